This design comes from an exercise in tuning for small area on the open sky130 flow, not from production work.
Where RTL was checked, it was by simulation tests only, not by an equivalence proof against the original.
Order is by start time. A run may have started before the one above it ended, and the first run may already hold edits.
Some runs may be left out. An edit can pass the tests and still lose a function that they never use.
Function not checked in runs 6 and 7: the RTL went through the layout flow alone.
The clock port is modelled as an ideal driver; clocking choices that lean on that would not hold on a real chip.

--- design.v ---
`timescale 1ns / 1ns
module Top(Clk, Rst, DivRst, Start, LED, LCD_Data, LCD_E, LCD_RS, LCD_RW);
   input Clk, Rst, DivRst;
   input Start;
   output [7:0] LED;
   output [11:8] LCD_Data;
   output LCD_E, LCD_RS, LCD_RW;
   reg [3:0] c12;
   reg [3:0] c10;
   always @(posedge Clk) begin
      if (DivRst) begin
         c12 <= 0;
         c10 <= 0;
      end
      else begin
         c12 <= (c12 == 11) ? 4'd0 : c12 + 4'd1;
         c10 <= (c10 == 9) ? 4'd0 : c10 + 4'd1;
      end
   end
   wire TickMS  = !DivRst && c12 == 5;
   wire TickLCD = !DivRst && c10 == 4;
   localparam G_BEGIN = 3'd0, G_WAIT = 3'd1, G_COUNTER = 3'd2, G_CHEAT = 3'd3,
              G_LOSE = 3'd4, G_WIN = 3'd5, G_WAITR = 3'd6;
   reg [2:0] gs;
   reg [12:0] X;       
   reg [12:0] Deb;     
   reg [10:0] T;       
   reg [10:0] R;       
   reg RecAck, Cheat, Slow, Wait, LCDUpdate, LEDr;
   wire LCDAck;
   wire inW = (gs == G_WAIT) || (gs == G_CHEAT);
   wire [8:0] RT = inW ? 9'd0 : X[8:0];
   always @(posedge Clk) if (TickMS) begin
      if (Rst) R <= 0;
      else R <= (R == 2001) ? 11'd0 : R + 11'd1;
   end
   always @(posedge Clk) if (TickMS) begin
      if (Rst) begin
         gs <= G_BEGIN;
         RecAck <= 0;
         if (inW) X <= 0;
      end
      else begin
         case (gs)
           G_BEGIN: begin
              LEDr <= 0; Cheat <= 0; Slow <= 0; Wait <= 0;
              if (!RecAck) LCDUpdate <= 1;
              if (LCDAck) begin RecAck <= 1; LCDUpdate <= 0; end
              Deb <= 0;
              X <= 13'd0;
              if (Start) begin
                 gs <= G_WAITR;
                 T <= R;
                 RecAck <= 0;
              end
           end
           G_WAIT, G_WAITR: begin
              Deb <= Deb + 13'd1;
              X <= (gs == G_WAITR) ? 13'd7193 : X + 13'd1;
              if (!Wait) begin Wait <= 1; LCDUpdate <= 1; end
              Slow <= 0; Cheat <= 0; LEDr <= 0;
              if (LCDAck) LCDUpdate <= 0;
              gs <= G_WAIT;
              if (gs == G_WAIT && X == {2'b00, T}) begin
                 gs <= G_COUNTER;
                 Wait <= 0;
                 Deb <= 0;
                 X <= 0;
              end
              else if (Deb > 500 && Start) begin
                 gs <= G_CHEAT;
                 Wait <= 0;
                 Deb <= 0;
              end
           end
           G_COUNTER: begin
              Wait <= 0;
              Deb <= 0;
              LEDr <= 1;
              X <= X + 13'd1;
              if (X >= 500) gs <= G_LOSE;
              else if (Start) gs <= G_WIN;
           end
           G_CHEAT: begin
              if (!Cheat) begin Cheat <= 1; LCDUpdate <= 1; end
              Wait <= 0;
              Deb <= Deb + 13'd1;
              if (LCDAck) LCDUpdate <= 0;
              if (Start && Deb > 500) begin
                 gs <= G_WAIT;
                 T <= R;
                 Cheat <= 0;
                 Deb <= 0;
              end
           end
           G_LOSE: begin
              if (!Slow) begin Slow <= 1; LCDUpdate <= 1; end
              if (LCDAck) LCDUpdate <= 0;
              if (Start) begin
                 gs <= G_WAITR;
                 T <= R;
              end
           end
           G_WIN: begin
              if (!RecAck) LCDUpdate <= 1;
              Deb <= Deb + 13'd1;
              if (LCDAck) LCDUpdate <= 0;
              RecAck <= 1;
              if (Start && Deb > 100) begin
                 gs <= G_WAITR;
                 T <= R;
                 Deb <= 0;
              end
           end
           default: ;
         endcase
      end
   end
   assign LED = {8{LEDr}};
   localparam D_INIT = 3'd0, D_WAIT = 3'd1, D_ACK = 3'd2,
              D_XC = 3'd4, D_XS = 3'd5, D_XW = 3'd6, D_XR = 3'd7;
   localparam M_CHEAT = 2'd0, M_SLOW = 2'd1, M_WAIT = 2'd2, M_REACT = 2'd3;
   reg [2:0] ds;
   reg AckR;
   reg [1:0] dtype;    
   reg [8:0] drt;
   reg [1:0] stype;    
   reg [8:0] srt;
   assign LCDAck = AckR;
   wire GO = (ds == D_ACK) || (ds == D_WAIT && AckR);
   always @(posedge Clk) if (TickLCD) begin
      if (Rst) begin
         ds <= D_INIT;
         AckR <= 0;
      end
      else begin
         AckR <= 0;
         case (ds)
           D_INIT: ds <= D_WAIT;
           D_WAIT: begin
              if (LCDUpdate) begin
                 if (Cheat) ds <= D_XC;
                 else if (Slow) ds <= D_XS;
                 else if (Wait) ds <= D_XW;
                 else ds <= D_XR;
              end
           end
           D_ACK: begin
              AckR <= 1;
              if (!LCDUpdate) ds <= D_WAIT;
           end
           default: begin    
              dtype <= ds[1:0];
              drt <= RT;
              ds <= D_ACK;
           end
         endcase
      end
   end
   reg [4:0] slot;
   reg [3:0] r;
   wire idle = (slot == 22) && (r == 11);
   wire preload = (slot == 5) && (r == 11);
   always @(posedge Clk) if (TickLCD) begin
      if (Rst) begin
         slot <= 0;
         r <= 0;
      end
      else if (idle) begin
         if (GO) begin
            slot <= 5;
            r <= 11;
         end
      end
      else if (r == 11) begin
         slot <= slot + 5'd1;
         r <= 0;
      end
      else r <= r + 4'd1;
      if (!Rst && preload) begin
         stype <= dtype;
         srt <= drt;
      end
   end
   reg [3:0] d2, d1, d0;
   reg [19:0] tmp;
   integer i;
   always @* begin
      tmp = {11'd0, srt};
      for (i = 0; i < 9; i = i + 1) begin
         if (tmp[12:9] > 4) tmp[12:9] = tmp[12:9] + 4'd3;
         if (tmp[16:13] > 4) tmp[16:13] = tmp[16:13] + 4'd3;
         tmp = tmp << 1;
      end
      d2 = tmp[20-1:17] & 4'hf;
      d1 = tmp[16:13];
      d0 = tmp[12:9];
   end
   wire [3:0] c = slot - 5'd7;
   reg [7:0] ch;
   always @* begin
      case (stype)
        M_CHEAT: case (c)
           0: ch = "N"; 1: ch = "o"; 2: ch = " "; 3: ch = "C"; 4: ch = "h"; 5: ch = "e";
           6: ch = "a"; 7: ch = "t"; 8: ch = "i"; 9: ch = "n"; 10: ch = "g"; 11: ch = "!";
           default: ch = " ";
        endcase
        M_SLOW: case (c)
           0: ch = "T"; 1: ch = "o"; 2: ch = "o"; 3: ch = " "; 4: ch = "S"; 5: ch = "l";
           6: ch = "o"; 7: ch = "w"; 8: ch = "!";
           default: ch = " ";
        endcase
        M_WAIT: case (c)
           0: ch = "W"; 1: ch = "a"; 2: ch = "i"; 3: ch = "t"; 4: ch = " "; 5: ch = "f";
           6: ch = "o"; 7: ch = "r"; 8: ch = " "; 9: ch = "L"; 10: ch = "E"; 11: ch = "D";
           12: ch = "s"; 13: ch = "."; 14: ch = "."; default: ch = ".";
        endcase
        default: case (c)
           0: ch = "0"; 1: ch = "."; 2: ch = {4'h3, d2}; 3: ch = {4'h3, d1}; 4: ch = {4'h3, d0};
           5: ch = " "; 6: ch = "s";
           default: ch = " ";
        endcase
      endcase
   end
   wire [7:0] byte_ = (slot == 6) ? 8'h80 : ch;
   reg [3:0] pd;
   reg pe;
   wire [6:0] m = {slot[2:0], 4'd0} - {slot[2:0], 2'd0} + {3'd0, r};
   always @* begin
      pd = 4'd0; pe = 1'b0;
      case (m)
        2, 4, 6, 8: pd = 4'h3;
        3, 5, 7: begin pd = 4'h3; pe = 1; end
        9, 11: pd = 4'h2;
        10, 12: begin pd = 4'h2; pe = 1; end
        14: begin pd = 4'h8; pe = 1; end
        16, 20, 24: pe = 1;
        18: begin pd = 4'h6; pe = 1; end
        22: begin pd = 4'hc; pe = 1; end
        26: begin pd = 4'h1; pe = 1; end
        default: ;
      endcase
   end
   wire init = slot < 6;
   wire sendw = (r >= 2) && (r <= 5);
   assign LCD_E  = init ? pe : (r == 2 || r == 4);
   assign LCD_RS = !init && sendw && (slot != 6);
   assign LCD_Data = init ? pd :
                     (r == 2) ? byte_[7:4] :
                     (r == 4) ? byte_[3:0] : 4'd0;
   assign LCD_RW = 1'b0;
endmodule
--- constraint.sdc ---
create_clock -name core_clock -period 10.0 [get_ports {Clk}]
set_input_delay 2.0000 -clock core_clock [delete_from_list [all_inputs] [get_ports {Clk}]]
set_output_delay 2.0000 -clock core_clock [all_outputs]
set_load 0.01 [all_outputs]
--- run.sh ---
#!/bin/bash
# synth_recipe.tcl (not shown) runs the flow's synth.tcl, then flattens the netlist and writes it again
# the make line also repeats each setting of config.mk as NAME=value (left out here)
make -C /OpenROAD-flow-scripts/flow DESIGN_CONFIG=/design/flow/config.mk WORK_HOME=/design/flow/orfs CLKGATE_MAP_FILE= SYNTH_SCRIPT=/design/flow/synth_recipe.tcl finish
--- config.mk ---
export PLATFORM = sky130hd
export DESIGN_NAME = Top
export DESIGN_NICKNAME = Top
export VERILOG_FILES = /design/flow/design.v
export SDC_FILE = /design/flow/constraint.sdc
export NUM_CORES = 4
export LEC_CHECK = 0
export CAP_MARGIN = 20
export CORE_MARGIN = 2
export CORE_UTILIZATION = 40
export SLEW_MARGIN = 20
==> results of run 1 <==
[worst max-delay path, stage by stage (launching register included)]
cell and delay (ps):
edfxtp_1 440, inv_1 100, ha_1 190, inv_1 50
ha_1 240, xor2_1 320, xnor2_1 240, nand2_2 230
nor2_1 230, xnor2_1 180, and2_1 230, inv_1 80
ha_1 220, o211a_1 160, nor3_2 240, o21a_1 320
mux2i_1 110, a21oi_1 230, ha_1 330, nor2_1 80
a32o_1 230, a211oi_4 210, xnor2_1 100, o221a_1 290
o211ai_2 150, clkdlybuf4s50_1 550
[registers in the layout (all words and copies together) (netlist names), 5 cells and up]
register / cells
Deb: 13
R: 11
T: 11
X: 13
drt: 9
slot: 5
srt: 9
[cell usage in the layout (no fill, tap or decap), drive strengths merged, types with 25 or more instances in the layout]
master,count
ha,42
a21oi,57
nand2,63
nand3,32
edfxtp,92
nor3,25
nor2,93
inv,44
xnor2,36
o21ai,26
[per-stage QoR]
step	cells	cell area, um^2	setup WS (ps)	hold WS [ps]
2_1_floorplan	833	7680	3380	400
3_3_place_gp	1042	7980	2410	401
3_5_place_dp	1042	7980	2260	405
4_1_cts	1058	8280	1870	416
5_1_grt	1058	8280	1330	429
6_report	1058	8280	1890	415
[layout make-up]
| class | count | area (um^2) | area share, % |
|---|---|---|---|
| clock buffers | 9 | 225 | 2.72 |
| clock inverters | 7 | 83.8 | 1.01 |
| inverters | 43 | 161 | 1.95 |
| multi-input cells | 642 | 4380 | 52.9 |
| flip-flops and latches | 100 | 2920 | 35.3 |
| well taps | 234 | 293 | 3.53 |
| repair buffers | 23 | 215 | 2.60 |
[path summary, 6_finish.rpt]
kind / from / end / depth (start not counted)
min: drt[6] / srt[6] / 0
min reg2reg: drt[6] / srt[6] / 0
max: srt[6] / LCD_Data[9] / 25
max reg2reg: gs[2] / Deb[5] / 7
[per-layer routing]
layer,vias to the layer above,part of all wire (%)
li1,3018,-
met1,2804,48
met2,80,48
met3,17,2.5
met4,0,1.6
met5,-,0
[logic make-up after synthesis]
| kind of cell | Yosys count | share of synthesized area, % |
|---|---|---|
| and+or+nand+nor | 326 | 21.6 |
| AOI/OAI and AO/OA | 199 | 19.3 |
| DFF | 100 | 38.1 |
| buffers and inverters | 91 | 5.13 |
| xor gates and xnor gates | 60 | 7.04 |
| adders and majority gates | 42 | 6.84 |
| muxes | 14 | 1.96 |
| other | 1 | 0.0488 |
[synthesized netlist by cell type, types with 5 or more instances]
master    instances  area, um^2
ha_1             42         526
dfxtp_1           8         160
nand3_1          32         160
a21oi_1          55         275
nor3b_1           9        67.6
o211ai_1          5        37.5
nor4_1            5        31.3
xnor2_1          36         315
inv_1            42         158
mux2i_1          12         120
o21a_1           10        75.1
buf_4             9        67.6
clkbuf_1         29         109
nor3_1           23         115
nand4_1          18         113
nor2_1           92         345
nand2b_1         12        75.1
a311oi_1          5        43.8
a211oi_1          9        67.6
nor2b_1          20         125
o21ai_0          23         115
xor2_1           23         201
a31oi_1          19         119
and2_1           15        93.8
buf_1             5        18.8
edfxtp_1         92        2760
and3_1           13        81.3
nand2_1          62         233
o22ai_1           7        43.8
==> flow_metrics.env, run 1 <==
export IMPL_grt_pass1_wl_mm=26.7
export IMPL_cts_repair_resize_count=0
export IMPL_required_ps=8000
export IMPL_wl_per_cell_um=14.8
export IMPL_totalWireLength_mm=15.7
export IMPL_antenna_left=0
export IMPL_cts_setup_buffers=0
export IMPL_critPathMaxFanout=10
export IMPL_synth_edff_count=92
export IMPL_syn_num_nets=879
export IMPL_fin_skew_ps=8.41
export IMPL_cts_hold_buf=0
export IMPL_num_rows=50
export IMPL_cts_root_buf="clkbuf_16"
export IMPL_finalWeightedCongestion=0.843
export IMPL_clkSinkCount=100
export IMPL_antenna_found_initial=0
export IMPL_syn_area_um2=7680
export IMPL_cts_buffers=9
export IMPL_status="no timing/DRC/antenna violations"
export IMPL_die_area_um2=20300
export IMPL_grt_usage_pct=15.9
export IMPL_cp_arrival_ps=6110
export IMPL_final_core_util_pct=44.1
export IMPL_yosys_warnings=1
export IMPL_critPathCaptureType="primary output"
export IMPL_clockBufferDepth=2
export IMPL_seq_area_frac_synth_pct=38.1
export IMPL_first_pass_iters=5
export IMPL_clkTransAtPathRegs_ps=70
export IMPL_r2r_setup_slack_ps=6600
export IMPL_core_um2=18800
export IMPL_slew_viol_final=0
export IMPL_grt_overflow_total=0
export IMPL_synthDistinctLibCells=94
export IMPL_start_util_pct=40.9
export IMPL_clk_latency_ps=350
export IMPL_syn_to_final_growth_pct=7.89
export IMPL_postSynthCellCount=833
export IMPL_grt_pass1_vias=5557
export IMPL_use_met1_pct=21.5
export IMPL_vias=5919
export IMPL_drtIter0Drc=294
export IMPL_hp_class="flip-flop to flip-flop"
export IMPL_critPathKind="flip-flop to primary output"
export IMPL_nNetsFinal=865
export IMPL_hold_viol_final=0
export IMPL_worstSetupStartpointType="flip-flop"
export IMPL_dp_hpwl_mm=11.4
export IMPL_finalCriticalPeriod_ps=8110
export IMPL_busiest_layer="met2"
export IMPL_synth_ff_type="edfxtp_1"
export IMPL_max_slew_margin_pct=35.3
export IMPL_die_w_um=143
export IMPL_drc=0
export IMPL_tightest_slew_ps=971
export IMPL_drive_gt1_share_pct=7.16
export IMPL_synthArstFlopShare_pct=0
export IMPL_n_fill_cell=1829
export IMPL_fmax_ghz=0.123
export IMPL_met2_usage_pct=26.6
export IMPL_ctsHtreeMaxLevel=3
export IMPL_ios=19
export IMPL_syn_avg_cell_area_um2=9.22
export IMPL_fin_crit_sh_pct=81.1
export IMPL_ys_ff_latch=100
export IMPL_use_met3_pct=1.62
export IMPL_maxCapViolations=0
export IMPL_grt_setup_unrepaired="no"
export IMPL_viasPerCell=5.59
export IMPL_grt_max_degree=29
export IMPL_die_y_um=143
export IMPL_port_buffers=17
export IMPL_antennaDiodeCount=0
export IMPL_finalSetupViolCount=0
export IMPL_cts_tree="done"
export IMPL_fin_setup_tns_ps=0
Power of run 1 is not shown: the default activity estimate is doubtful for this run.
==> run 2, diff against run 1 <==
--- a/design.v
+++ b/design.v
@@ -5,20 +5,23 @@
    output [7:0] LED;
    output [11:8] LCD_Data;
    output LCD_E, LCD_RS, LCD_RW;
-   reg [3:0] c12;
-   reg [3:0] c10;
+   reg [1:0] k4;    
+   reg [1:0] k3;    
+   reg [2:0] k5;    
    always @(posedge Clk) begin
       if (DivRst) begin
-         c12 <= 0;
-         c10 <= 0;
+         k4 <= 0;
+         k3 <= 0;
+         k5 <= 0;
       end
       else begin
-         c12 <= (c12 == 11) ? 4'd0 : c12 + 4'd1;
-         c10 <= (c10 == 9) ? 4'd0 : c10 + 4'd1;
-      end
-   end
-   wire TickMS  = !DivRst && c12 == 5;
-   wire TickLCD = !DivRst && c10 == 4;
+         k4 <= {k4[0], !k4[1]};
+         k3 <= {k3[0], !(k3[1] | k3[0])};
+         k5 <= {k5[1], k5[0], !(k5[2] | k5[1])};
+      end
+   end
+   wire TickMS  = !DivRst && k4[0] && !k4[1] && k3[1];
+   wire TickLCD = !DivRst && (k4[0] == k4[1]) && k5[2] && !k5[1];
    localparam G_BEGIN = 3'd0, G_WAIT = 3'd1, G_COUNTER = 3'd2, G_CHEAT = 3'd3,
               G_LOSE = 3'd4, G_WIN = 3'd5, G_WAITR = 3'd6;
    reg [2:0] gs;
@@ -28,8 +31,17 @@
    reg [10:0] R;       
    reg RecAck, Cheat, Slow, Wait, LCDUpdate, LEDr;
    wire LCDAck;
-   wire inW = (gs == G_WAIT) || (gs == G_CHEAT);
-   wire [8:0] RT = inW ? 9'd0 : X[8:0];
+   wire inW = !gs[2] && gs[0];    
+   wire [10:0] RT = inW ? 11'd0 : X[10:0];
+   wire bcd = (gs == G_COUNTER);
+   wire [4:0] n0 = {1'b0, X[3:0]} + 5'd1;
+   wire w0 = bcd && X[3:0] == 4'd9;
+   wire c0 = n0[4] | w0;
+   wire [4:0] n1 = {1'b0, X[7:4]} + {4'd0, c0};
+   wire w1 = bcd && c0 && X[7:4] == 4'd9;
+   wire c1 = n1[4] | w1;
+   wire [4:0] n2 = X[12:8] + {4'd0, c1};
+   wire [12:0] Xinc = {n2, w1 ? 4'd0 : n1[3:0], w0 ? 4'd0 : n0[3:0]};
    always @(posedge Clk) if (TickMS) begin
       if (Rst) R <= 0;
       else R <= (R == 2001) ? 11'd0 : R + 11'd1;
@@ -56,7 +68,7 @@
            end
            G_WAIT, G_WAITR: begin
               Deb <= Deb + 13'd1;
-              X <= (gs == G_WAITR) ? 13'd7193 : X + 13'd1;
+              X <= (gs == G_WAITR) ? 13'd7193 : Xinc;
               if (!Wait) begin Wait <= 1; LCDUpdate <= 1; end
               Slow <= 0; Cheat <= 0; LEDr <= 0;
               if (LCDAck) LCDUpdate <= 0;
@@ -77,8 +89,8 @@
               Wait <= 0;
               Deb <= 0;
               LEDr <= 1;
-              X <= X + 13'd1;
-              if (X >= 500) gs <= G_LOSE;
+              X <= Xinc;
+              if (X[10] && X[8]) gs <= G_LOSE;    
               else if (Start) gs <= G_WIN;
            end
            G_CHEAT: begin
@@ -123,9 +135,9 @@
    reg [2:0] ds;
    reg AckR;
    reg [1:0] dtype;    
-   reg [8:0] drt;
+   reg [10:0] drt;
    reg [1:0] stype;    
-   reg [8:0] srt;
+   reg [10:0] srt;
    assign LCDAck = AckR;
    wire GO = (ds == D_ACK) || (ds == D_WAIT && AckR);
    always @(posedge Clk) if (TickLCD) begin
@@ -159,16 +171,16 @@
    end
    reg [4:0] slot;
    reg [3:0] r;
-   wire idle = (slot == 22) && (r == 11);
-   wire preload = (slot == 5) && (r == 11);
+   wire idle = (slot == 31) && (r == 11);
+   wire preload = (slot == 14) && (r == 11);
    always @(posedge Clk) if (TickLCD) begin
       if (Rst) begin
-         slot <= 0;
+         slot <= 9;
          r <= 0;
       end
       else if (idle) begin
          if (GO) begin
-            slot <= 5;
+            slot <= 14;
             r <= 11;
          end
       end
@@ -182,69 +194,107 @@
          srt <= drt;
       end
    end
-   reg [3:0] d2, d1, d0;
-   reg [19:0] tmp;
-   integer i;
-   always @* begin
-      tmp = {11'd0, srt};
-      for (i = 0; i < 9; i = i + 1) begin
-         if (tmp[12:9] > 4) tmp[12:9] = tmp[12:9] + 4'd3;
-         if (tmp[16:13] > 4) tmp[16:13] = tmp[16:13] + 4'd3;
-         tmp = tmp << 1;
-      end
-      d2 = tmp[20-1:17] & 4'hf;
-      d1 = tmp[16:13];
-      d0 = tmp[12:9];
-   end
-   wire [3:0] c = slot - 5'd7;
-   reg [7:0] ch;
-   always @* begin
-      case (stype)
-        M_CHEAT: case (c)
-           0: ch = "N"; 1: ch = "o"; 2: ch = " "; 3: ch = "C"; 4: ch = "h"; 5: ch = "e";
-           6: ch = "a"; 7: ch = "t"; 8: ch = "i"; 9: ch = "n"; 10: ch = "g"; 11: ch = "!";
-           default: ch = " ";
-        endcase
-        M_SLOW: case (c)
-           0: ch = "T"; 1: ch = "o"; 2: ch = "o"; 3: ch = " "; 4: ch = "S"; 5: ch = "l";
-           6: ch = "o"; 7: ch = "w"; 8: ch = "!";
-           default: ch = " ";
-        endcase
-        M_WAIT: case (c)
-           0: ch = "W"; 1: ch = "a"; 2: ch = "i"; 3: ch = "t"; 4: ch = " "; 5: ch = "f";
-           6: ch = "o"; 7: ch = "r"; 8: ch = " "; 9: ch = "L"; 10: ch = "E"; 11: ch = "D";
-           12: ch = "s"; 13: ch = "."; 14: ch = "."; default: ch = ".";
-        endcase
-        default: case (c)
-           0: ch = "0"; 1: ch = "."; 2: ch = {4'h3, d2}; 3: ch = {4'h3, d1}; 4: ch = {4'h3, d0};
-           5: ch = " "; 6: ch = "s";
-           default: ch = " ";
-        endcase
-      endcase
-   end
-   wire [7:0] byte_ = (slot == 6) ? 8'h80 : ch;
-   reg [3:0] pd;
-   reg pe;
-   wire [6:0] m = {slot[2:0], 4'd0} - {slot[2:0], 2'd0} + {3'd0, r};
-   always @* begin
-      pd = 4'd0; pe = 1'b0;
-      case (m)
-        2, 4, 6, 8: pd = 4'h3;
-        3, 5, 7: begin pd = 4'h3; pe = 1; end
-        9, 11: pd = 4'h2;
-        10, 12: begin pd = 4'h2; pe = 1; end
-        14: begin pd = 4'h8; pe = 1; end
-        16, 20, 24: pe = 1;
-        18: begin pd = 4'h6; pe = 1; end
-        22: begin pd = 4'hc; pe = 1; end
-        26: begin pd = 4'h1; pe = 1; end
-        default: ;
-      endcase
-   end
-   wire init = slot < 6;
+   wire [3:0] d2 = {1'b0, srt[10:8]};
+   wire [3:0] d1 = srt[7:4];
+   wire [3:0] d0 = srt[3:0];
+   wire [3:0] c = slot[3:0];
+   wire [5:0] ci = {stype, c};
+   wire [7:0] chc =
+      (ci == 6'd0) ? 8'h4e :
+      (ci == 6'd1) ? 8'h6f :
+      (ci == 6'd2) ? 8'h20 :
+      (ci == 6'd3) ? 8'h43 :
+      (ci == 6'd4) ? 8'h68 :
+      (ci == 6'd5) ? 8'h65 :
+      (ci == 6'd6) ? 8'h61 :
+      (ci == 6'd7) ? 8'h74 :
+      (ci == 6'd8) ? 8'h69 :
+      (ci == 6'd9) ? 8'h6e :
+      (ci == 6'd10) ? 8'h67 :
+      (ci == 6'd11) ? 8'h21 :
+      (ci == 6'd12) ? 8'h20 :
+      (ci == 6'd13) ? 8'h20 :
+      (ci == 6'd14) ? 8'h20 :
+      (ci == 6'd15) ? 8'h20 :
+      (ci == 6'd16) ? 8'h54 :
+      (ci == 6'd17) ? 8'h6f :
+      (ci == 6'd18) ? 8'h6f :
+      (ci == 6'd19) ? 8'h20 :
+      (ci == 6'd20) ? 8'h53 :
+      (ci == 6'd21) ? 8'h6c :
+      (ci == 6'd22) ? 8'h6f :
+      (ci == 6'd23) ? 8'h77 :
+      (ci == 6'd24) ? 8'h21 :
+      (ci == 6'd25) ? 8'h20 :
+      (ci == 6'd26) ? 8'h20 :
+      (ci == 6'd27) ? 8'h20 :
+      (ci == 6'd28) ? 8'h20 :
+      (ci == 6'd29) ? 8'h20 :
+      (ci == 6'd30) ? 8'h20 :
+      (ci == 6'd31) ? 8'h20 :
+      (ci == 6'd32) ? 8'h57 :
+      (ci == 6'd33) ? 8'h61 :
+      (ci == 6'd34) ? 8'h69 :
+      (ci == 6'd35) ? 8'h74 :
+      (ci == 6'd36) ? 8'h20 :
+      (ci == 6'd37) ? 8'h66 :
+      (ci == 6'd38) ? 8'h6f :
+      (ci == 6'd39) ? 8'h72 :
+      (ci == 6'd40) ? 8'h20 :
+      (ci == 6'd41) ? 8'h4c :
+      (ci == 6'd42) ? 8'h45 :
+      (ci == 6'd43) ? 8'h44 :
+      (ci == 6'd44) ? 8'h73 :
+      (ci == 6'd45) ? 8'h2e :
+      (ci == 6'd46) ? 8'h2e :
+      (ci == 6'd47) ? 8'h2e :
+      (ci == 6'd48) ? 8'h30 :
+      (ci == 6'd49) ? 8'h2e :
+      (ci == 6'd50) ? 8'h30 :
+      (ci == 6'd51) ? 8'h30 :
+      (ci == 6'd52) ? 8'h30 :
+      (ci == 6'd53) ? 8'h20 :
+      (ci == 6'd54) ? 8'h73 :
+      (ci == 6'd55) ? 8'h20 :
+      (ci == 6'd56) ? 8'h20 :
+      (ci == 6'd57) ? 8'h20 :
+      (ci == 6'd58) ? 8'h20 :
+      (ci == 6'd59) ? 8'h20 :
+      (ci == 6'd60) ? 8'h20 :
+      (ci == 6'd61) ? 8'h20 :
+      (ci == 6'd62) ? 8'h20 :
+      8'h20;
+   wire [7:0] ch = (stype == M_REACT && c == 2) ? {4'h3, d2} :
+                   (stype == M_REACT && c == 3) ? {4'h3, d1} :
+                   (stype == M_REACT && c == 4) ? {4'h3, d0} : chc;
+   wire [7:0] byte_ = slot[4] ? ch : 8'h80;
+   wire [8:0] sr = {slot, r};
+   wire [4:0] pw =
+      (sr == {5'd9, 4'd2}) ? 5'b00011 :
+      (sr == {5'd9, 4'd3}) ? 5'b10011 :
+      (sr == {5'd9, 4'd4}) ? 5'b00011 :
+      (sr == {5'd9, 4'd5}) ? 5'b10011 :
+      (sr == {5'd9, 4'd6}) ? 5'b00011 :
+      (sr == {5'd9, 4'd7}) ? 5'b10011 :
+      (sr == {5'd9, 4'd8}) ? 5'b00011 :
+      (sr == {5'd9, 4'd9}) ? 5'b00010 :
+      (sr == {5'd9, 4'd10}) ? 5'b10010 :
+      (sr == {5'd9, 4'd11}) ? 5'b00010 :
+      (sr == {5'd10, 4'd0}) ? 5'b10010 :
+      (sr == {5'd10, 4'd2}) ? 5'b11000 :
+      (sr == {5'd10, 4'd4}) ? 5'b10000 :
+      (sr == {5'd10, 4'd6}) ? 5'b10110 :
+      (sr == {5'd10, 4'd8}) ? 5'b10000 :
+      (sr == {5'd10, 4'd10}) ? 5'b11100 :
+      (sr == {5'd11, 4'd0}) ? 5'b10000 :
+      (sr == {5'd11, 4'd2}) ? 5'b10001 :
+      5'b00000;
+   wire [3:0] pd = pw[3:0];
+   wire pe = pw[4];
+   wire init = !slot[4] && slot[3:0] != 4'd15;
    wire sendw = (r >= 2) && (r <= 5);
    assign LCD_E  = init ? pe : (r == 2 || r == 4);
-   assign LCD_RS = !init && sendw && (slot != 6);
+   assign LCD_RS = slot[4] && sendw;
    assign LCD_Data = init ? pd :
                      (r == 2) ? byte_[7:4] :
                      (r == 4) ? byte_[3:0] : 4'd0;
--- a/config.mk
+++ b/config.mk
@@ -5,6 +5,7 @@
 export SDC_FILE = /design/flow/constraint.sdc
 export NUM_CORES = 4
 export LEC_CHECK = 0
+export ABC_AREA = 1
 export CAP_MARGIN = 20
 export CORE_MARGIN = 2
 export CORE_UTILIZATION = 40
==> run 2 against run 1 <==
Highest routed layer unchanged. Routed wire length is 11% lower. Still clean on timing, DRC and antenna. Sequential share of layout area increased by 6.4 points. First-iteration DRC count up 27%. Non-clock buffer count grew 1. Critical path type unchanged. Worst hold slack lost 3.6 ps. Final cell count up 0.95%. Utilization grew 1.2 points. Critical endpoint is now LCD_Data[8]. Synthesized cell count grew 0.12%.
==> flow_metrics.env, run 2 <==
export IMPL_antenna_found_initial=0
export IMPL_drc=0
export IMPL_yosys_top_cells_count="160 x nand2_1, 146 x nor2_1, 128 x inv_1"
export IMPL_grt_max_degree=19
export IMPL_crit_family="simple AND/OR/NAND/NOR gates"
export IMPL_status="no timing/DRC/antenna violations"
export IMPL_grt_usage_pct=16.2
export IMPL_antennaDiodeCount=0
export IMPL_yosysMostFrequentCell="nand2_1"
export IMPL_dp_hpwl_mm=10.8
export IMPL_syn_avg_cell_area_um2=7.90
export IMPL_clockBufferDepth=2
export IMPL_grt_pass1_vias=5041
export IMPL_postSynthCellCount=834
export IMPL_synth_top_cell_area_share_pct=43.8
export IMPL_nNetsFinal=871
export IMPL_totalWireLength_mm=14.0
export IMPL_cts_setup_buffers=0
export IMPL_finalSetupViolCount=0
export IMPL_core_um2=16000
export IMPL_start_util_pct=41.2
export IMPL_cts_tree="done"
export IMPL_synth_edff_count=96
export IMPL_min_from="k5[0]"
export IMPL_synth_ff_type="edfxtp_1"
export IMPL_clk_latency_ps=340
export IMPL_r2r_cells=14
export IMPL_finalWeightedCongestion=0.946
export IMPL_worstSetupStartpointType="flip-flop"
export IMPL_final_cell_mix="160 x nand2_1, 146 x nor2_1, 128 x inv_1, 96 x edfxtp_1, 52 x nand3_1"
export IMPL_first_pass_iters=6
export IMPL_clkTransAtPathRegs_ps=70
export IMPL_antenna_left=0
export IMPL_timing_rr_start="gs[0]"
export IMPL_critPathMaxFanout=5
export IMPL_grt_pass1_wl_mm=23.5
export IMPL_yosysTopAreaCell="edfxtp_1"
export IMPL_biggestRegsByFlops="Deb x13, X x13"
export IMPL_max_stage_delay_ps=520
export IMPL_die_y_um=132
export IMPL_hp_class="flip-flop to flip-flop"
export IMPL_port_buffers=17
export IMPL_syn_to_final_growth_pct=10.2
export IMPL_grt_overflow_total=0
export IMPL_synthDistinctLibCells=49
export IMPL_fin_skew_ps=8.36
export IMPL_worst_path_most_repeated_cell="nand2_1"
export IMPL_cp_arrival_ps=3330
export IMPL_slew_viol_final=0
export IMPL_r2r_end="X[12]"
export IMPL_die_w_um=132
export IMPL_grt_setup_unrepaired="no"
export IMPL_fin_setup_tns_ps=0
export IMPL_synthArstFlopShare_pct=0
export IMPL_worstSetupPathDepth=27
export IMPL_drive_gt1_share_pct=7.04
export IMPL_cts_repair_resize_count=0
export IMPL_tightest_slew_ps=844
export IMPL_syn_num_nets=858
export IMPL_r2r_setup_slack_ps=6830
export IMPL_die_area_um2=17500
export IMPL_cts_root_buf="clkbuf_16"
export IMPL_drtIter0Drc=372
export IMPL_vias=5328
export IMPL_layout_commonest_cell="nand2_1"
export IMPL_hold_viol_final=0
export IMPL_critPathCaptureType="primary output"
export IMPL_clkSinkCount=103
export IMPL_finalCriticalPeriod_ps=5330
export IMPL_yosys_warnings=1
export IMPL_viasPerCell=4.99
export IMPL_cts_hold_buf=0
export IMPL_cts_buffers=9
export IMPL_max_slew_margin_pct=43.5
export IMPL_critPathKind="flip-flop to primary output"
export IMPL_required_ps=8000
export IMPL_ys_ff_latch=103
export IMPL_ctsHtreeMaxLevel=3
export IMPL_wl_per_cell_um=13.1
export IMPL_seq_area_frac_synth_pct=45.9
export IMPL_fin_crit_sh_pct=53.3
export IMPL_crit_path_end="LCD_Data[8]"
export IMPL_syn_area_um2=6590
export IMPL_ios=19
export IMPL_maxCapViolations=0
export IMPL_num_rows=46
export IMPL_crit_buf_inv=2
export IMPL_synth_area_leaders="edfxtp_1 44%, nand2_1 9.1%, nor2_1 8.3%"
export IMPL_crit_slowest_cell="clkdlybuf4s50_1"
export IMPL_crit_path_start="slot[0]"
export IMPL_fmax_ghz=0.188
## run 2: how the worst min path moves through the flow
stage | to | cells past startpoint | slack [ps]
floorplan | k5[1] | 2 | 390
global placement | srt[3] | 0 | 400
detailed placement | srt[5] | 0 | 400
CTS | k5[1] | 2 | 420
global route | srt[8] | 0 | 430
finish | k5[1] | 2 | 410
## run 2: final cells by class
type	count	area, um^2
Inverter	138	524
Sequential cell	103	3020
Fill cell	1619	8740
Clock buffer	9	225
Clock inverter	7	80.1
Timing Repair Buffer	24	223
Tap cell	216	270
Multi-Input combinational cell	571	2910
## run 2: stage by stage
stage | util [%] | std cells | instance area [um^2] | worst slack [ps] | hold WS, ps
global placement | 43.4 | 1052 | 6950 | 5030 | 400
finish | 45.3 | 1068 | 7260 | 4670 | 412
detailed placement | 43.4 | 1052 | 6950 | 5070 | 405
global route | 45.3 | 1068 | 7260 | 4320 | 425
CTS | 45.3 | 1068 | 7260 | 4690 | 420
floorplan | - | 834 | 6590 | 5070 | 388
## run 2: worst min-delay path, stage by stage, from the launching register on
cell and delay [ps]:
dfxtp_1 300, inv_1 40, nor2_1 30
## run 2: kinds of logic after synthesis
group                    synth area share (%)
adder cells (fa/ha/maj)                  3.80
XOR/XNOR                                 3.33
AO/OA/AOI/OAI                            7.79
flip-flops                               45.9
AND/OR/NAND/NOR                          29.0
buffers and inverters                    10.1
other                                  0.0569
## run 2: routing by layer
| metal | wire (um) | GRT usage [%] |
|---|---|---|
| met1 | 6610 | 21.0 |
| met2 | 6460 | 27.1 |
| met3 | 576 | 2.42 |
| met4 | 360 | 6.63 |
| met5 | 0 | 0 |
Power of run 2 is not shown: the default activity estimate is doubtful for this run.
==> run 3, diff against run 2 <==
--- a/design.v
+++ b/design.v
@@ -29,7 +29,7 @@
    reg [12:0] Deb;     
    reg [10:0] T;       
    reg [10:0] R;       
-   reg RecAck, Cheat, Slow, Wait, LCDUpdate, LEDr;
+   reg RecAck, Cheat, Slow, Wait, LCDUpdate;
    wire LCDAck;
    wire inW = !gs[2] && gs[0];    
    wire [10:0] RT = inW ? 11'd0 : X[10:0];
@@ -55,7 +55,7 @@
       else begin
          case (gs)
            G_BEGIN: begin
-              LEDr <= 0; Cheat <= 0; Slow <= 0; Wait <= 0;
+              Cheat <= 0; Slow <= 0; Wait <= 0;
               if (!RecAck) LCDUpdate <= 1;
               if (LCDAck) begin RecAck <= 1; LCDUpdate <= 0; end
               Deb <= 0;
@@ -70,7 +70,7 @@
               Deb <= Deb + 13'd1;
               X <= (gs == G_WAITR) ? 13'd7193 : Xinc;
               if (!Wait) begin Wait <= 1; LCDUpdate <= 1; end
-              Slow <= 0; Cheat <= 0; LEDr <= 0;
+              Slow <= 0; Cheat <= 0; 
               if (LCDAck) LCDUpdate <= 0;
               gs <= G_WAIT;
               if (gs == G_WAIT && X == {2'b00, T}) begin
@@ -88,7 +88,6 @@
            G_COUNTER: begin
               Wait <= 0;
               Deb <= 0;
-              LEDr <= 1;
               X <= Xinc;
               if (X[10] && X[8]) gs <= G_LOSE;    
               else if (Start) gs <= G_WIN;
@@ -128,6 +127,7 @@
          endcase
       end
    end
+   wire LEDr = (gs[2] && !gs[1]) || (gs[1] && !gs[0] && X[10:0] != 11'd0);
    assign LED = {8{LEDr}};
    localparam D_INIT = 3'd0, D_WAIT = 3'd1, D_ACK = 3'd2,
               D_XC = 3'd4, D_XS = 3'd5, D_XW = 3'd6, D_XR = 3'd7;
--- a/config.mk
+++ b/config.mk
@@ -8,5 +8,7 @@
 export ABC_AREA = 1
 export CAP_MARGIN = 20
 export CORE_MARGIN = 2
-export CORE_UTILIZATION = 40
+export CORE_UTILIZATION = 70
+export CTS_BUF_LIST = sky130_fd_sc_hd__clkbuf_8
+export PLACE_DENSITY = 0.8
 export SLEW_MARGIN = 20
==> run 3 against run 2 <==
Still clean on timing, DRC and antenna. Clock skew increased by 3.7 ps. Die area decreased by 43%. Worst setup slack got worse by 200 ps. Utilization increased by 31 points. Synthesized cell count decreased by 1.7%. Critical path depth decreased by 1. Largest cell class unchanged.
==> flow_metrics.env, run 3 <==
export IMPL_grt_usage_pct=31.6
export IMPL_cts_setup_buffers=0
export IMPL_port_buffers=17
export IMPL_clk_latency_ps=380
export IMPL_die_area_um2=9990
export IMPL_dp_hpwl_mm=11.3
export IMPL_nNetsFinal=861
export IMPL_finalCriticalPeriod_ps=5530
export IMPL_max_slew_margin_pct=44.0
export IMPL_cts_root_buf="clkbuf_8"
export IMPL_drc=0
export IMPL_stdcell_count=952
export IMPL_grt_pass1_vias=5459
export IMPL_ys_ff_latch=102
export IMPL_die_y_um=99.9
export IMPL_cp_arrival_ps=3530
export IMPL_fmax_ghz=0.181
export IMPL_synth_top_cell_area_share_pct=44.3
export IMPL_clkTransAtPathRegs_ps=100
export IMPL_syn_area_um2=6440
export IMPL_fin_crit_sh_pct=55.3
export IMPL_synth_area_leaders="edfxtp_1 44%, nand2_1 9.4%, nor2_1 8.6%"
export IMPL_seq_area_um2=2990
export IMPL_synthArstFlopShare_pct=0
export IMPL_cts_repair_resize_count=0
export IMPL_yosys_top_cells_count="162 x nand2_1, 148 x nor2_1, 128 x inv_1"
export IMPL_syn_num_nets=845
export IMPL_finalWeightedCongestion=0.980
export IMPL_hold_viol_final=0
export IMPL_biggestRegsByFlops="Deb x13, X x13"
export IMPL_ctsHtreeMaxLevel=3
export IMPL_hp_class="flip-flop to flip-flop"
export IMPL_synth_ff_type="edfxtp_1"
export IMPL_worstSetupStartpointType="flip-flop"
export IMPL_start_util_pct=71.1
export IMPL_die_w_um=99.9
export IMPL_drtIter0Drc=508
export IMPL_core_um2=9060
export IMPL_dp_slack_ps=4930
export IMPL_yosysMostFrequentCell="nand2_1"
export IMPL_yosys_warnings=1
export IMPL_tightest_slew_ps=837
export IMPL_grt_pass1_wl_mm=25.1
export IMPL_cts_buffers=9
export IMPL_critPathCaptureType="primary output"
export IMPL_grt_max_degree=19
export IMPL_required_ps=8000
export IMPL_drive_gt1_share_pct=4.64
export IMPL_final_cell_mix="162 x nand2_1, 148 x nor2_1, 128 x inv_1, 95 x edfxtp_1, 53 x nand3_1"
export IMPL_cts_tree="done"
export IMPL_multi_input_comb_area_um2=2860
export IMPL_vias=5715
export IMPL_maxCapViolations=0
export IMPL_clockBufferDepth=2
export IMPL_n_fill_cell=628
export IMPL_first_pass_iters=10
export IMPL_grt_overflow_total=0
export IMPL_syn_avg_cell_area_um2=7.86
export IMPL_status="no timing/DRC/antenna violations"
export IMPL_antennaDiodeCount=0
export IMPL_seq_area_frac_synth_pct=46.4
export IMPL_ios=19
export IMPL_fin_skew_ps=12.1
export IMPL_num_rows=35
export IMPL_layout_commonest_cell="nand2_1"
export IMPL_synth_edff_count=95
export IMPL_slew_viol_final=0
export IMPL_critPathKind="flip-flop to primary output"
export IMPL_viasPerCell=6.00
export IMPL_setup_slack_ps=4470
export IMPL_critPathMaxFanout=6
export IMPL_grt_setup_unrepaired="no"
export IMPL_wl_per_cell_um=15.9
export IMPL_dp_cells=936
export IMPL_antenna_left=0
export IMPL_yosysTopAreaCell="edfxtp_1"
export IMPL_fin_setup_tns_ps=0
export IMPL_antenna_found_initial=0
export IMPL_syn_to_final_growth_pct=7.09
export IMPL_clkSinkCount=102
export IMPL_finalSetupViolCount=0
export IMPL_synthDistinctLibCells=43
export IMPL_totalWireLength_mm=15.1
export IMPL_postSynthCellCount=820
export IMPL_cts_hold_buf=0
## run 3: cell types whose count changed in the layout (fill, tap and decap cells not counted), sizes merged, moves of 3 or more
cell / before / now
clkinv: 4 / 1
nor2: 154 / 151
nor3b: 3 / 8
xor2: 16 / 11
inv: 139 / 135
a211oi: 0 / 4
nand4: 10 / 18
a21oi: 27 / 33
o211ai: 5 / 2
nand2: 168 / 164
nor4: 10 / 4
## run 3: cell type report
class / count / area share, %
inverters: 132 / 7.18
clock inverters: 7 / 1.18
flip-flops and latches: 102 / 43.4
multi-input cells: 569 / 41.5
well taps: 111 / 2.01
clock buffers: 9 / 1.80
repair buffers: 22 / 3.01
## run 3: final timing paths
check                           depth (start not counted)     from           to  slack, ps
worst max-delay path                                   26  slot[0]  LCD_Data[8]       4470
worst min-delay path                                    2    k5[0]        k5[1]        410
worst max register to register                         14    gs[2]        X[12]       6580
worst min register to register                          2    k5[0]        k5[1]        410
## run 3: cells by family after synthesis
logic type,Yosys count,share of synthesized area (%)
XOR/XNOR,18,2.45
adder cells (fa/ha/maj),21,4.08
buffers and inverters,149,9.22
AO/OA/AOI/OAI,91,8.27
flip-flops,102,46.4
other,1,0.0582
AND/OR/NAND/NOR,438,29.5
## run 3: metrics by stage
stage / area, um^2 / util [%] / hold slack, ps
after floorplan: 6440 / - / 388
after global placement: 6690 / 73.8 / 393
after detailed placement: 6700 / 73.9 / 399
after CTS: 6900 / 76.1 / 413
after global routing: 6900 / 76.1 / 437
final: 6900 / 76.1 / 411
## run 3: metal layers
metal  vias to the layer above  track usage (%)  wire length (um)
li1                       2733                -                 -
met1                      2572             37.8              5660
met2                       332             56.0              7600
met3                        78             4.46              1140
met4                         0             15.4               750
met5                         -                0                 0
## run 3: critical path, cell delays in order, from the launching register on
cell	delay [ps]
edfxtp_1	460
inv_1	120
ha_1	310
inv_1	120
nor2_1	220
nand2_1	180
nand2_1	100
nor2_1	50
nand2_1	80
nand3_1	80
nand2_1	70
nand3_1	60
nand2_1	60
nand2_1	50
nand2_1	50
nand3_1	60
nand2_1	60
nand2_1	50
nand2_1	50
nand2_1	40
nand2_1	50
nand3_1	120
nand2_1	90
nand2_1	50
nand2_1	60
nand2_1	50
clkdlybuf4s50_1	470
Power of run 3 is not shown: the default activity estimate is doubtful for this run.
==> run 4, diff against run 3 <==
==> flow/run.sh (new file) <==
#!/bin/bash
# Standard synthesis, then the combinational logic re-mapped for area (the
# flip-flops stay as the standard synthesis made them, by name and cell), a
# SAT proof that the re-mapped logic equals the standard one, then the
# standard layout steps with small port buffers and a clock tree without
# dummy loads.
set -euo pipefail
R=orfs/results/$FLOW_PLATFORM/Top/base
LIB=$FLOW_HOME/platforms/$FLOW_PLATFORM/lib/sky130_fd_sc_hd__tt_025C_1v80.lib
bash standard.sh synth > 1_standard_synth.log 2>&1
cp $R/1_2_yosys.v standard_synth_netlist.v.txt
yosys -c flow/reopt.tcl > 2_reopt_yosys.log 2>&1
python3 flow/cutff.py standard_synth_netlist.v.txt comb_std.v gold
python3 flow/cutff.py $R/1_2_yosys.v comb_new.v gate
sed "s#@LIB@#$LIB#" flow/combeq.ys.in > combeq.ys
yosys -s combeq.ys > 3_combeq_yosys.log 2>&1
grep -q "SAT proof finished - no model found: SUCCESS" 3_combeq_yosys.log
rm -f $R/1_synth.odb $R/1_synth.sdc
bash standard.sh \
  BUFFER_PORTS_ARGS="-buffer_cell sky130_fd_sc_hd__buf_1" \
  CTS_ARGS="-sink_clustering_enable -repair_clock_nets -dont_use_dummy_load -buf_list sky130_fd_sc_hd__clkbuf_8 -sink_clustering_size 30 -sink_clustering_max_diameter 200" \
  finish > 4_standard_layout.log 2>&1
==> flow/combeq.ys.in (new file) <==
read_liberty -ignore_miss_func @LIB@
read_verilog comb_std.v comb_new.v
hierarchy -check
flatten gold gate
opt_clean
miter -equiv -flatten -make_assert gold gate miter
hierarchy -top miter
sat -verify -prove-asserts miter
==> flow/cutff.py (new file) <==
# cutff.py in.v out.v modname : replace flop instances by ports (comb-only module)
import re,sys
s=open(sys.argv[1]).read()
inst=re.compile(r'\n\s*(sky130_fd_sc_hd__e?dfxtp_1)\s+(\S+)\s*\((.*?)\);',re.S)
ports=[];decl=[];assigns=[]
def fix(n): return re.sub(r'[^A-Za-z0-9_]','_',n)
def repl(m):
    t,name,body=m.groups()
    pins=dict((k,v.strip()) for k,v in re.findall(r'\.(\w+)\(([^)]*)\)',body))
    b=fix(name)
    ports.append('q_'+b); decl.append(f'  input q_{b};'); assigns.append(f'  assign {pins["Q"]} = q_{b};')
    ports.append('d_'+b); decl.append(f'  output d_{b};'); assigns.append(f'  assign d_{b} = {pins["D"]} ;')
    if 'DE' in pins:
        ports.append('e_'+b); decl.append(f'  output e_{b};'); assigns.append(f'  assign e_{b} = {pins["DE"]} ;')
    return '\n'
s=inst.sub(repl,s)
s=re.sub(r'module Top\((.*?)\);',lambda m:'module '+sys.argv[3]+'('+m.group(1)+', '+', '.join(ports)+');\n'+'\n'.join(decl),s,count=1,flags=re.S)
s=s.replace('endmodule','\n'.join(assigns)+'\nendmodule')
open(sys.argv[2],'w').write(s)
==> flow/dontuse.txt (new file) <==
sky130_fd_sc_hd__probe_p_8 sky130_fd_sc_hd__probec_p_8 sky130_fd_sc_hd__lpflow_bleeder_1 sky130_fd_sc_hd__lpflow_clkbufkapwr_1 sky130_fd_sc_hd__lpflow_clkbufkapwr_16 sky130_fd_sc_hd__lpflow_clkbufkapwr_2 sky130_fd_sc_hd__lpflow_clkbufkapwr_4 sky130_fd_sc_hd__lpflow_clkbufkapwr_8 sky130_fd_sc_hd__lpflow_clkinvkapwr_1 sky130_fd_sc_hd__lpflow_clkinvkapwr_16 sky130_fd_sc_hd__lpflow_clkinvkapwr_2 sky130_fd_sc_hd__lpflow_clkinvkapwr_4 sky130_fd_sc_hd__lpflow_clkinvkapwr_8 sky130_fd_sc_hd__lpflow_decapkapwr_12 sky130_fd_sc_hd__lpflow_decapkapwr_3 sky130_fd_sc_hd__lpflow_decapkapwr_4 sky130_fd_sc_hd__lpflow_decapkapwr_6 sky130_fd_sc_hd__lpflow_decapkapwr_8 sky130_fd_sc_hd__lpflow_inputiso0n_1 sky130_fd_sc_hd__lpflow_inputiso0p_1 sky130_fd_sc_hd__lpflow_inputiso1n_1 sky130_fd_sc_hd__lpflow_inputiso1p_1 sky130_fd_sc_hd__lpflow_inputisolatch_1 sky130_fd_sc_hd__lpflow_isobufsrc_1 sky130_fd_sc_hd__lpflow_isobufsrc_16 sky130_fd_sc_hd__lpflow_isobufsrc_2 sky130_fd_sc_hd__lpflow_isobufsrc_4 sky130_fd_sc_hd__lpflow_isobufsrc_8 sky130_fd_sc_hd__lpflow_isobufsrckapwr_16 sky130_fd_sc_hd__lpflow_lsbuf_lh_hl_isowell_tap_1 sky130_fd_sc_hd__lpflow_lsbuf_lh_hl_isowell_tap_2 sky130_fd_sc_hd__lpflow_lsbuf_lh_hl_isowell_tap_4 sky130_fd_sc_hd__lpflow_lsbuf_lh_isowell_4 sky130_fd_sc_hd__lpflow_lsbuf_lh_isowell_tap_1 sky130_fd_sc_hd__lpflow_lsbuf_lh_isowell_tap_2 sky130_fd_sc_hd__lpflow_lsbuf_lh_isowell_tap_4
==> flow/flop_stubs.v (new file) <==
(* blackbox *) module sky130_fd_sc_hd__edfxtp_1(input CLK, input D, input DE, output Q); endmodule
(* blackbox *) module sky130_fd_sc_hd__dfxtp_1(input CLK, input D, output Q); endmodule
==> flow/reopt.abc (new file) <==
strash; &get -n; &deepsyn -T 60; &put; &get -n; &dch -f; &nf -R 1000; &put; dnsize
==> flow/reopt.tcl (new file) <==
# Re-map the combinational logic of the standard synthesis netlist for area.
# The flip-flops are kept as they are (black boxes), with their names and cells.
set lib $::env(FLOW_HOME)/platforms/$::env(FLOW_PLATFORM)/lib/sky130_fd_sc_hd__tt_025C_1v80.lib
set res orfs/results/$::env(FLOW_PLATFORM)/Top/base
set f [open flow/dontuse.txt]; set du [read $f]; close $f
set duargs {}
foreach c $du { lappend duargs -dont_use $c }
yosys read_verilog -lib flow/flop_stubs.v
yosys read_liberty -ignore_miss_func -nooverwrite $lib
yosys read_verilog $res/1_2_yosys.v
yosys hierarchy -top $::env(FLOW_TOP)
yosys stat -liberty $lib
yosys flatten
yosys opt -purge
yosys abc -liberty $lib {*}$duargs -script flow/reopt.abc
yosys opt_clean -purge
yosys hilomap -singleton -hicell sky130_fd_sc_hd__conb_1 HI -locell sky130_fd_sc_hd__conb_1 LO
yosys insbuf -buf sky130_fd_sc_hd__buf_1 A X
yosys splitnets
yosys opt_clean -purge
yosys read_liberty -lib -ignore_miss_func -nooverwrite $lib
yosys stat -liberty $lib
yosys check -assert
yosys write_verilog -noattr -nohex -nodec $res/1_2_yosys.v
==> standard.sh (new file) <==
#!/bin/bash
# synth_recipe.tcl (not shown) runs the flow's synth.tcl, then flattens the netlist and writes it again
# the make line also repeats each setting of config.mk as NAME=value (left out here)
make -C /OpenROAD-flow-scripts/flow DESIGN_CONFIG=/design/flow/config.mk WORK_HOME=/design/flow/orfs CLKGATE_MAP_FILE= SYNTH_SCRIPT=/design/flow/synth_recipe.tcl "${@:-finish}"
--- a/config.mk
+++ b/config.mk
@@ -8,7 +8,6 @@
 export ABC_AREA = 1
 export CAP_MARGIN = 20
 export CORE_MARGIN = 2
-export CORE_UTILIZATION = 70
-export CTS_BUF_LIST = sky130_fd_sc_hd__clkbuf_8
-export PLACE_DENSITY = 0.8
+export CORE_UTILIZATION = 85
+export PLACE_DENSITY = 0.9
 export SLEW_MARGIN = 20
removed: run.sh
==> run 4 against run 3 <==
Still clean on timing, DRC and antenna. Global-route usage up 12 points. Die area down 33%. Routed wire length down 9.5%. Worst hold slack better by 14 ps. Cell area down 21%. Register-to-register slack worse by 140 ps. Via count down 20%. Fmax down 0.59%. Flip-flop and latch count unchanged. Critical path type unchanged.
==> flow_metrics.env, run 4 <==
export IMPL_layout_commonest_cell="edfxtp_1"
export IMPL_maxCapViolations=0
export IMPL_clkTransAtPathRegs_ps=80
export IMPL_max_slew_margin_pct=30.8
export IMPL_critPathCaptureType="primary output"
export IMPL_grt_pass1_wl_mm=21.4
export IMPL_drc=0
export IMPL_finalSetupViolCount=0
export IMPL_finalCriticalPeriod_ps=5560
export IMPL_cts_hold_buf=0
export IMPL_worstSetupStartpointType="flip-flop"
export IMPL_antennaDiodeCount=0
export IMPL_hp_class="flip-flop to flip-flop"
export IMPL_cts_buffers=9
export IMPL_busiest_layer="met2"
export IMPL_crit_buf_inv=1
export IMPL_cts_repair_resize_count=0
export IMPL_required_ps=8000
export IMPL_slew_viol_final=0
export IMPL_grt_pass1_vias=4180
export IMPL_worst_path_most_repeated_cell="a311oi_1"
export IMPL_grt_overflow_total=0
export IMPL_first_pass_iters=9
export IMPL_n_fill_cell=205
export IMPL_syn_num_nets=501
export IMPL_r2r_setup_slack_ps=6440
export IMPL_final_area_um2=5470
export IMPL_drtIter0Drc=837
export IMPL_hold_viol_final=0
export IMPL_cts_tree="done"
export IMPL_viasPerCell=7.64
export IMPL_setup_slack_ps=4440
export IMPL_fin_crit_sh_pct=55.6
export IMPL_clk_latency_ps=360
export IMPL_crit_family="simple AND/OR/NAND/NOR gates"
export IMPL_postSynthCellCount=497
export IMPL_critPathKind="flip-flop to primary output"
export IMPL_antenna_found_initial=0
export IMPL_whs_endpoint="srt[10]"
export IMPL_start_util_pct=87.9
export IMPL_clockBufferDepth=2
export IMPL_r2r_end="Deb[1]"
export IMPL_holdWs_ps=424
export IMPL_dp_hpwl_mm=8.96
export IMPL_timing_rr_start="gs[1]"
export IMPL_dp_slack_ps=4960
export IMPL_totalWireLength_mm=13.7
export IMPL_seq_area_um2=2990
export IMPL_r2r_cells=8
export IMPL_syn_area_um2=5170
export IMPL_fin_skew_ps=20.4
export IMPL_syn_avg_cell_area_um2=10.4
export IMPL_syn_to_final_growth_pct=5.68
export IMPL_nNetsFinal=526
export IMPL_die_y_um=82.0
export IMPL_port_buffers=17
export IMPL_wl_per_cell_um=23.0
export IMPL_grt_max_degree=26
export IMPL_tightest_slew_ps=1040
export IMPL_core_um2=5890
export IMPL_post_dp_cell_area_um2=5340
export IMPL_cp_arrival_ps=3560
export IMPL_yosys_warnings=1
export IMPL_die_area_um2=6730
export IMPL_vias=4548
export IMPL_hold_depth=0
export IMPL_use_met3_pct=15.4
export IMPL_crit_slowest_cell="edfxtp_1"
export IMPL_min_from="drt[10]"
export IMPL_fmax_ghz=0.180
export IMPL_ios=19
export IMPL_met2_usage_pct=72.3
export IMPL_die_w_um=82.0
export IMPL_drive_gt1_share_pct=2.88
export IMPL_biggestRegsByFlops="Deb x13, X x13"
export IMPL_ctsHtreeMaxLevel=3
export IMPL_use_met1_pct=52.0
export IMPL_cts_setup_buffers=0
export IMPL_critPathMaxFanout=20
export IMPL_status="no timing/DRC/antenna violations"
export IMPL_final_cell_mix="95 x edfxtp_1, 62 x nor2_1, 45 x a21oi_1, 44 x nand2_1, 27 x nor3_1"
export IMPL_grt_setup_unrepaired="no"
export IMPL_cts_root_buf="clkbuf_8"
export IMPL_grt_usage_pct=44.0
export IMPL_crit_chain="nor2_1 > nand2_1 > o311ai_0 > a311oi_1 > or4_1 > and3_1 > a31oi_1 > a311oi_1 > or3_1 > buf_1"
export IMPL_clkSinkCount=102
export IMPL_fin_setup_tns_ps=0
export IMPL_finalWeightedCongestion=1.03
export IMPL_multi_input_comb_area_um2=2080
export IMPL_num_rows=28
export IMPL_antenna_left=0
export IMPL_max_stage_delay_ps=660
[run 4: changes by cell type in the layout (fill, tap and decap cells not counted), moves of 17 or more]
cell and delta:
inv_1 -128, nand2_1 -118, nor2_1 -86, nand3_1 -39, ha_1 -21, clkinv_1 +20, buf_1 +17, clkdlybuf4s50_1 -17
nor2b_1 +17
[run 4: area by class of cell]
type / count / area share [%]
clock buffers: 9 / 2.27
inverters: 20 / 1.37
multi-input cells: 367 / 38.1
flip-flops and latches: 102 / 54.7
well taps: 75 / 1.72
repair buffers: 22 / 1.85
[run 4: worst max-delay path by stage]
stage / startpoint / to / slack, ps / cells past startpoint
after floorplan: slot[0] / LCD_Data[9] / 5400 / 9
after global placement: slot[0] / LCD_Data[9] / 5190 / 10
after detailed placement: slot[0] / LCD_Data[9] / 4960 / 10
after CTS: slot[0] / LCD_Data[9] / 4590 / 10
after global routing: slot[0] / LCD_Data[9] / 4340 / 10
final: slot[0] / LCD_Data[9] / 4440 / 10
[run 4: per-layer routing]
| metal | routed length (um) | vias up |
|---|---|---|
| met2 | 6630 | 497 |
| met5 | 0 | - |
| met1 | 4360 | 2022 |
| met3 | 1860 | 119 |
| met4 | 869 | 0 |
| li1 | - | 1910 |
[run 4: worst register-to-register path: stages, from the launching register on]
cell and delay [ps]:
edfxtp_1 600, nor4_1 580, o221ai_1 250, nor4_1 400
nand3_1 230, nand2_1 150, nor3_1 70, a21oi_1 790
nor2_1 170
[run 4: through the flow]
stage | util, % | cells
2_1_floorplan | - | 497
3_3_place_gp | 90.7 | 585
3_5_place_dp | 90.7 | 585
4_1_cts | 92.8 | 594
5_1_grt | 92.9 | 595
6_report | 92.9 | 595
Power of run 4 is not shown: the default activity estimate is doubtful for this run.
==> run 5, diff against run 4 <==
--- a/flow/run.sh
+++ b/flow/run.sh
@@ -18,5 +18,5 @@
 rm -f $R/1_synth.odb $R/1_synth.sdc
 bash standard.sh \
   BUFFER_PORTS_ARGS="-buffer_cell sky130_fd_sc_hd__buf_1" \
-  CTS_ARGS="-sink_clustering_enable -repair_clock_nets -dont_use_dummy_load -buf_list sky130_fd_sc_hd__clkbuf_8 -sink_clustering_size 30 -sink_clustering_max_diameter 200" \
+  CTS_ARGS="-sink_clustering_enable -repair_clock_nets -dont_use_dummy_load -buf_list sky130_fd_sc_hd__clkbuf_8" \
   finish > 4_standard_layout.log 2>&1
--- a/config.mk
+++ b/config.mk
@@ -8,6 +8,6 @@
 export ABC_AREA = 1
 export CAP_MARGIN = 20
 export CORE_MARGIN = 2
-export CORE_UTILIZATION = 85
-export PLACE_DENSITY = 0.9
+export CORE_UTILIZATION = 70
+export PLACE_DENSITY = 0.8
 export SLEW_MARGIN = 20
==> run 5 against run 4 <==
Clock-buffer cell count unchanged. Worst setup slack improved by 97 ps. Flip-flop and latch count unchanged. Routed wire length decreased by 14%. Utilization decreased by 17 points. Largest cell class unchanged. Final cell count increased by 3.9%. Non-clock buffer count decreased by 1. Via count decreased by 7.8%. Critical path depth unchanged. Still clean. Worst hold slack got worse by 12 ps. Clock skew increased by 6.2 ps.
==> flow_metrics.env, run 5 <==
export IMPL_status="no timing/DRC/antenna violations"
export IMPL_grt_overflow_total=0
export IMPL_tightest_slew_ps=1070
export IMPL_crit_path_start="slot[0]"
export IMPL_first_pass_iters=5
export IMPL_syn_area_um2=5170
export IMPL_cts_setup_buffers=0
export IMPL_final_core_util_pct=76.1
export IMPL_dp_hpwl_mm=7.95
export IMPL_critPathKind="flip-flop to primary output"
export IMPL_setup_slack_ps=4540
export IMPL_hold_depth=1
export IMPL_die_w_um=90.0
export IMPL_antenna_found_initial=0
export IMPL_grt_pass1_vias=4119
export IMPL_hold_viol_final=0
export IMPL_dp_slack_ps=4980
export IMPL_crit_chain="nor2_1 > nand2_1 > o311ai_0 > a311oi_1 > or4_1 > and3_1 > a31oi_1 > a2111oi_0 > or3_1 > buf_1"
export IMPL_port_buffers=17
export IMPL_wl_per_cell_um=19.1
export IMPL_vias=4194
export IMPL_clk_latency_ps=360
export IMPL_antenna_left=0
export IMPL_holdWs_ps=413
export IMPL_nNetsFinal=525
export IMPL_biggestRegsByFlops="Deb x13, X x13"
export IMPL_clockBufferDepth=2
export IMPL_grt_max_degree=26
export IMPL_num_rows=31
export IMPL_slew_viol_final=0
export IMPL_cts_repair_resize_count=0
export IMPL_core_um2=7210
export IMPL_finalCriticalPeriod_ps=5460
export IMPL_critPathCaptureType="primary output"
export IMPL_hp_class="flip-flop to flip-flop"
export IMPL_fin_setup_tns_ps=0
export IMPL_cts_hold_buf=0
export IMPL_viasPerCell=6.79
export IMPL_max_stage_delay_ps=670
export IMPL_cts_tree="done"
export IMPL_postSynthCellCount=497
export IMPL_grt_pass1_wl_mm=19.9
export IMPL_clkSinkCount=102
export IMPL_syn_to_final_growth_pct=6.12
export IMPL_maxCapViolations=0
export IMPL_r2r_cells=8
export IMPL_finalSetupViolCount=0
export IMPL_grt_usage_pct=30.6
export IMPL_yosys_warnings=1
export IMPL_worstSetupStartpointType="flip-flop"
export IMPL_fmax_ghz=0.183
export IMPL_final_cell_mix="95 x edfxtp_1, 62 x nor2_1, 45 x a21oi_1, 44 x nand2_1, 27 x nor3_1"
export IMPL_crit_slowest_cell="edfxtp_1"
export IMPL_cts_root_buf="clkbuf_8"
export IMPL_cp_arrival_ps=3460
export IMPL_finalWeightedCongestion=0.927
export IMPL_ios=19
export IMPL_antennaDiodeCount=0
export IMPL_min_from="k3[0]"
export IMPL_fin_crit_sh_pct=54.6
export IMPL_die_area_um2=8090
export IMPL_fin_skew_ps=26.7
export IMPL_drtIter0Drc=410
export IMPL_max_slew_margin_pct=28.6
export IMPL_cts_buffers=9
export IMPL_ctsHtreeMaxLevel=3
export IMPL_drc=0
export IMPL_required_ps=8000
export IMPL_clkTransAtPathRegs_ps=90
export IMPL_syn_num_nets=501
export IMPL_totalWireLength_mm=11.8
export IMPL_timing_rr_start="gs[1]"
export IMPL_n_fill_cell=469
export IMPL_drive_gt1_share_pct=2.70
export IMPL_die_y_um=90.0
export IMPL_syn_avg_cell_area_um2=10.4
export IMPL_layout_commonest_cell="edfxtp_1"
export IMPL_grt_setup_unrepaired="no"
export IMPL_start_util_pct=71.7
export IMPL_critPathMaxFanout=20
-- run 5: stage by stage --
step	area [um^2]	instances
floorplan	5170	497
global placement	5370	609
detailed placement	5370	609
CTS	5490	618
global route	5490	618
finish	5490	618
-- run 5: path summary, 6_finish.rpt --
| path | end | slack (ps) |
|---|---|---|
| max | LCD_Data[9] | 4540 |
| min | k3[0] | 410 |
| max reg2reg | Deb[10] | 6650 |
| min reg2reg | k3[0] | 410 |
-- run 5: area by class of cell --
class	instances	area, um^2	share of cell area (%)
multi-input combinational	367	2080	37.9
clock buffer	9	124	2.26
inverter	20	75.1	1.37
tap	99	124	2.26
sequential	102	2990	54.5
timing repair buffer	21	93.8	1.71
-- run 5: layer usage --
layer | vias up | GRT usage (%) | wire (um)
met3 | 45 | 3.35 | 970
met2 | 273 | 52.6 | 5960
met1 | 1967 | 39.1 | 4490
met4 | 0 | 15.3 | 393
li1 | 1909 | - | -
met5 | - | 0 | 0
-- run 5: worst max-delay path, delay by kind of cell (launching register included) --
| kind | cells | cell delay (ps) |
|---|---|---|
| DFF | 1 | 670 |
| AOI/OAI and AO/OA | 4 | 1000 |
| buffers and inverters | 1 | 140 |
| and+or+nand+nor | 5 | 1310 |
Power of run 5 is not shown: the default activity estimate is doubtful for this run.
==> run 6, diff against run 5 <==
--- a/design.v
+++ b/design.v
@@ -198,76 +198,144 @@
    wire [3:0] d1 = srt[7:4];
    wire [3:0] d0 = srt[3:0];
    wire [3:0] c = slot[3:0];
-   wire [5:0] ci = {stype, c};
-   wire [7:0] chc =
-      (ci == 6'd0) ? 8'h4e :
-      (ci == 6'd1) ? 8'h6f :
-      (ci == 6'd2) ? 8'h20 :
-      (ci == 6'd3) ? 8'h43 :
-      (ci == 6'd4) ? 8'h68 :
-      (ci == 6'd5) ? 8'h65 :
-      (ci == 6'd6) ? 8'h61 :
-      (ci == 6'd7) ? 8'h74 :
-      (ci == 6'd8) ? 8'h69 :
-      (ci == 6'd9) ? 8'h6e :
-      (ci == 6'd10) ? 8'h67 :
-      (ci == 6'd11) ? 8'h21 :
-      (ci == 6'd12) ? 8'h20 :
-      (ci == 6'd13) ? 8'h20 :
-      (ci == 6'd14) ? 8'h20 :
-      (ci == 6'd15) ? 8'h20 :
-      (ci == 6'd16) ? 8'h54 :
-      (ci == 6'd17) ? 8'h6f :
-      (ci == 6'd18) ? 8'h6f :
-      (ci == 6'd19) ? 8'h20 :
-      (ci == 6'd20) ? 8'h53 :
-      (ci == 6'd21) ? 8'h6c :
-      (ci == 6'd22) ? 8'h6f :
-      (ci == 6'd23) ? 8'h77 :
-      (ci == 6'd24) ? 8'h21 :
-      (ci == 6'd25) ? 8'h20 :
-      (ci == 6'd26) ? 8'h20 :
-      (ci == 6'd27) ? 8'h20 :
-      (ci == 6'd28) ? 8'h20 :
-      (ci == 6'd29) ? 8'h20 :
-      (ci == 6'd30) ? 8'h20 :
-      (ci == 6'd31) ? 8'h20 :
-      (ci == 6'd32) ? 8'h57 :
-      (ci == 6'd33) ? 8'h61 :
-      (ci == 6'd34) ? 8'h69 :
-      (ci == 6'd35) ? 8'h74 :
-      (ci == 6'd36) ? 8'h20 :
-      (ci == 6'd37) ? 8'h66 :
-      (ci == 6'd38) ? 8'h6f :
-      (ci == 6'd39) ? 8'h72 :
-      (ci == 6'd40) ? 8'h20 :
-      (ci == 6'd41) ? 8'h4c :
-      (ci == 6'd42) ? 8'h45 :
-      (ci == 6'd43) ? 8'h44 :
-      (ci == 6'd44) ? 8'h73 :
-      (ci == 6'd45) ? 8'h2e :
-      (ci == 6'd46) ? 8'h2e :
-      (ci == 6'd47) ? 8'h2e :
-      (ci == 6'd48) ? 8'h30 :
-      (ci == 6'd49) ? 8'h2e :
-      (ci == 6'd50) ? 8'h30 :
-      (ci == 6'd51) ? 8'h30 :
-      (ci == 6'd52) ? 8'h30 :
-      (ci == 6'd53) ? 8'h20 :
-      (ci == 6'd54) ? 8'h73 :
-      (ci == 6'd55) ? 8'h20 :
-      (ci == 6'd56) ? 8'h20 :
-      (ci == 6'd57) ? 8'h20 :
-      (ci == 6'd58) ? 8'h20 :
-      (ci == 6'd59) ? 8'h20 :
-      (ci == 6'd60) ? 8'h20 :
-      (ci == 6'd61) ? 8'h20 :
-      (ci == 6'd62) ? 8'h20 :
-      8'h20;
-   wire [7:0] ch = (stype == M_REACT && c == 2) ? {4'h3, d2} :
-                   (stype == M_REACT && c == 3) ? {4'h3, d1} :
-                   (stype == M_REACT && c == 4) ? {4'h3, d0} : chc;
-   wire [7:0] byte_ = slot[4] ? ch : 8'h80;
+   wire lo = r[2];
+   reg [3:0] nib;
+   always @* begin
+      case ({stype, c, lo})
+        7'd0: nib = 4'h4;
+        7'd1: nib = 4'he;
+        7'd2: nib = 4'h6;
+        7'd3: nib = 4'hf;
+        7'd4: nib = 4'h2;
+        7'd5: nib = 4'h0;
+        7'd6: nib = 4'h4;
+        7'd7: nib = 4'h3;
+        7'd8: nib = 4'h6;
+        7'd9: nib = 4'h8;
+        7'd10: nib = 4'h6;
+        7'd11: nib = 4'h5;
+        7'd12: nib = 4'h6;
+        7'd13: nib = 4'h1;
+        7'd14: nib = 4'h7;
+        7'd15: nib = 4'h4;
+        7'd16: nib = 4'h6;
+        7'd17: nib = 4'h9;
+        7'd18: nib = 4'h6;
+        7'd19: nib = 4'he;
+        7'd20: nib = 4'h6;
+        7'd21: nib = 4'h7;
+        7'd22: nib = 4'h2;
+        7'd23: nib = 4'h1;
+        7'd24: nib = 4'h2;
+        7'd25: nib = 4'h0;
+        7'd26: nib = 4'h2;
+        7'd27: nib = 4'h0;
+        7'd28: nib = 4'h2;
+        7'd29: nib = 4'h0;
+        7'd30: nib = 4'h2;
+        7'd31: nib = 4'h0;
+        7'd32: nib = 4'h5;
+        7'd33: nib = 4'h4;
+        7'd34: nib = 4'h6;
+        7'd35: nib = 4'hf;
+        7'd36: nib = 4'h6;
+        7'd37: nib = 4'hf;
+        7'd38: nib = 4'h2;
+        7'd39: nib = 4'h0;
+        7'd40: nib = 4'h5;
+        7'd41: nib = 4'h3;
+        7'd42: nib = 4'h6;
+        7'd43: nib = 4'hc;
+        7'd44: nib = 4'h6;
+        7'd45: nib = 4'hf;
+        7'd46: nib = 4'h7;
+        7'd47: nib = 4'h7;
+        7'd48: nib = 4'h2;
+        7'd49: nib = 4'h1;
+        7'd50: nib = 4'h2;
+        7'd51: nib = 4'h0;
+        7'd52: nib = 4'h2;
+        7'd53: nib = 4'h0;
+        7'd54: nib = 4'h2;
+        7'd55: nib = 4'h0;
+        7'd56: nib = 4'h2;
+        7'd57: nib = 4'h0;
+        7'd58: nib = 4'h2;
+        7'd59: nib = 4'h0;
+        7'd60: nib = 4'h2;
+        7'd61: nib = 4'h0;
+        7'd62: nib = 4'h2;
+        7'd63: nib = 4'h0;
+        7'd64: nib = 4'h5;
+        7'd65: nib = 4'h7;
+        7'd66: nib = 4'h6;
+        7'd67: nib = 4'h1;
+        7'd68: nib = 4'h6;
+        7'd69: nib = 4'h9;
+        7'd70: nib = 4'h7;
+        7'd71: nib = 4'h4;
+        7'd72: nib = 4'h2;
+        7'd73: nib = 4'h0;
+        7'd74: nib = 4'h6;
+        7'd75: nib = 4'h6;
+        7'd76: nib = 4'h6;
+        7'd77: nib = 4'hf;
+        7'd78: nib = 4'h7;
+        7'd79: nib = 4'h2;
+        7'd80: nib = 4'h2;
+        7'd81: nib = 4'h0;
+        7'd82: nib = 4'h4;
+        7'd83: nib = 4'hc;
+        7'd84: nib = 4'h4;
+        7'd85: nib = 4'h5;
+        7'd86: nib = 4'h4;
+        7'd87: nib = 4'h4;
+        7'd88: nib = 4'h7;
+        7'd89: nib = 4'h3;
+        7'd90: nib = 4'h2;
+        7'd91: nib = 4'he;
+        7'd92: nib = 4'h2;
+        7'd93: nib = 4'he;
+        7'd94: nib = 4'h2;
+        7'd95: nib = 4'he;
+        7'd96: nib = 4'h3;
+        7'd97: nib = 4'h0;
+        7'd98: nib = 4'h2;
+        7'd99: nib = 4'he;
+        7'd100: nib = 4'h3;
+        7'd101: nib = 4'h0;
+        7'd102: nib = 4'h3;
+        7'd103: nib = 4'h0;
+        7'd104: nib = 4'h3;
+        7'd105: nib = 4'h0;
+        7'd106: nib = 4'h2;
+        7'd107: nib = 4'h0;
+        7'd108: nib = 4'h7;
+        7'd109: nib = 4'h3;
+        7'd110: nib = 4'h2;
+        7'd111: nib = 4'h0;
+        7'd112: nib = 4'h2;
+        7'd113: nib = 4'h0;
+        7'd114: nib = 4'h2;
+        7'd115: nib = 4'h0;
+        7'd116: nib = 4'h2;
+        7'd117: nib = 4'h0;
+        7'd118: nib = 4'h2;
+        7'd119: nib = 4'h0;
+        7'd120: nib = 4'h2;
+        7'd121: nib = 4'h0;
+        7'd122: nib = 4'h2;
+        7'd123: nib = 4'h0;
+        7'd124: nib = 4'h2;
+        7'd125: nib = 4'h0;
+        7'd126: nib = 4'h2;
+        7'd127: nib = 4'h0;
+      endcase
+      if (stype == M_REACT && lo && c == 2) nib = {1'b0, srt[10:8]};
+      if (stype == M_REACT && lo && c == 3) nib = srt[7:4];
+      if (stype == M_REACT && lo && c == 4) nib = srt[3:0];
+   end
+   wire [3:0] snib = slot[4] ? nib : {!lo, 3'b000};    
    wire [8:0] sr = {slot, r};
    wire [4:0] pw =
       (sr == {5'd9, 4'd2}) ? 5'b00011 :
@@ -295,8 +363,6 @@
    wire sendw = (r >= 2) && (r <= 5);
    assign LCD_E  = init ? pe : (r == 2 || r == 4);
    assign LCD_RS = slot[4] && sendw;
-   assign LCD_Data = init ? pd :
-                     (r == 2) ? byte_[7:4] :
-                     (r == 4) ? byte_[3:0] : 4'd0;
+   assign LCD_Data = init ? pd : (r == 2 || r == 4) ? snib : 4'd0;
    assign LCD_RW = 1'b0;
 endmodule
--- a/flow/run.sh
+++ b/flow/run.sh
@@ -18,5 +18,5 @@
 rm -f $R/1_synth.odb $R/1_synth.sdc
 bash standard.sh \
   BUFFER_PORTS_ARGS="-buffer_cell sky130_fd_sc_hd__buf_1" \
-  CTS_ARGS="-sink_clustering_enable -repair_clock_nets -dont_use_dummy_load -buf_list sky130_fd_sc_hd__clkbuf_8" \
+  CTS_ARGS="-sink_clustering_enable -repair_clock_nets -dont_use_dummy_load -buf_list {sky130_fd_sc_hd__clkbuf_4 sky130_fd_sc_hd__clkbuf_8}" \
   finish > 4_standard_layout.log 2>&1
==> run 6 against run 5 <==
Via count shrank 3.4%. Clock skew is 14 ps higher. Synthesized cell count is the same. Routed wire length fell by 6.0%. Worst hold slack improved by 7.8 ps.
==> flow_metrics.env, run 6 <==
export IMPL_ios=19
export IMPL_grt_pass1_vias=3532
export IMPL_cts_hold_buf=0
export IMPL_antenna_found_initial=0
export IMPL_cts_tree="done"
export IMPL_viasPerCell=6.54
export IMPL_nNetsFinal=527
export IMPL_cp_arrival_ps=3390
export IMPL_clk_latency_ps=370
export IMPL_drive_gt1_share_pct=3.07
export IMPL_clkSinkCount=102
export IMPL_cts_buffers=9
export IMPL_final_cell_mix="95 x edfxtp_1, 66 x nor2_1, 51 x a21oi_1, 41 x nand2_1, 32 x nor3_1"
export IMPL_num_rows=31
export IMPL_wl_per_cell_um=17.9
export IMPL_vias=4052
export IMPL_die_y_um=89.5
export IMPL_critPathCaptureType="primary output"
export IMPL_syn_area_um2=5120
export IMPL_fin_crit_sh_pct=53.9
export IMPL_busiest_layer="met2"
export IMPL_ctsHtreeMaxLevel=3
export IMPL_fin_skew_ps=40.3
export IMPL_grt_pass1_wl_mm=17.5
export IMPL_fin_setup_tns_ps=0
export IMPL_final_core_util_pct=76.0
export IMPL_start_util_pct=71.3
export IMPL_n_fill_cell=477
export IMPL_finalWeightedCongestion=1.01
export IMPL_drtIter0Drc=466
export IMPL_drc=0
export IMPL_fmax_ghz=0.186
export IMPL_status="no timing/DRC/antenna violations"
export IMPL_use_met3_pct=5.08
export IMPL_met2_usage_pct=45.9
export IMPL_clockBufferDepth=2
export IMPL_cts_setup_buffers=0
export IMPL_max_slew_margin_pct=30.4
export IMPL_maxCapViolations=0
export IMPL_cts_repair_resize_count=0
export IMPL_die_area_um2=8010
export IMPL_totalWireLength_mm=11.1
export IMPL_dp_hpwl_mm=8.21
export IMPL_grt_max_degree=22
export IMPL_port_buffers=17
export IMPL_use_met1_pct=41.3
export IMPL_hold_viol_final=0
export IMPL_syn_to_final_growth_pct=6.50
export IMPL_dp_cells=611
export IMPL_tightest_slew_ps=1040
export IMPL_cts_root_buf="clkbuf_8"
export IMPL_antenna_left=0
export IMPL_first_pass_iters=5
export IMPL_hold_depth=0
export IMPL_grt_overflow_total=0
export IMPL_finalSetupViolCount=0
export IMPL_holdWs_ps=420
export IMPL_biggestRegsByFlops="Deb x13, X x13"
export IMPL_postSynthCellCount=497
export IMPL_die_w_um=89.5
export IMPL_clkTransAtPathRegs_ps=70
export IMPL_finalCriticalPeriod_ps=5390
export IMPL_critPathMaxFanout=17
export IMPL_antennaDiodeCount=0
export IMPL_required_ps=8000
export IMPL_critPathKind="flip-flop to primary output"
export IMPL_core_um2=7180
export IMPL_hp_class="flip-flop to flip-flop"
export IMPL_yosys_warnings=1
export IMPL_layout_commonest_cell="edfxtp_1"
export IMPL_grt_usage_pct=29.2
export IMPL_stdcell_count=620
export IMPL_worstSetupStartpointType="flip-flop"
export IMPL_syn_avg_cell_area_um2=10.3
export IMPL_slew_viol_final=0
export IMPL_grt_setup_unrepaired="no"
export IMPL_syn_num_nets=501
export IMPL_r2r_cells=10
run 6: critical path, cell delays in order (launching register included):
cell and delay, ps:
edfxtp_1 620, or2_0 410, nor2_1 210, nor2_1 80, nor3_1 270, a21oi_1 90, o31ai_1 330, a21oi_1 140
nand2_1 100, nor2_1 80, a221oi_1 450, nor3_1 110, buf_1 150
run 6: through the flow:
step	worst slack [ps]	area [um^2]
6_report	4610	5450
5_1_grt	4260	5450
4_1_cts	4620	5450
3_5_place_dp	4990	5330
3_3_place_gp	5060	5330
2_1_floorplan	5530	5120
run 6: cell type report:
type | count | area, um^2 | area share, %
Clock buffer | 9 | 124 | 2.27
Timing Repair Buffer | 23 | 109 | 2.00
Tap cell | 99 | 124 | 2.27
Sequential cell | 102 | 2990 | 54.9
Multi-Input combinational cell | 365 | 2020 | 37.0
Inverter | 22 | 82.6 | 1.52
run 6: final timing paths:
path                       end  slack [ps]     start
hold reg to reg       stype[0]         420  dtype[0]
setup / recovery  LCD_Data[11]        4610   slot[0]
hold / removal        stype[0]         420  dtype[0]
setup reg to reg         X[12]        7230     gs[1]
run 6: routing by layer:
metal | routed length (um) | part of all wire [%] | vias to the layer above
met2 | 5170 | 47 | 208
met3 | 892 | 8.0 | 43
met1 | 4730 | 43 | 1885
met5 | 0 | 0 | -
met4 | 320 | 2.9 | 0
li1 | - | - | 1916
Power of run 6 is not shown: the default activity estimate is doubtful for this run.
==> run 7, diff against run 6 <==
--- a/flow/run.sh
+++ b/flow/run.sh
@@ -18,5 +18,5 @@
 rm -f $R/1_synth.odb $R/1_synth.sdc
 bash standard.sh \
   BUFFER_PORTS_ARGS="-buffer_cell sky130_fd_sc_hd__buf_1" \
-  CTS_ARGS="-sink_clustering_enable -repair_clock_nets -dont_use_dummy_load -buf_list {sky130_fd_sc_hd__clkbuf_4 sky130_fd_sc_hd__clkbuf_8}" \
+  CTS_ARGS="-sink_clustering_enable -repair_clock_nets -dont_use_dummy_load -root_buf sky130_fd_sc_hd__clkbuf_8 -buf_list sky130_fd_sc_hd__clkbuf_4" \
   finish > 4_standard_layout.log 2>&1
==> run 7 against run 6 <==
Utilization is the same. Sequential share of layout area is the same. Via count is the same. Die area is the same. Clock-buffer cell count is the same. Still clean. Clock skew is the same. Non-clock buffer count is the same. First-iteration DRC count is the same. Flip-flop and latch count is the same. Worst hold slack is the same. Global-route usage is the same. Register-to-register slack is essentially flat.
==> flow_metrics.env, run 7 <==
export IMPL_cts_tree="done"
export IMPL_cts_repair_resize_count=0
export IMPL_antennaDiodeCount=0
export IMPL_wl_per_cell_um=17.9
export IMPL_cts_setup_buffers=0
export IMPL_antenna_found_initial=0
export IMPL_ios=19
export IMPL_grt_overflow_total=0
export IMPL_biggestRegsByFlops="Deb x13, X x13"
export IMPL_core_um2=7180
export IMPL_fin_crit_sh_pct=53.9
export IMPL_clkTransAtPathRegs_ps=70
export IMPL_fin_setup_tns_ps=0
export IMPL_die_area_um2=8010
export IMPL_crit_chain="or2_0 > nor2_1 > nor2_1 > nor3_1 > a21oi_1 > o31ai_1 > a21oi_1 > nand2_1 > nor2_1 > a221oi_1 > nor3_1 > buf_1"
export IMPL_fin_skew_ps=40.3
export IMPL_syn_num_nets=501
export IMPL_port_buffers=17
export IMPL_critPathMaxFanout=17
export IMPL_die_w_um=89.5
export IMPL_postSynthCellCount=497
export IMPL_critPathCaptureType="primary output"
export IMPL_finalCriticalPeriod_ps=5390
export IMPL_ctsHtreeMaxLevel=3
export IMPL_hp_class="flip-flop to flip-flop"
export IMPL_drive_gt1_share_pct=3.07
export IMPL_grt_max_degree=22
export IMPL_slew_viol_final=0
export IMPL_max_stage_delay_ps=620
export IMPL_maxCapViolations=0
export IMPL_finalSetupViolCount=0
export IMPL_n_fill_cell=477
export IMPL_start_util_pct=71.3
export IMPL_grt_pass1_vias=3532
export IMPL_yosys_warnings=1
export IMPL_clkSinkCount=102
export IMPL_crit_slowest_cell="edfxtp_1"
export IMPL_cp_arrival_ps=3390
export IMPL_worst_path_most_repeated_cell="nor2_1"
export IMPL_grt_setup_unrepaired="no"
export IMPL_dp_hpwl_mm=8.21
export IMPL_cts_buffers=9
export IMPL_die_y_um=89.5
export IMPL_layout_commonest_cell="edfxtp_1"
export IMPL_min_from="dtype[0]"
export IMPL_num_rows=31
export IMPL_tightest_slew_ps=1040
export IMPL_required_ps=8000
export IMPL_viasPerCell=6.54
export IMPL_crit_path_start="slot[0]"
export IMPL_grt_usage_pct=29.2
export IMPL_cts_root_buf="clkbuf_8"
export IMPL_final_cell_mix="95 x edfxtp_1, 66 x nor2_1, 51 x a21oi_1, 41 x nand2_1, 32 x nor3_1"
export IMPL_hold_viol_final=0
export IMPL_totalWireLength_mm=11.1
export IMPL_syn_to_final_growth_pct=6.50
export IMPL_clk_latency_ps=370
export IMPL_r2r_setup_slack_ps=7230
export IMPL_vias=4052
export IMPL_antenna_left=0
export IMPL_finalWeightedCongestion=1.01
export IMPL_worstSetupStartpointType="flip-flop"
export IMPL_critPathKind="flip-flop to primary output"
export IMPL_cts_hold_buf=0
export IMPL_timing_rr_start="gs[1]"
export IMPL_nNetsFinal=527
export IMPL_clockBufferDepth=2
export IMPL_first_pass_iters=5
export IMPL_drtIter0Drc=466
export IMPL_grt_pass1_wl_mm=17.5
export IMPL_status="no timing/DRC/antenna violations"
export IMPL_max_slew_margin_pct=30.4
export IMPL_syn_avg_cell_area_um2=10.3
export IMPL_drc=0
export IMPL_fmax_ghz=0.186
export IMPL_syn_area_um2=5120
-- run 7: routing by layer --
metal / GRT usage, % / up-vias / part of all wire [%]
met5: 0 / - / 0
met4: 10.9 / 0 / 2.9
met3: 5.08 / 43 / 8.0
met2: 45.9 / 208 / 47
met1: 41.3 / 1885 / 43
li1: - / 1916 / -
-- run 7: through the flow --
step           instance area, um^2  setup slack, ps  utilization, %  hold WS, ps  cells
4_1_cts                       5450             4620            76.0          420    620
5_1_grt                       5450             4260            76.0          434    620
6_report                      5450             4610            76.0          420    620
2_1_floorplan                 5120             5530               -          389    497
3_5_place_dp                  5330             4990            74.2          407    611
3_3_place_gp                  5330             5060            74.2          401    611
-- run 7: critical path, delay by kind of cell, from the launching register on --
kind                   cells  cell delay [ps]
buffers and inverters      1              150
and+or+nand+nor            7             1260
DFF                        1              620
AOI/OAI and AO/OA          4             1010
-- run 7: area by class of cell --
class / instances / area, um^2 / share of cell area [%]
Sequential cell: 102 / 2990 / 54.9
Multi-Input combinational cell: 365 / 2020 / 37.0
Clock buffer: 9 / 124 / 2.27
Tap cell: 99 / 124 / 2.27
Inverter: 22 / 82.6 / 1.52
Timing Repair Buffer: 23 / 109 / 2.00
-- run 7: worst paths after layout --
check / end / cells past startpoint
setup / recovery: LCD_Data[11] / 12
hold / removal: stype[0] / 0
setup reg to reg: X[12] / 10
hold reg to reg: stype[0] / 0
Power of run 7 is not shown: the default activity estimate is doubtful for this run.
==> run 8, diff against run 7 <==
--- a/design.v
+++ b/design.v
@@ -42,15 +42,36 @@
    wire c1 = n1[4] | w1;
    wire [4:0] n2 = X[12:8] + {4'd0, c1};
    wire [12:0] Xinc = {n2, w1 ? 4'd0 : n1[3:0], w0 ? 4'd0 : n0[3:0]};
-   always @(posedge Clk) if (TickMS) begin
-      if (Rst) R <= 0;
-      else R <= (R == 2001) ? 11'd0 : R + 11'd1;
+   wire [10:0] Rtog = {11{TickMS}} & ((R + 11'd1) ^ R);
+   always @(posedge Clk) begin
+      if (TickMS && (Rst || R == 2001)) R <= 0;
+      else R <= R ^ Rtog;
+   end
+   wire wait_hit = (gs == G_WAIT) && X == {2'b00, T};
+   wire wait_cheat = (gs == G_WAIT || gs == G_WAITR) && !wait_hit && Deb > 500 && Start;
+   wire cheat_exit = (gs == G_CHEAT) && Start && Deb > 500;
+   wire win_exit = (gs == G_WIN) && Start && Deb > 100;
+   wire deb_clr = TickMS && !Rst && (gs == G_BEGIN || gs == G_COUNTER || wait_hit ||
+                                     wait_cheat || cheat_exit || win_exit);
+   wire deb_inc = TickMS && !Rst && (gs == G_WAIT || gs == G_WAITR || gs == G_CHEAT || gs == G_WIN);
+   wire [12:0] Debtog = {13{deb_inc}} & ((Deb + 13'd1) ^ Deb);
+   always @(posedge Clk) begin
+      if (deb_clr) Deb <= 0;
+      else Deb <= Deb ^ Debtog;
+   end
+   wire x_zero = TickMS && (Rst ? inW : (gs == G_BEGIN || wait_hit));
+   wire x_ld = TickMS && !Rst && gs == G_WAITR;
+   wire x_inc = TickMS && !Rst && (gs == G_WAIT || gs == G_COUNTER);
+   wire [12:0] Xtog = {13{x_inc}} & (Xinc ^ X);
+   always @(posedge Clk) begin
+      if (x_zero) X <= 0;
+      else if (x_ld) X <= 13'd7193;
+      else X <= X ^ Xtog;
    end
    always @(posedge Clk) if (TickMS) begin
       if (Rst) begin
          gs <= G_BEGIN;
          RecAck <= 0;
-         if (inW) X <= 0;
       end
       else begin
          case (gs)
@@ -58,8 +79,6 @@
               Cheat <= 0; Slow <= 0; Wait <= 0;
               if (!RecAck) LCDUpdate <= 1;
               if (LCDAck) begin RecAck <= 1; LCDUpdate <= 0; end
-              Deb <= 0;
-              X <= 13'd0;
               if (Start) begin
                  gs <= G_WAITR;
                  T <= R;
@@ -67,8 +86,6 @@
               end
            end
            G_WAIT, G_WAITR: begin
-              Deb <= Deb + 13'd1;
-              X <= (gs == G_WAITR) ? 13'd7193 : Xinc;
               if (!Wait) begin Wait <= 1; LCDUpdate <= 1; end
               Slow <= 0; Cheat <= 0; 
               if (LCDAck) LCDUpdate <= 0;
@@ -76,32 +93,25 @@
               if (gs == G_WAIT && X == {2'b00, T}) begin
                  gs <= G_COUNTER;
                  Wait <= 0;
-                 Deb <= 0;
-                 X <= 0;
               end
               else if (Deb > 500 && Start) begin
                  gs <= G_CHEAT;
                  Wait <= 0;
-                 Deb <= 0;
               end
            end
            G_COUNTER: begin
               Wait <= 0;
-              Deb <= 0;
-              X <= Xinc;
               if (X[10] && X[8]) gs <= G_LOSE;    
               else if (Start) gs <= G_WIN;
            end
            G_CHEAT: begin
               if (!Cheat) begin Cheat <= 1; LCDUpdate <= 1; end
               Wait <= 0;
-              Deb <= Deb + 13'd1;
               if (LCDAck) LCDUpdate <= 0;
               if (Start && Deb > 500) begin
                  gs <= G_WAIT;
                  T <= R;
                  Cheat <= 0;
-                 Deb <= 0;
               end
            end
            G_LOSE: begin
@@ -114,13 +124,11 @@
            end
            G_WIN: begin
               if (!RecAck) LCDUpdate <= 1;
-              Deb <= Deb + 13'd1;
               if (LCDAck) LCDUpdate <= 0;
               RecAck <= 1;
               if (Start && Deb > 100) begin
                  gs <= G_WAITR;
                  T <= R;
-                 Deb <= 0;
               end
            end
            default: ;
@@ -173,30 +181,31 @@
    reg [3:0] r;
    wire idle = (slot == 31) && (r == 11);
    wire preload = (slot == 14) && (r == 11);
-   always @(posedge Clk) if (TickLCD) begin
-      if (Rst) begin
+   wire seq_rst = TickLCD && Rst;
+   wire seq_go = TickLCD && !Rst && idle && GO;
+   wire seq_adv = TickLCD && !Rst && !idle;
+   wire [3:0] rtog = {4{seq_adv}} & ((r == 11) ? r : ((r + 4'd1) ^ r));
+   wire [4:0] slottog = {5{seq_adv && r == 11}} & ((slot + 5'd1) ^ slot);
+   always @(posedge Clk) begin
+      if (seq_rst) begin
          slot <= 9;
          r <= 0;
       end
-      else if (idle) begin
-         if (GO) begin
-            slot <= 14;
-            r <= 11;
-         end
+      else if (seq_go) begin
+         slot <= 14;
+         r <= 11;
       end
-      else if (r == 11) begin
-         slot <= slot + 5'd1;
-         r <= 0;
+      else begin
+         slot <= slot ^ slottog;
+         r <= r ^ rtog;
       end
-      else r <= r + 4'd1;
+   end
+   always @(posedge Clk) if (TickLCD) begin
       if (!Rst && preload) begin
          stype <= dtype;
          srt <= drt;
       end
    end
-   wire [3:0] d2 = {1'b0, srt[10:8]};
-   wire [3:0] d1 = srt[7:4];
-   wire [3:0] d0 = srt[3:0];
    wire [3:0] c = slot[3:0];
    wire lo = r[2];
    reg [3:0] nib;
--- a/flow/run.sh
+++ b/flow/run.sh
@@ -18,5 +18,5 @@
 rm -f $R/1_synth.odb $R/1_synth.sdc
 bash standard.sh \
   BUFFER_PORTS_ARGS="-buffer_cell sky130_fd_sc_hd__buf_1" \
-  CTS_ARGS="-sink_clustering_enable -repair_clock_nets -dont_use_dummy_load -root_buf sky130_fd_sc_hd__clkbuf_8 -buf_list sky130_fd_sc_hd__clkbuf_4" \
+  CTS_ARGS="-sink_clustering_enable -repair_clock_nets -dont_use_dummy_load -buf_list sky130_fd_sc_hd__clkbuf_8" \
   finish > 4_standard_layout.log 2>&1
==> run 8 against run 7 <==
Final cell count is 2.7% lower. Area after synthesis is 7.3% lower. Synthesized cell count is 1.6% higher. Sequential share of layout area is 4.5 points lower. First-iteration DRC count is 18% lower. Flip-flop and latch count stayed put. Utilization is 1.9 points higher. Routed wire length is 6.5% lower. Clock-buffer cell count stayed put. Global-route usage is 0.37 points higher. Die area is 7.0% lower. Largest cell class unchanged.
==> flow_metrics.env, run 8 <==
export IMPL_syn_to_final_growth_pct=5.99
export IMPL_fin_setup_tns_ps=0
export IMPL_timing_rr_start="k4[0]"
export IMPL_critPathMaxFanout=21
export IMPL_cts_setup_buffers=0
export IMPL_vias=3927
export IMPL_finalCriticalPeriod_ps=5110
export IMPL_die_w_um=86.3
export IMPL_n_fill_cell=455
export IMPL_worstSetupStartpointType="flip-flop"
export IMPL_maxCapViolations=0
export IMPL_drc=0
export IMPL_wl_per_cell_um=17.2
export IMPL_totalWireLength_mm=10.4
export IMPL_clk_latency_ps=370
export IMPL_num_rows=29
export IMPL_critPathCaptureType="primary output"
export IMPL_yosys_warnings=1
export IMPL_first_pass_iters=7
export IMPL_slew_viol_final=0
export IMPL_core_um2=6460
export IMPL_grt_setup_unrepaired="no"
export IMPL_antennaDiodeCount=0
export IMPL_layout_commonest_cell="nor2_1"
export IMPL_finalWeightedCongestion=0.937
export IMPL_grt_pass1_vias=3669
export IMPL_viasPerCell=6.51
export IMPL_syn_num_nets=509
export IMPL_cts_hold_buf=0
export IMPL_drtIter0Drc=381
export IMPL_max_stage_delay_ps=760
export IMPL_crit_chain="nor2b_1 > and2_0 > nand2_1 > o31ai_1 > a21oi_1 > o21ai_0 > nor2_1 > a2111oi_0 > a21oi_1 > a21o_1 > buf_1"
export IMPL_hold_viol_final=0
export IMPL_dp_hpwl_mm=7.61
export IMPL_hp_class="flip-flop to flip-flop"
export IMPL_syn_avg_cell_area_um2=9.39
export IMPL_antenna_found_initial=0
export IMPL_tightest_slew_ps=812
export IMPL_start_util_pct=73.4
export IMPL_crit_buf_inv=1
export IMPL_ctsHtreeMaxLevel=3
export IMPL_critPathKind="flip-flop to primary output"
export IMPL_postSynthCellCount=505
export IMPL_cp_arrival_ps=3110
export IMPL_required_ps=8000
export IMPL_fmax_ghz=0.196
export IMPL_min_from="k3[0]"
export IMPL_crit_family="compound AO/OA/AOI/OAI gates"
export IMPL_max_slew_margin_pct=45.7
export IMPL_syn_area_um2=4740
export IMPL_die_y_um=86.3
export IMPL_crit_path_start="r[2]"
export IMPL_final_cell_mix="74 x nor2_1, 53 x dfxtp_1, 49 x edfxtp_1, 40 x a21oi_1"
export IMPL_cts_repair_resize_count=0
export IMPL_port_buffers=17
export IMPL_die_area_um2=7450
export IMPL_grt_max_degree=22
export IMPL_drive_gt1_share_pct=2.47
export IMPL_clockBufferDepth=2
export IMPL_clkTransAtPathRegs_ps=90
export IMPL_ios=19
export IMPL_grt_overflow_total=0
export IMPL_worst_path_most_repeated_cell="a21oi_1"
export IMPL_cts_root_buf="clkbuf_8"
export IMPL_nNetsFinal=532
export IMPL_grt_usage_pct=29.6
export IMPL_fin_skew_ps=31.0
export IMPL_cts_buffers=9
export IMPL_antenna_left=0
export IMPL_status="no timing/DRC/antenna violations"
export IMPL_finalSetupViolCount=0
export IMPL_cts_tree="done"
export IMPL_crit_slowest_cell="dfxtp_1"
export IMPL_fin_crit_sh_pct=51.1
export IMPL_clkSinkCount=102
export IMPL_grt_pass1_wl_mm=17.2
==> run 8: cell type report <==
cell class / instances / area (um^2) / share of cell area (%)
repair buffers: 20 / 86.3 / 1.72
multi-input cells: 384 / 2150 / 42.7
flip-flops and latches: 102 / 2530 / 50.4
clock buffers: 9 / 124 / 2.46
well taps: 77 / 96.3 / 1.92
inverters: 11 / 41.3 / 0.821
==> run 8: final timing paths <==
path | end | slack [ps] | depth (start not counted)
worst min-delay path | k3[0] | 410 | 1
worst max-delay path | LCD_Data[8] | 4890 | 11
worst max register to register | X[12] | 6350 | 14
worst min register to register | k3[0] | 410 | 1
==> run 8: metrics by stage <==
stage | hold slack [ps] | setup slack (ps) | utilization, % | cells | cell area (um^2)
finish | 407 | 4890 | 77.8 | 603 | 5030
global placement | 390 | 4970 | 75.9 | 594 | 4900
detailed placement | 394 | 4660 | 75.9 | 594 | 4900
floorplan | 383 | 4630 | - | 505 | 4740
global route | 417 | 4490 | 77.8 | 603 | 5030
CTS | 407 | 4910 | 77.8 | 603 | 5030
==> run 8: metal layers <==
layer	up-vias	track usage (%)	share of wire, %	routed length (um)
met5	-	0	0	0
met4	0	16.2	4.3	443
met3	43	5.05	5.8	603
met2	171	51.0	50	5140
met1	1818	35.4	40	4200
li1	1895	-	-	-
==> run 8: worst register-to-register path, cell delays in order (launching register included) <==
cell	delay [ps]
dfxtp_1	360
nor2b_1	220
nand3_1	250
nor2_1	230
and3_1	360
nand4_1	210
xor2_1	210
a31o_1	150
and2_0	240
nand2_1	130
nor3b_1	400
and2_0	310
nand4_1	180
xor2_1	180
a21oi_1	150
Power of run 8 is not shown: the default activity estimate is doubtful for this run.
==> run 9, diff against run 8 <==
--- a/flow/run.sh
+++ b/flow/run.sh
@@ -19,4 +19,5 @@
 bash standard.sh \
   BUFFER_PORTS_ARGS="-buffer_cell sky130_fd_sc_hd__buf_1" \
   CTS_ARGS="-sink_clustering_enable -repair_clock_nets -dont_use_dummy_load -buf_list sky130_fd_sc_hd__clkbuf_8" \
+  POST_CTS_TCL=$PWD/flow/clksize.tcl \
   finish > 4_standard_layout.log 2>&1
==> flow/clksize.tcl (new file) <==
# After CTS: size each clock buffer down to the smallest clock buffer that
# keeps every flip-flop clock-pin slew under the limit (estimated from
# placement), then legalize the placement again.
proc clksize_max_slew {} {
  estimate_parasitics -placement
  set mx 0
  foreach p [get_pins -hierarchical */CLK] {
    foreach k {slew_max_rise slew_max_fall} {
      set v [get_property $p $k]
      if {$v > $mx} { set mx $v }
    }
  }
  return $mx
}
set clksize_limit 0.105
set clksize_sizes {sky130_fd_sc_hd__clkbuf_1 sky130_fd_sc_hd__clkbuf_2 sky130_fd_sc_hd__clkbuf_4 sky130_fd_sc_hd__clkbuf_8 sky130_fd_sc_hd__clkbuf_16}
puts "clksize: start, max clock-pin slew [clksize_max_slew]"
set clksize_bufs {}
foreach inst [[ord::get_db_block] getInsts] {
  if {[string match "sky130_fd_sc_hd__clkbuf_*" [[$inst getMaster] getName]]} { lappend clksize_bufs [$inst getName] }
}
foreach name $clksize_bufs {
  set inst [[ord::get_db_block] findInst $name]
  set orig [[$inst getMaster] getName]
  foreach s $clksize_sizes {
    if {$s == $orig} break
    replace_cell [get_cells $name] $s
    if {[clksize_max_slew] < $clksize_limit} {
      puts "clksize: $name $orig -> $s"
      set orig $s
      break
    }
    replace_cell [get_cells $name] $orig
  }
}
detailed_placement
puts "clksize: end, max clock-pin slew [clksize_max_slew]"
--- a/config.mk
+++ b/config.mk
@@ -9,5 +9,6 @@
 export CAP_MARGIN = 20
 export CORE_MARGIN = 2
 export CORE_UTILIZATION = 70
+export GPL_TIMING_DRIVEN = 0
 export PLACE_DENSITY = 0.8
 export SLEW_MARGIN = 20
==> run 9 against run 8 <==
Worst hold slack lost 9.5 ps. Global-route usage up 0.72 points. Routed wire length grew 3.8%. Area after synthesis is the same. Critical path type is now primary input to flip-flop. Largest cell class unchanged. Highest routed layer unchanged.
==> flow_metrics.env, run 9 <==
export IMPL_status="no timing/DRC/antenna violations"
export IMPL_syn_to_final_growth_pct=6.62
export IMPL_dp_cells=601
export IMPL_required_ps=10280
export IMPL_fin_crit_sh_pct=54.3
export IMPL_wl_per_cell_um=17.7
export IMPL_maxCapViolations=0
export IMPL_postSynthCellCount=505
export IMPL_grt_max_degree=22
export IMPL_r2r_cells=14
export IMPL_grt_overflow_total=0
export IMPL_post_dp_cell_area_um2=4930
export IMPL_dp_hpwl_mm=7.66
export IMPL_die_w_um=86.3
export IMPL_critPathMaxFanout=8
export IMPL_finalSetupViolCount=0
export IMPL_tightest_slew_ps=867
export IMPL_num_rows=29
export IMPL_hold_depth=0
export IMPL_ios=19
export IMPL_final_cell_mix="74 x nor2_1, 53 x dfxtp_1, 49 x edfxtp_1, 40 x a21oi_1"
export IMPL_grt_setup_unrepaired="no"
export IMPL_grt_pass1_wl_mm=17.8
export IMPL_totalWireLength_mm=10.8
export IMPL_antenna_found_initial=0
export IMPL_n_fill_cell=430
export IMPL_holdWs_ps=397
export IMPL_syn_avg_cell_area_um2=9.39
export IMPL_syn_num_nets=509
export IMPL_finalWeightedCongestion=0.890
export IMPL_antennaDiodeCount=0
export IMPL_first_pass_iters=5
export IMPL_final_area_um2=5060
export IMPL_vias=4061
export IMPL_clkSinkCount=102
export IMPL_worstSetupStartpointType="primary input"
export IMPL_fin_setup_tns_ps=0
export IMPL_syn_area_um2=4740
export IMPL_drc=0
export IMPL_die_area_um2=7450
export IMPL_finalCriticalPeriod_ps=5430
export IMPL_antenna_left=0
export IMPL_clk_latency_ps=350
export IMPL_yosys_warnings=1
export IMPL_grt_pass1_vias=3879
export IMPL_nNetsFinal=539
export IMPL_cp_arrival_ps=5710
export IMPL_fin_skew_ps=33.6
export IMPL_slew_viol_final=0
export IMPL_stdcell_count=610
export IMPL_critPathKind="primary input to flip-flop"
export IMPL_hp_class="flip-flop to flip-flop"
export IMPL_core_um2=6460
export IMPL_port_buffers=17
export IMPL_clkTransAtPathRegs_ps=90
export IMPL_grt_usage_pct=30.3
export IMPL_drive_gt1_share_pct=2.63
export IMPL_layout_commonest_cell="nor2_1"
export IMPL_hold_viol_final=0
export IMPL_viasPerCell=6.66
export IMPL_max_slew_margin_pct=42.0
export IMPL_start_util_pct=73.4
export IMPL_cts_tree="done"
export IMPL_fmax_ghz=0.184
export IMPL_drtIter0Drc=264
export IMPL_die_y_um=86.3
export IMPL_critPathCaptureType="flip-flop"
[run 9: worst paths after layout]
check / from / end / slack (ps)
hold / removal: drt[5] / srt[5] / 400
setup reg to reg: k4[0] / X[12] / 6030
hold reg to reg: drt[5] / srt[5] / 400
setup / recovery: DivRst / X[12] / 4570
[run 9: layer usage]
metal	vias to the layer above	part of all wire, %	GRT usage (%)
met4	0	2.9	12.2
met2	218	52	54.2
met1	1895	38	35.7
met5	-	0	0
met3	37	6.8	6.38
li1	1911	-	-
[run 9: critical path, stage by stage]
cell     delay [ps]
buf_1           190
nor2b_1         230
nand3_1         350
nor2_1          300
and3_1          370
nand4_1         200
xor2_1          220
a31o_1          150
and2_0          260
nand2_1         140
nor3b_1         440
and2_0          330
nand4_1         190
xor2_1          180
a21oi_1         140
[run 9: area by class of cell]
class | count | area [um^2] | share of cell area [%]
clock buffers | 9 | 124 | 2.45
flip-flops and latches | 102 | 2530 | 50.1
multi-input cells | 384 | 2160 | 42.7
well taps | 77 | 96.3 | 1.90
repair buffers | 19 | 76.3 | 1.51
inverters | 11 | 41.3 | 0.816
plain buffers | 8 | 30.0 | 0.594
[run 9: per-stage QoR]
step / util, % / setup slack [ps]
after detailed placement: 76.4 / 4300
after global placement: 75.9 / 3080
after global routing: 78.3 / 4220
after floorplan: - / 4630
final: 78.3 / 4570
Power of run 9 is not shown: the default activity estimate is doubtful for this run.
==> run 10, diff against run 9 <==
--- a/flow/clksize.tcl
+++ b/flow/clksize.tcl
@@ -12,7 +12,7 @@
   }
   return $mx
 }
-set clksize_limit 0.105
+set clksize_limit 0.115
 set clksize_sizes {sky130_fd_sc_hd__clkbuf_1 sky130_fd_sc_hd__clkbuf_2 sky130_fd_sc_hd__clkbuf_4 sky130_fd_sc_hd__clkbuf_8 sky130_fd_sc_hd__clkbuf_16}
 puts "clksize: start, max clock-pin slew [clksize_max_slew]"
 set clksize_bufs {}
==> run 10 against run 9 <==
Area after synthesis did not move. Clock skew is 4.4 ps lower. Die area unchanged. Synthesized cell count is the same. Non-clock buffer count unchanged. Flip-flop and latch count stayed put. Critical path depth is 4 lower. Largest cell class unchanged.
==> flow_metrics.env, run 10 <==
export IMPL_hold_depth=1
export IMPL_clk_latency_ps=510
export IMPL_finalCriticalPeriod_ps=5360
export IMPL_antenna_found_initial=0
export IMPL_worstSetupStartpointType="flip-flop"
export IMPL_r2r_setup_slack_ps=6050
export IMPL_drtIter0Drc=264
export IMPL_viasPerCell=6.66
export IMPL_crit_slowest_cell="dfxtp_1"
export IMPL_layout_commonest_cell="nor2_1"
export IMPL_finalWeightedCongestion=0.890
export IMPL_nNetsFinal=539
export IMPL_fmax_ghz=0.187
export IMPL_clkSinkCount=102
export IMPL_wl_per_cell_um=17.8
export IMPL_drc=0
export IMPL_hold_viol_final=0
export IMPL_cts_tree="done"
export IMPL_syn_area_um2=4740
export IMPL_grt_setup_unrepaired="no"
export IMPL_fin_skew_ps=29.2
export IMPL_whs_endpoint="k3[0]"
export IMPL_stdcell_count=610
export IMPL_max_stage_delay_ps=790
export IMPL_cp_arrival_ps=3360
export IMPL_crit_buf_inv=1
export IMPL_grt_pass1_wl_mm=17.8
export IMPL_die_area_um2=7450
export IMPL_worst_path_most_repeated_cell="a21oi_1"
export IMPL_r2r_cells=14
export IMPL_fin_setup_tns_ps=0
export IMPL_grt_usage_pct=30.3
export IMPL_critPathMaxFanout=21
export IMPL_crit_family="compound AO/OA/AOI/OAI gates"
export IMPL_status="no timing/DRC/antenna violations"
export IMPL_port_buffers=17
export IMPL_totalWireLength_mm=10.8
export IMPL_fin_crit_sh_pct=53.6
export IMPL_grt_max_degree=22
export IMPL_dp_hpwl_mm=7.66
export IMPL_crit_chain="nor2b_1 > and2_0 > nand2_1 > o31ai_1 > a21oi_1 > o21ai_0 > nor2_1 > a2111oi_0 > a21oi_1 > a21o_1 > buf_1"
export IMPL_timing_rr_start="k4[0]"
export IMPL_num_rows=29
export IMPL_drive_gt1_share_pct=2.63
export IMPL_r2r_end="X[12]"
export IMPL_first_pass_iters=5
export IMPL_slew_viol_final=0
export IMPL_grt_overflow_total=0
export IMPL_grt_pass1_vias=3882
export IMPL_syn_num_nets=509
export IMPL_core_um2=6460
export IMPL_critPathCaptureType="primary output"
export IMPL_min_from="k3[0]"
export IMPL_holdWs_ps=415
export IMPL_die_y_um=86.3
export IMPL_maxCapViolations=0
export IMPL_syn_to_final_growth_pct=5.99
export IMPL_required_ps=8000
export IMPL_syn_avg_cell_area_um2=9.39
export IMPL_final_cell_mix="74 x nor2_1, 53 x dfxtp_1, 49 x edfxtp_1, 40 x a21oi_1"
export IMPL_tightest_slew_ps=902
export IMPL_postSynthCellCount=505
export IMPL_yosys_warnings=1
export IMPL_critPathKind="flip-flop to primary output"
export IMPL_hp_class="flip-flop to flip-flop"
export IMPL_finalSetupViolCount=0
export IMPL_antennaDiodeCount=0
export IMPL_start_util_pct=73.4
export IMPL_clkTransAtPathRegs_ps=100
export IMPL_die_w_um=86.3
export IMPL_max_slew_margin_pct=39.6
export IMPL_vias=4060
export IMPL_ios=19
export IMPL_antenna_left=0
export IMPL_dp_cells=601
[run 10: through the flow]
step	area, um^2	setup slack (ps)	utilization (%)
after floorplan	4740	4630	-
after global placement	4900	3080	75.9
after detailed placement	4930	4300	76.4
after global routing	5030	4330	77.8
final	5030	4640	77.8
[run 10: final cells by class]
cell class	instances	area [um^2]
fillers	439	1430
inverters	11	41.3
repair buffers	19	76.3
plain buffers	8	30.0
multi-input cells	384	2160
clock buffers	9	93.8
well taps	77	96.3
flip-flops and latches	102	2530
[run 10: per-layer routing]
metal / vias up / GRT usage (%) / part of all wire [%]
met5: - / 0 / 0
met1: 1924 / 35.6 / 39
li1: 1910 / - / -
met2: 187 / 54.2 / 52
met4: 0 / 12.2 / 2.9
met3: 39 / 6.38 / 6.0
[run 10: worst max path at each step]
stage            from          end  slack, ps  depth (start not counted)
2_1_floorplan  DivRst       srt[0]       4630                          4
3_3_place_gp   DivRst     stype[0]       3080                          5
3_5_place_dp   DivRst        X[12]       4300                         15
5_1_grt          r[2]  LCD_Data[8]       4330                         11
6_report         r[2]  LCD_Data[8]       4640                         11
[run 10: worst register-to-register path: cells and delay by family (launching register included)]
kind | cells | cell delay, ps
xor+xnor | 2 | 400
compound gates | 2 | 290
simple gates | 10 | 2790
flops | 1 | 390
Power of run 10 is not shown: the default activity estimate is doubtful for this run.
==> run 11, diff against run 10 <==
==> flow/run.sh (replaced) <==
#!/bin/bash
# Standard synthesis, then the combinational logic re-mapped for area in a
# few passes, keeping the smallest (the flip-flops stay as the standard
# synthesis made them, by name and cell), a SAT proof that the re-mapped
# logic equals the standard one, then the standard layout steps with small
# port buffers, a clock tree without dummy loads, and clock buffers sized
# down after CTS while the clock-pin slew stays low.
set -euo pipefail
R=orfs/results/$FLOW_PLATFORM/Top/base
LIB=$FLOW_HOME/platforms/$FLOW_PLATFORM/lib/sky130_fd_sc_hd__tt_025C_1v80.lib
bash standard.sh synth > 1_standard_synth.log 2>&1
cp $R/1_2_yosys.v standard_synth_netlist.v.txt
best=0
bestA=1000000000
for i in 1 2 3 4; do
  yosys -c flow/reopt.tcl > 2_reopt_yosys_$i.log 2>&1
  a=$(grep "Chip area for module" 2_reopt_yosys_$i.log | tail -1 | awk '{print $NF}')
  cp $R/1_2_yosys.v reopt_pass_$i.v.txt
  if awk "BEGIN { exit !($a < $bestA) }"; then bestA=$a; best=$i; fi
done
echo "best re-mapping: pass $best, area $bestA" > 2_reopt_choice.log
cp reopt_pass_$best.v.txt $R/1_2_yosys.v
python3 flow/cutff.py standard_synth_netlist.v.txt comb_std.v gold
python3 flow/cutff.py $R/1_2_yosys.v comb_new.v gate
sed "s#@LIB@#$LIB#" flow/combeq.ys.in > combeq.ys
yosys -s combeq.ys > 3_combeq_yosys.log 2>&1
grep -q "SAT proof finished - no model found: SUCCESS" 3_combeq_yosys.log
rm -f $R/1_synth.odb $R/1_synth.sdc
bash standard.sh \
  BUFFER_PORTS_ARGS="-buffer_cell sky130_fd_sc_hd__buf_1" \
  CTS_ARGS="-sink_clustering_enable -repair_clock_nets -dont_use_dummy_load -buf_list sky130_fd_sc_hd__clkbuf_8" \
  POST_CTS_TCL=$PWD/flow/clksize.tcl \
  finish > 4_standard_layout.log 2>&1
--- a/config.mk
+++ b/config.mk
@@ -9,6 +9,5 @@
 export CAP_MARGIN = 20
 export CORE_MARGIN = 2
 export CORE_UTILIZATION = 70
-export GPL_TIMING_DRIVEN = 0
 export PLACE_DENSITY = 0.8
 export SLEW_MARGIN = 20
==> run 11 against run 10 <==
Clock-buffer cell count is the same. Sequential share of layout area is 1.0 points higher. Worst setup slack worse by 860 ps. Cell area is 2.0% lower. Register-to-register slack worse by 140 ps.
==> flow_metrics.env, run 11 <==
export IMPL_status="no timing/DRC/antenna violations"
export IMPL_final_cell_mix="55 x nor2_1, 53 x dfxtp_1, 49 x edfxtp_1, 44 x a21oi_1, 34 x nand2_1"
export IMPL_viasPerCell=6.62
export IMPL_grt_setup_unrepaired="no"
export IMPL_syn_avg_cell_area_um2=9.59
export IMPL_syn_to_final_growth_pct=5.44
export IMPL_clkSinkCount=102
export IMPL_die_w_um=85.7
export IMPL_vias=3872
export IMPL_cp_arrival_ps=4220
export IMPL_dp_hpwl_mm=7.10
export IMPL_fin_skew_ps=44.2
export IMPL_grt_pass1_wl_mm=16.7
export IMPL_final_core_util_pct=77.1
export IMPL_clk_latency_ps=870
export IMPL_drive_gt1_share_pct=2.17
export IMPL_die_area_um2=7340
export IMPL_syn_area_um2=4670
export IMPL_first_pass_iters=5
export IMPL_hp_class="flip-flop to flip-flop"
export IMPL_stdcell_count=585
export IMPL_maxCapViolations=0
export IMPL_grt_usage_pct=28.7
export IMPL_die_y_um=85.7
export IMPL_finalSetupViolCount=0
export IMPL_totalWireLength_mm=10.0
export IMPL_antenna_found_initial=0
export IMPL_cts_tree="done"
export IMPL_max_slew_margin_pct=29.7
export IMPL_critPathKind="flip-flop to primary output"
export IMPL_grt_pass1_vias=3615
export IMPL_antenna_left=0
export IMPL_ios=19
export IMPL_fmax_ghz=0.161
export IMPL_num_rows=29
export IMPL_critPathCaptureType="primary output"
export IMPL_hold_viol_final=0
export IMPL_fin_crit_sh_pct=62.2
export IMPL_port_buffers=17
export IMPL_start_util_pct=73.2
export IMPL_clkTransAtPathRegs_ps=110
export IMPL_nNetsFinal=514
export IMPL_slew_viol_final=0
export IMPL_layout_commonest_cell="nor2_1"
export IMPL_tightest_slew_ps=1040
export IMPL_yosys_warnings=1
export IMPL_grt_max_degree=23
export IMPL_drc=0
export IMPL_postSynthCellCount=487
export IMPL_wl_per_cell_um=17.2
export IMPL_antennaDiodeCount=0
export IMPL_finalCriticalPeriod_ps=6220
export IMPL_worstSetupStartpointType="flip-flop"
export IMPL_drtIter0Drc=316
export IMPL_fin_setup_tns_ps=0
export IMPL_grt_overflow_total=0
export IMPL_syn_num_nets=491
export IMPL_dp_cells=576
export IMPL_required_ps=8000
export IMPL_critPathMaxFanout=16
export IMPL_core_um2=6390
export IMPL_finalWeightedCongestion=1.00
-- run 11: cell type report --
class | instances | area [um^2]
flip-flops and latches | 102 | 2530
repair buffers | 20 | 86.3
multi-input cells | 365 | 2060
well taps | 77 | 96.3
fillers | 423 | 1460
inverters | 12 | 45.0
clock buffers | 9 | 101
-- run 11: critical path, cell delays in order, from the launching register on --
cell	delay (ps)
dfxtp_1	500
nor2b_1	440
a21oi_1	170
o22ai_1	290
nor2_1	70
nor3_1	350
nand2_1	130
nand3b_1	170
o211ai_1	100
o21ai_0	130
nor2_1	160
a221oi_1	360
a21boi_0	160
a31o_1	210
buf_1	120
-- run 11: metrics by stage --
step	setup slack (ps)	hold WS, ps	cell area [um^2]
2_1_floorplan	5010	383	4670
3_3_place_gp	4580	392	4820
3_5_place_dp	4170	405	4820
5_1_grt	3360	421	4930
6_report	3780	414	4930
-- run 11: path summary, 6_finish.rpt --
kind	startpoint	depth (start not counted)	end	slack (ps)
worst max-delay path	flip-flop	14	LCD_Data[10]	3780
worst min-delay path	k3[1]	1	k3[0]	410
worst max register to register	k4[1]	17	X[12]	5910
worst min register to register	k3[1]	1	k3[0]	410
-- run 11: per-layer routing --
| metal | global-route usage [%] | vias to the layer above | wire length [um] |
|---|---|---|---|
| met2 | 50.1 | 170 | 5110 |
| met1 | 33.5 | 1820 | 3980 |
| li1 | - | 1843 | - |
| met4 | 14.9 | 0 | 387 |
| met5 | 0 | - | 0 |
| met3 | 5.68 | 39 | 577 |
Power of run 11 is not shown: the default activity estimate is doubtful for this run.
==> run 12, diff against run 11 <==
--- a/flow/run.sh
+++ b/flow/run.sh
@@ -12,7 +12,7 @@
 cp $R/1_2_yosys.v standard_synth_netlist.v.txt
 best=0
 bestA=1000000000
-for i in 1 2 3 4; do
+for i in 1 2 3 4 5 6 7; do
   yosys -c flow/reopt.tcl > 2_reopt_yosys_$i.log 2>&1
   a=$(grep "Chip area for module" 2_reopt_yosys_$i.log | tail -1 | awk '{print $NF}')
   cp $R/1_2_yosys.v reopt_pass_$i.v.txt
--- a/flow/clksize.tcl
+++ b/flow/clksize.tcl
@@ -12,7 +12,7 @@
   }
   return $mx
 }
-set clksize_limit 0.115
+set clksize_limit 0.112
 set clksize_sizes {sky130_fd_sc_hd__clkbuf_1 sky130_fd_sc_hd__clkbuf_2 sky130_fd_sc_hd__clkbuf_4 sky130_fd_sc_hd__clkbuf_8 sky130_fd_sc_hd__clkbuf_16}
 puts "clksize: start, max clock-pin slew [clksize_max_slew]"
 set clksize_bufs {}
==> run 12 against run 11 <==
Routed wire length down 2.7%. Clock skew down 7.5 ps. Still clean. Final cell count down 0.51%. Register-to-register slack better by 220 ps. Worst hold slack better by 6.4 ps. Clock-buffer cell count unchanged. First-iteration DRC count down 4.4%. Sequential share of layout area down 0.10 points. Die area up 0.13%. Area after synthesis up 0.13%. Non-clock buffer count unchanged.
==> flow_metrics.env, run 12 <==
export IMPL_max_stage_delay_ps=630
export IMPL_n_fill_cell=463
export IMPL_die_w_um=85.8
export IMPL_cp_arrival_ps=3960
export IMPL_ios=19
export IMPL_dp_hpwl_mm=7.22
export IMPL_finalWeightedCongestion=1.00
export IMPL_worstSetupPathDepth=13
export IMPL_syn_num_nets=488
export IMPL_cts_tree="done"
export IMPL_grt_usage_pct=28.0
export IMPL_crit_buf_inv=1
export IMPL_antenna_found_initial=0
export IMPL_vias=3745
export IMPL_crit_family="compound AO/OA/AOI/OAI gates"
export IMPL_fin_crit_sh_pct=59.6
export IMPL_worstSetupStartpointType="flip-flop"
export IMPL_drc=0
export IMPL_grt_pass1_wl_mm=16.3
export IMPL_core_um2=6420
export IMPL_postSynthCellCount=484
export IMPL_clkSinkCount=102
export IMPL_slew_viol_final=0
export IMPL_drtIter0Drc=302
export IMPL_first_pass_iters=24
export IMPL_syn_to_final_growth_pct=5.51
export IMPL_grt_pass1_vias=3580
export IMPL_yosys_warnings=1
export IMPL_syn_area_um2=4680
export IMPL_finalCriticalPeriod_ps=5960
export IMPL_final_cell_mix="53 x dfxtp_1, 49 x edfxtp_1, 49 x nor2_1, 44 x a21oi_1, 33 x nor3_1"
export IMPL_critPathCaptureType="primary output"
export IMPL_grt_max_degree=20
export IMPL_r2r_setup_slack_ps=6130
export IMPL_finalSetupViolCount=0
export IMPL_critPathMaxFanout=10
export IMPL_tightest_slew_ps=929
export IMPL_wl_per_cell_um=16.8
export IMPL_syn_avg_cell_area_um2=9.67
export IMPL_fin_setup_tns_ps=0
export IMPL_r2r_cells=16
export IMPL_drive_gt1_share_pct=2.77
export IMPL_max_slew_margin_pct=37.4
export IMPL_port_buffers=17
export IMPL_fin_skew_ps=36.7
export IMPL_viasPerCell=6.43
export IMPL_die_y_um=85.8
export IMPL_die_area_um2=7350
export IMPL_dp_slack_ps=4350
export IMPL_grt_setup_unrepaired="no"
export IMPL_setup_slack_ps=4040
export IMPL_status="no timing/DRC/antenna violations"
export IMPL_layout_commonest_cell="dfxtp_1"
export IMPL_nNetsFinal=511
export IMPL_critPathKind="flip-flop to primary output"
export IMPL_maxCapViolations=0
export IMPL_start_util_pct=72.8
export IMPL_crit_chain="nor2b_1 > a21o_1 > nand3_1 > o21ai_0 > a21oi_1 > a2111oi_0 > a221oi_1 > a211oi_1 > nor2_1 > and3_1 > a221o_1 > a22o_1 > buf_1"
export IMPL_num_rows=29
export IMPL_crit_slowest_cell="a2111oi_0"
export IMPL_stdcell_count=582
export IMPL_totalWireLength_mm=9.78
export IMPL_hold_depth=0
export IMPL_required_ps=8000
export IMPL_hp_class="flip-flop to flip-flop"
export IMPL_clk_latency_ps=530
export IMPL_antenna_left=0
export IMPL_antennaDiodeCount=0
export IMPL_hold_viol_final=0
export IMPL_fmax_ghz=0.168
export IMPL_dp_cells=573
export IMPL_grt_overflow_total=0
export IMPL_clkTransAtPathRegs_ps=110
run 12: cell count changes in the layout (fill, tap and decap cells not counted), moves of 4 or more:
cell / change
nor2b_1: -5
clkinv_1: +7
o221ai_1: -4
and3_1: +4
nor2_1: -6
o21ai_0: -8
a2111oi_0: +4
run 12: layout make-up:
cell class	instances	area (um^2)	share of cell area [%]
Inverter	19	71.3	1.44
Sequential cell	102	2530	51.3
Tap cell	77	96.3	1.95
Clock buffer	9	96.3	1.95
Timing Repair Buffer	20	86.3	1.75
Multi-Input combinational cell	355	2050	41.6
run 12: path summary, 6_finish.rpt:
check,start,endpoint
max,stype[0],LCD_Data[10]
max reg2reg,k4[1],X[12]
min reg2reg,drt[0],srt[0]
min,drt[0],srt[0]
run 12: through the flow:
step	area, um^2	hold slack, ps	utilization [%]
floorplan	4680	386	-
global route	4940	425	76.9
detailed placement	4840	409	75.3
finish	4940	420	76.9
global placement	4840	400	75.3
run 12: per-layer routing:
layer  global-route usage [%]  share of wire [%]  vias up
met5                        0                  0        -
li1                         -                  -     1838
met3                     5.00                4.9       31
met4                     11.3                2.6        0
met2                     49.7                 50      146
met1                     33.9                 42     1730
Power of run 12 is not shown: the default activity estimate is doubtful for this run.
==> run 13, diff against run 12 <==
--- a/flow/run.sh
+++ b/flow/run.sh
@@ -12,7 +12,7 @@
 cp $R/1_2_yosys.v standard_synth_netlist.v.txt
 best=0
 bestA=1000000000
-for i in 1 2 3 4 5 6 7; do
+for i in 1 2 3 4; do
   yosys -c flow/reopt.tcl > 2_reopt_yosys_$i.log 2>&1
   a=$(grep "Chip area for module" 2_reopt_yosys_$i.log | tail -1 | awk '{print $NF}')
   cp $R/1_2_yosys.v reopt_pass_$i.v.txt
--- a/flow/clksize.tcl
+++ b/flow/clksize.tcl
@@ -12,7 +12,7 @@
   }
   return $mx
 }
-set clksize_limit 0.112
+set clksize_limit 0.115
 set clksize_sizes {sky130_fd_sc_hd__clkbuf_1 sky130_fd_sc_hd__clkbuf_2 sky130_fd_sc_hd__clkbuf_4 sky130_fd_sc_hd__clkbuf_8 sky130_fd_sc_hd__clkbuf_16}
 puts "clksize: start, max clock-pin slew [clksize_max_slew]"
 set clksize_bufs {}
--- a/config.mk
+++ b/config.mk
@@ -8,6 +8,6 @@
 export ABC_AREA = 1
 export CAP_MARGIN = 20
 export CORE_MARGIN = 2
-export CORE_UTILIZATION = 70
-export PLACE_DENSITY = 0.8
+export CORE_UTILIZATION = 60
+export PLACE_DENSITY = 0.7
 export SLEW_MARGIN = 20
==> run 13 against run 12 <==
Fmax fell by 1.7%. Critical endpoint unchanged. Area after synthesis down 0.13%. Still clean on timing, DRC and antenna. Highest routed layer unchanged. Via count fell by 2.7%. Final cell count rose by 4.8%. Cell area up 0.43%. Worst setup slack worse by 100 ps.
==> flow_metrics.env, run 13 <==
export IMPL_status="no timing/DRC/antenna violations"
export IMPL_finalCriticalPeriod_ps=6060
export IMPL_crit_chain="nor2b_1 > a21oi_1 > o22ai_1 > nor2_1 > nor3_1 > nand2_1 > nand3b_1 > o211ai_1 > o21ai_0 > nor2_1 > a221oi_1 > a21boi_0 > a31o_1 > buf_1"
export IMPL_postSynthCellCount=487
export IMPL_dp_cells=601
export IMPL_crit_slowest_cell="edfxtp_1"
export IMPL_fin_crit_sh_pct=60.6
export IMPL_tightest_slew_ps=1040
export IMPL_post_dp_cell_area_um2=4860
export IMPL_worstSetupStartpointType="flip-flop"
export IMPL_num_rows=32
export IMPL_hold_depth=0
export IMPL_hold_viol_final=0
export IMPL_final_area_um2=4960
export IMPL_yosys_warnings=1
export IMPL_die_w_um=92.2
export IMPL_fin_setup_tns_ps=0
export IMPL_ios=19
export IMPL_r2r_cells=17
export IMPL_dp_hpwl_mm=6.88
export IMPL_max_stage_delay_ps=510
export IMPL_grt_max_degree=23
export IMPL_grt_usage_pct=23.1
export IMPL_required_ps=8000
export IMPL_grt_pass1_wl_mm=15.8
export IMPL_critPathMaxFanout=7
export IMPL_critPathKind="flip-flop to primary output"
export IMPL_maxCapViolations=0
export IMPL_syn_area_um2=4670
export IMPL_fmax_ghz=0.165
export IMPL_slew_viol_final=0
export IMPL_vias=3643
export IMPL_grt_setup_unrepaired="no"
export IMPL_totalWireLength_mm=9.36
export IMPL_antenna_left=0
export IMPL_port_buffers=17
export IMPL_grt_pass1_vias=3506
export IMPL_fin_skew_ps=41.7
export IMPL_drc=0
export IMPL_die_y_um=92.2
export IMPL_syn_num_nets=491
export IMPL_layout_commonest_cell="nor2_1"
export IMPL_nNetsFinal=514
export IMPL_stdcell_count=610
export IMPL_cp_arrival_ps=4060
export IMPL_holdWs_ps=392
export IMPL_final_cell_mix="55 x nor2_1, 53 x dfxtp_1, 49 x edfxtp_1, 44 x a21oi_1, 34 x nand2_1"
export IMPL_antennaDiodeCount=0
export IMPL_critPathCaptureType="primary output"
export IMPL_viasPerCell=5.97
export IMPL_clkTransAtPathRegs_ps=100
export IMPL_clkSinkCount=102
export IMPL_core_um2=7650
export IMPL_drive_gt1_share_pct=2.17
export IMPL_worst_path_most_repeated_cell="nor2_1"
export IMPL_drtIter0Drc=164
export IMPL_start_util_pct=61.1
export IMPL_cts_tree="done"
export IMPL_wl_per_cell_um=15.3
export IMPL_syn_to_final_growth_pct=6.11
export IMPL_die_area_um2=8510
export IMPL_finalWeightedCongestion=0.950
export IMPL_clk_latency_ps=790
export IMPL_antenna_found_initial=0
export IMPL_syn_avg_cell_area_um2=9.59
export IMPL_max_slew_margin_pct=30.6
export IMPL_hp_class="flip-flop to flip-flop"
export IMPL_finalSetupViolCount=0
export IMPL_first_pass_iters=5
export IMPL_grt_overflow_total=0
run 13: cell types whose count changed in the layout (fill, tap and decap cells not counted), sizes merged, moves of 3 or more:
| cell | delta |
|---|---|
| a2111oi | -4 |
| nor2 | +5 |
| and3 | -4 |
| clkinv | -7 |
| nor2b | +5 |
| o21ai | +8 |
| and2 | -3 |
| o221ai | +4 |
| a221oi | +3 |
run 13: worst paths after layout:
check / from / to / slack, ps
worst max-delay path: stype[0] / LCD_Data[10] / 3940
worst min register to register: drt[0] / srt[0] / 390
worst max register to register: k4[1] / X[12] / 6000
worst min-delay path: drt[0] / srt[0] / 390
run 13: routing by layer:
layer  vias to the layer above  GRT usage, %  part of all wire [%]
li1                       1850             -                     -
met1                      1675          27.8                    44
met2                        98          41.2                    51
met3                        20          2.55                   3.7
met4                         0          11.3                   1.5
met5                         -             0                     0
run 13: critical path, delay by kind of cell (launching register included):
family / cells / cell delay [ps]
AND/OR/NAND/NOR: 6 / 1250
flip-flops: 1 / 510
AO/OA/AOI/OAI: 7 / 1380
buffers and inverters: 1 / 120
run 13: stage by stage:
stage               utilization, %  setup slack, ps
finish                        64.8             3940
floorplan                        -             5010
detailed placement            63.5             4210
global route                  64.8             3600
global placement              63.5             4550
run 13: layout make-up:
cell class | instances | area (um^2)
clock buffers | 9 | 101
fillers | 645 | 2690
inverters | 12 | 45.0
multi-input cells | 365 | 2060
flip-flops and latches | 102 | 2530
well taps | 102 | 128
repair buffers | 20 | 86.3
Power of run 13 is not shown: the default activity estimate is doubtful for this run.
==> run 14, diff against run 13 <==
--- a/flow/run.sh
+++ b/flow/run.sh
@@ -12,7 +12,7 @@
 cp $R/1_2_yosys.v standard_synth_netlist.v.txt
 best=0
 bestA=1000000000
-for i in 1 2 3 4; do
+for i in 1 2 3 4 5 6; do
   yosys -c flow/reopt.tcl > 2_reopt_yosys_$i.log 2>&1
   a=$(grep "Chip area for module" 2_reopt_yosys_$i.log | tail -1 | awk '{print $NF}')
   cp $R/1_2_yosys.v reopt_pass_$i.v.txt
--- a/config.mk
+++ b/config.mk
@@ -8,6 +8,6 @@
 export ABC_AREA = 1
 export CAP_MARGIN = 20
 export CORE_MARGIN = 2
-export CORE_UTILIZATION = 60
-export PLACE_DENSITY = 0.7
+export CORE_UTILIZATION = 70
+export PLACE_DENSITY = 0.8
 export SLEW_MARGIN = 20
==> run 14 against run 13 <==
Clock-buffer cell count is the same. Utilization grew 12 points. Routed wire length grew 7.6%. Clock skew shrank 9.1 ps. Area after synthesis shrank 0.29%. Largest cell class unchanged. Highest routed layer unchanged.
==> flow_metrics.env, run 14 <==
export IMPL_cp_arrival_ps=3710
export IMPL_tightest_slew_ps=788
export IMPL_grt_pass1_vias=3641
export IMPL_first_pass_iters=5
export IMPL_stdcell_count=582
export IMPL_crit_slowest_cell="dfxtp_1"
export IMPL_num_rows=29
export IMPL_timing_rr_start="gs[0]"
export IMPL_ios=19
export IMPL_totalWireLength_mm=10.1
export IMPL_drc=0
export IMPL_finalSetupViolCount=0
export IMPL_finalWeightedCongestion=0.965
export IMPL_critPathKind="flip-flop to primary output"
export IMPL_viasPerCell=6.51
export IMPL_critPathMaxFanout=16
export IMPL_worstSetupPathDepth=11
export IMPL_grt_usage_pct=29.3
export IMPL_max_slew_margin_pct=46.8
export IMPL_antenna_found_initial=0
export IMPL_drtIter0Drc=223
export IMPL_die_area_um2=7320
export IMPL_maxCapViolations=0
export IMPL_status="no timing/DRC/antenna violations"
export IMPL_antennaDiodeCount=0
export IMPL_port_buffers=17
export IMPL_r2r_setup_slack_ps=5950
export IMPL_required_ps=8000
export IMPL_wl_met3_um=603
export IMPL_grt_overflow_total=0
export IMPL_layout_commonest_cell="dfxtp_1"
export IMPL_fin_setup_tns_ps=0
export IMPL_post_dp_cell_area_um2=4820
export IMPL_syn_avg_cell_area_um2=9.64
export IMPL_fin_skew_ps=32.6
export IMPL_start_util_pct=72.9
export IMPL_hold_viol_final=0
export IMPL_m1WireLength_mm=4.07
export IMPL_postSynthCellCount=483
export IMPL_cts_tree="done"
export IMPL_fin_crit_sh_pct=57.1
export IMPL_yosys_warnings=1
export IMPL_crit_family="compound AO/OA/AOI/OAI gates"
export IMPL_max_stage_delay_ps=710
export IMPL_syn_to_final_growth_pct=5.75
export IMPL_die_y_um=85.6
export IMPL_finalCriticalPeriod_ps=5710
export IMPL_wl_per_cell_um=17.3
export IMPL_crit_path_end="LCD_Data[11]"
export IMPL_clkTransAtPathRegs_ps=110
export IMPL_hp_class="flip-flop to flip-flop"
export IMPL_drive_gt1_share_pct=2.77
export IMPL_grt_setup_unrepaired="no"
export IMPL_top_layer="met4"
export IMPL_grt_max_degree=20
export IMPL_worstSetupStartpointType="flip-flop"
export IMPL_clk_latency_ps=790
export IMPL_slew_viol_final=0
export IMPL_clkSinkCount=102
export IMPL_final_area_um2=4930
export IMPL_fmax_ghz=0.175
export IMPL_crit_path_start="slot[2]"
export IMPL_r2r_end="X[12]"
export IMPL_die_w_um=85.6
export IMPL_r2r_cells=17
export IMPL_nNetsFinal=511
export IMPL_wl_met2_mm=5.07
export IMPL_antenna_left=0
export IMPL_syn_area_um2=4660
export IMPL_critPathCaptureType="primary output"
export IMPL_final_cell_mix="53 x dfxtp_1, 52 x a21oi_1, 49 x edfxtp_1, 46 x nor2_1, 36 x nand2_1"
export IMPL_syn_num_nets=487
export IMPL_dp_cells=573
export IMPL_crit_chain="o21ai_0 > o21ai_0 > o22ai_1 > o221ai_1 > nand2b_1 > nor3_1 > a2111oi_0 > a21oi_1 > a21oi_1 > nor3_1 > buf_1"
export IMPL_holdWs_ps=421
export IMPL_vias=3791
export IMPL_dp_hpwl_mm=7.35
export IMPL_grt_pass1_wl_mm=17.0
export IMPL_core_um2=6390
export IMPL_crit_buf_inv=1
-- run 14: changes by cell type in the layout (fill, tap and decap cells not counted), sizes merged, moves of 4 or more --
cell,before,now
nor2,55,46
a21oi,44,52
nor3,32,26
xnor2,9,14
clkinv,12,16
xor2,4,8
-- run 14: worst min-delay path by stage --
stage          slack, ps  cells past startpoint    start      end
6_report             420                      1    k5[2]    k5[0]
5_1_grt              430                      0  drt[10]  srt[10]
3_5_place_dp         400                      1    k3[0]    k3[0]
3_3_place_gp         390                      1    k3[0]    k3[0]
2_1_floorplan        380                      1    k3[0]    k3[0]
-- run 14: metal layers --
layer / up-vias / GRT usage [%]
met2: 176 / 51.3
met4: 0 / 13.7
met3: 34 / 5.77
met1: 1769 / 35.0
met5: - / 0
li1: 1812 / -
-- run 14: per-stage QoR --
step	worst slack, ps	utilization (%)
2_1_floorplan	5030	-
5_1_grt	4000	77.1
3_5_place_dp	4250	75.5
6_report	4290	77.1
3_3_place_gp	4540	75.5
-- run 14: worst reg2reg max path, stage by stage, from the launching register on --
cell      delay [ps]
edfxtp_1         620
nor2_1           110
nand2b_1         210
a21oi_1          340
and2_0           230
a21o_1           130
a21boi_0         260
nand2_1          150
clkinv_1         100
nand2_1           70
xnor2_1          150
nor3_1           280
and2_0           290
and3b_1          260
and3_1           220
and2_0           230
a21oi_1          100
o31ai_1          210
-- run 14: layout make-up --
cell class,instances,area (um^2)
Clock buffer,9,95.1
Fill cell,422,1460
Inverter,16,60.1
Multi-Input combinational cell,357,2050
Sequential cell,102,2530
Tap cell,77,96.3
Timing Repair Buffer,21,93.8
Power of run 14 is not shown: the default activity estimate is doubtful for this run.

-- afterwards: timing with drivers on the ports --
How much do the figures lean on ideal ports? The routed layouts below were timed once more, with nothing changed but the port constraints.
Step 1 assumes that a clkbuf_16 drives the clock port and a buf_2 every other input.
Step 2 adds t to the input delays and takes it off the output delays; t is the mean of the earliest and latest rising clock arrival at the registers after step 1. Input paths then give back, and output paths get back, about the clock's delay inside the block.
Three values: ideal, step 1, step 2; two values: the first two.
run | shift t [ns] | setup WS [ns] | hold slack, ns | clock arrival spread, ns
run 1 | 0.381 | 1.887 / 1.849 / 2.229 | 0.415 / 0.415 / 0.415 | 0.008 / 0.009
run 2 | 0.376 | 4.668 / 4.630 / 5.005 | 0.412 / 0.412 / 0.412 | 0.009 / 0.009
run 3 | 0.404 | 4.472 / 4.439 / 4.844 | 0.411 / 0.411 / 0.411 | 0.013 / 0.013
run 4 | 0.386 | 4.439 / 4.406 / 4.792 | 0.424 / 0.424 / 0.424 | 0.020 / 0.020
run 5 | 0.386 | 4.536 / 4.501 / 4.887 | 0.413 / 0.413 / 0.413 | 0.026 / 0.026
run 6 | 0.377 | 4.613 / 4.582 / 4.959 | 0.420 / 0.420 / 0.420 | 0.040 / 0.040
run 7 | 0.377 | 4.613 / 4.582 / 4.959 | 0.420 / 0.420 / 0.420 | 0.040 / 0.040
run 8 | 0.390 | 4.885 / 4.854 / 4.527 | 0.407 / 0.407 / 0.407 | 0.032 / 0.032
run 9 | 0.369 | 4.567 / 4.561 / 4.192 | 0.397 / 0.397 / 0.397 | 0.042 / 0.042
run 10 | 0.526 | 4.644 / 4.617 / 4.206 | 0.415 / 0.415 / 0.415 | 0.033 / 0.033
run 11 | 0.881 | 3.781 / 3.747 / 4.033 | 0.414 / 0.414 / 0.414 | 0.044 / 0.044
run 12 | 0.544 | 4.044 / 4.015 / 4.248 | 0.420 / 0.420 / 0.420 | 0.037 / 0.037
run 13 | 0.801 | 3.943 / 3.916 / 4.139 | 0.392 / 0.392 / 0.392 | 0.042 / 0.042
run 14 | 0.805 | 4.294 / 4.263 / 4.152 | 0.421 / 0.421 / 0.421 | 0.033 / 0.033
After both steps every run listed still meets setup and hold. The setup slack of run 10, which loses most, moves by -0.027 ns with the drivers and by -0.438 ns with both steps.
